This design comes from an exercise in tuning for small area on the open sky130 flow, not from production work. The RTL was checked by simulation tests, not by an equivalence proof against the original design. The runs stand in the order in which they began. Some may have run side by side, so a run need not build on the results above it, and the first need not be the original design. Not every run is shown, and edits may drop behaviour that the tests do not exercise. Power is estimated from default activity; no workload was simulated.

[design/flow/config.mk]
export PLATFORM = sky130hd
export DESIGN_NAME = pd
export DESIGN_NICKNAME = pd
export VERILOG_FILES = /design/flow/design.v
export SDC_FILE = /design/flow/constraint.sdc
export NUM_CORES = 4
export LEC_CHECK = 0
export CAP_MARGIN = 20
export CORE_MARGIN = 2
export CORE_UTILIZATION = 30
export PLACE_DENSITY = 0.5
export SLEW_MARGIN = 20
[design/flow/constraint.sdc]
create_clock -name core_clock -period 8.0 [get_ports {clock}]
set_input_delay 1.6000 -clock core_clock [delete_from_list [all_inputs] [get_ports {clock}]]
set_output_delay 1.6000 -clock core_clock [all_outputs]
set_load 0.01 [all_outputs]
[design/flow/design.v]
module alu(
    input  wire clock,
    input  wire reset,
    input wire [3:0] ALUSel,
    input wire [31:0] A,
    input wire [31:0] B,
    output reg [31:0] ALU_res
); 
always @( * ) begin
    case(ALUSel)
        4'b0000:  ALU_res = $signed(A) + $signed(B);   
        4'b1000:  ALU_res = $signed(A) - $signed(B);  
        4'b0001:  ALU_res = $unsigned(A) << $unsigned(B[4:0]);  
        4'b0010:  ALU_res = $signed(A) < $signed(B) ? 1:0 ;  
        4'b0011:  ALU_res = $unsigned(A) < $unsigned(B) ? 1:0 ; 
        4'b0100:  ALU_res = $unsigned(A) ^ $unsigned(B);  
        4'b0101:  ALU_res = $unsigned(A) >> $unsigned(B[4:0]); 
        4'b1101:  ALU_res = $signed(A) >>> $unsigned(B[4:0]);  
        4'b0110:  ALU_res = $unsigned(A) | $unsigned(B);  
        4'b0111:  ALU_res = $unsigned(A) & $unsigned(B);  
        default:  ALU_res = A + B;
    endcase
end
endmodule
module cu(
    input  wire clock,
    input  wire reset,
    input wire [6:0] OPC,
    input wire [2:0] func3,
    input wire [6:0] func7,
    input wire BrEQ,  
    input wire BrLT,  
    output reg PCSel,  
    output reg RegWEn,  
    output reg [1:0] BrUn,  
    output reg BSel,  
    output reg ASel,  
    output reg MemRW,  
    output reg [1:0]WBSel,  
    output reg [3:0]ALUSel
); 
always @( * ) begin
    BrUn[0] = func3[1];
    ALUSel[3] = (func7 == 0)? 0 : 1;
    case(OPC)
        7'b0110011: begin    
            PCSel = 0;  
            RegWEn = 1;  
            BSel = 0;  
            ASel = 0;  
            MemRW = 0;  
            WBSel = 2'b01;  
            ALUSel[2:0] = func3;  
            BrUn[1] = 0;
        end 
        7'b0010011: begin  
            PCSel = 0;  
            RegWEn = 1;  
            BSel = 1;  
            ASel = 0;  
            MemRW = 0;  
            WBSel = 2'b01;  
            ALUSel[2:0] = func3;  
            BrUn[1] = 0;
        end 
        7'b1100111: begin  
            PCSel = 1;  
            RegWEn = 1;  
            BSel = 1;  
            ASel = 0;  
            MemRW = 0;  
            WBSel = 2'b10;  
            ALUSel[2:0] = 3'b000;  
            BrUn[1] = 0;
        end 
        7'b0100011: begin
            PCSel = 0;  
            RegWEn = 0;  
            BSel = 1;  
            ASel = 0;  
            MemRW = 1;  
            WBSel = 2'b01;  
            ALUSel[2:0] = 3'b000;  
            BrUn[1] = 0;
        end
        7'b1100011: begin
            PCSel = 0;
            RegWEn = 0;  
            BSel = 1;  
            ASel = 1;  
            MemRW = 0;  
            WBSel = 2'b01;  
            ALUSel[2:0] = 3'b000;  
            BrUn[1] = 1'b1;
        end 
        7'b0110111: begin
            PCSel = 0;  
            RegWEn = 1;  
            BSel = 1;  
            ASel = 0;  
            MemRW = 0;  
            WBSel = 2'b01;  
            ALUSel[2:0] = 3'b000;  
            BrUn[1] = 0;
        end 
        7'b0010111: begin
            PCSel = 0;  
            RegWEn = 1;  
            BSel = 1;  
            ASel = 1;  
            MemRW = 0;  
            WBSel = 2'b01;  
            ALUSel[2:0] = 3'b000;  
            BrUn[1] = 0;
        end 
        7'b1101111: begin
            PCSel = 0;  
            RegWEn = 1;  
            BSel = 1;  
            ASel = 1;  
            MemRW = 0;  
            WBSel = 2'b10;  
            ALUSel[2:0] = 3'b000;  
            BrUn[1] = 0;
        end 
        7'b0000011: begin 
            PCSel = 0;  
            RegWEn = 1;  
            BSel = 1;  
            ASel = 0;  
            MemRW = 0;  
            WBSel = 2'b00;  
            ALUSel[2:0] = 3'b000;  
            BrUn[1] = 0;
        end
        7'b1110011: begin
            PCSel = 0;  
            RegWEn = 0;  
            BSel = 0;  
            ASel = 0;  
            MemRW = 0;  
            WBSel = 2'b01;  
            ALUSel[2:0] = 3'b000;  
            BrUn[1] = 0;
        end 
        default: begin
            PCSel = 0;  
            RegWEn = 0;  
            BSel = 0;  
            ASel = 0;  
            MemRW = 0;  
            WBSel = 2'b01;  
            ALUSel[2:0] = 3'b000;  
            BrUn[1] = 0;
        end
    endcase
end
endmodule
module decode_memory(
    input  wire clock,
    input  wire reset,
    input  wire [31:0] inst,
    output reg [6:0] OPC,
    output reg [4:0] RD,
    output reg [4:0] RS1,
    output reg [4:0] RS2,
    output reg [2:0] func3,
    output reg [6:0] func7,
    output reg [31:0] IMM,
    output reg [4:0] SHAMT
);
wire[19:0] imm_20;
wire[11:0] imm_12;
assign imm_20 = {20{inst[31]}};
assign imm_12 = {12{inst[31]}};
always @( * ) begin
    OPC = inst[6:0];
    case(OPC)
        7'b0110011: begin    
            RD = inst[11:7];
            RS1 = inst[19:15];
            RS2 = inst[24:20];
            func3 = inst[14:12];
            func7 = inst[31:25];
            IMM = 0;
            SHAMT = 0;
        end 
        7'b0010011: begin  
            RD = inst[11:7];
            RS1 = inst[19:15];
            RS2 = 0;
            func3 = inst[14:12];
            func7 = 0;
            IMM[11:0] = inst[31:20];
            IMM[31:12] = imm_20;
            SHAMT = 0 ;
            if(func3 == 3'b001||func3 == 3'b101)begin  
                SHAMT = inst[24:20];
            end
        end 
        7'b1100111: begin  
            RD = inst[11:7];
            RS1 = inst[19:15];
            RS2 = 0;
            func3 = inst[14:12];
            func7 = 0;
            IMM[11:0] = inst[31:20];
            IMM[31:12] = imm_20;
            SHAMT = 0;
        end 
        7'b0100011: begin
            RD = 0;
            RS1 = inst[19:15];
            RS2 = inst[24:20];
            func3 = inst[14:12];
            func7 = 0;
            IMM[4:0] = inst[11:7];
            IMM[11:5] = inst[31:25];
            IMM[31:12] = imm_20;
            SHAMT = 0;
        end
        7'b1100011: begin
            RD = 0;
            RS1 = inst[19:15];
            RS2 = inst[24:20];
            func3 = inst[14:12];
            func7 = 0;
            IMM[0] = 0;
            IMM[4:1] = inst[11:8];
            IMM[10:5] = inst[30:25];
            IMM[11] = inst[7];
            IMM[31:12] = imm_20;
            SHAMT = 0;
        end 
        7'b0110111: begin
            RD = inst[11:7];
            RS1 = 0;
            RS2 = 0;
            func3 = 0;
            func7 = 0;
            IMM[31:12] = inst[31:12];
            IMM[11:0] = {12{1'b0}};
            SHAMT = 0;
        end 
        7'b0010111: begin
            RD = inst[11:7];
            RS1 = 0;
            RS2 = 0;
            func3 = 0;
            func7 = 0;
            IMM[31:12] = inst[31:12];
            IMM[11:0] = {12{1'b0}};
            SHAMT = 0;
        end 
        7'b1101111: begin
            RD = inst[11:7];
            RS1 = 0;
            RS2 = 0;
            func3 = 0;
            func7 = 0;
            IMM[0]= 0; 
            IMM[10:1] = inst[30:21];
            IMM[11] = inst[20];
            IMM[19:12] = inst[19:12];
            IMM[31:20] = imm_12;
            SHAMT = 0;
        end 
        7'b0000011: begin
            RD = inst[11:7];
            RS1 = inst[19:15];
            RS2 = 0;
            func3 = inst[14:12];
            func7 = 0;
            IMM[11:0] = inst[31:20];
            IMM[31:12] = imm_20;
            SHAMT = 0;
        end 
        7'b1110011: begin
            RD = 0;
            RS1 = 0;
            RS2 = 0;
            func3 = 0;
            func7 = 0;
            IMM = 0;
            SHAMT = 0;
        end 
        default: begin
            RD = 0;
            RS1 = 0;
            RS2 = 0;
            func3 = 0;
            func7 = 0;
            IMM = 0;
            SHAMT = 0;
        end
    endcase
end
endmodule
module register_file(
  input  wire clock,
  input wire reset,
  input  wire write_enable,
  input  wire [4:0] addr_rs1,
  input  wire [4:0] addr_rs2,
  input  wire [4:0] addr_rd,
  input  wire [31:0] data_rd,
  output  wire [31:0] data_rs1,
  output  wire [31:0] data_rs2
);
reg [31:0] register[0:31]; 
integer i;  
assign data_rs1 = register[addr_rs1];
assign data_rs2 = register[addr_rs2];
  always @(posedge clock or posedge reset) begin
    if(reset) begin
      for(i=0; i< 32; i=i+1) begin
        register[i] = 0;
      end
      register[2] = 32'h01000000 + 32'd1048576;  
    end
    else if (write_enable && addr_rd != 5'b00000) 
      register[addr_rd] <= data_rd;
  end
endmodule
module pipeline_regs(
    input  wire clock,
    input  wire reset,
    input  wire nop,
    input  wire PCSel_f, 
    input  wire PCSel,  
    input  wire [1:0] BrUn,
    input  wire RegWEn,  
    input  wire BSel,  
    input  wire ASel,  
    input  wire MemRW,  
    input  wire [1:0]WBSel,  
    input  wire [3:0]ALUSel,
    input  wire [31:0]IMM,
    input  wire [2:0] func3,
    input  wire [31:0] pcDi,
    input  wire [31:0] instDi,
    input  wire [31:0] rs1Xi,
    input  wire [31:0] rs2Xi,
    input  wire [4:0]  addr_Xi,
    input  wire [31:0] aluMi,
    input  wire [31:0] rs2Mi,
    input  wire [31:0] dmemWi,
    output reg BSelX,  
    output reg ASelX,  
    output reg MemRWM,  
    output reg PCSelX,  
    output reg [1:0]BrUnX,
    output reg PCSelM,  
    output reg RegWEnW,  
    output reg [1:0]WBSelW,  
    output reg [3:0]ALUSelX,
    output reg [2:0] func3_Xo,
    output reg [2:0]func3_Mo,
    output reg [31:0] pcDo,
    output reg [31:0] instDo,
    output reg [31:0] pcXo,
    output reg [31:0] rs1Xo,
    output reg [31:0] rs2Xo,
    output reg [31:0] immXo,
    output reg [31:0] pcMo,
    output reg [31:0] aluMo,
    output reg [31:0] rs2Mo,
    output reg [31:0] dmemWo,
    output reg [4:0]  addr_Wo,
    output reg [31:0] pcWo
);
    reg [4:0]  addr_Xo;
    reg [4:0]  addr_Mo;
    reg RegWEnX;  
    reg MemRWX;  
    reg RegWEnM;  
    reg [1:0]WBSelM;  
  always @(posedge clock or posedge reset) begin
    if(reset) begin   
        BSelX <= 0;
        ASelX <= 0;
        MemRWM <= 0;
        RegWEnW <= 0;
        WBSelW <= 0;
        ALUSelX <= 0;
        func3_Xo <= 0;
        PCSelX <= 0;
        BrUnX <= 0;
        RegWEnX <= 0;
        MemRWX <= 0;
        PCSelM <= 0;
        RegWEnM <= 0;
        WBSelM <= 0;
        func3_Mo <= 0;
        instDo <= 0;
        pcXo <= 0;
        rs1Xo <= 0;
        rs2Xo <= 0;
        immXo <= 0;
        pcMo <= 0;
        aluMo <= 0;
        rs2Mo <= 0;
        dmemWo <= 0;
        addr_Wo <= 0;
        pcDo <= 0;
        addr_Xo <= 0;
        addr_Mo <= 0;
        pcWo <= 0;
    end
    else if (nop) begin
        RegWEnW  <= RegWEnM;
        WBSelW  <= WBSelM;
        pcWo <= pcMo;
        MemRWM  <= MemRWX;
        PCSelM  <= PCSelX;
        RegWEnM  <= RegWEnX;
        WBSelM  <= WBSel;
        func3_Mo  <= func3_Xo;     
        BSelX  <= 0;
        ASelX  <= 0;
        ALUSelX  <= 0;
        PCSelX  <= 0;
        BrUnX <= 0;
        RegWEnX  <= 0;
        MemRWX  <= 0;
        dmemWo  <= dmemWi;
        addr_Wo  <= addr_Mo;
        pcMo  <= pcXo;
        aluMo  <= aluMi;
        rs2Mo  <= rs2Mi;
        pcXo  <= 0;
        rs1Xo  <= 0;
        rs2Xo  <= 0;
        immXo  <= 0;
        addr_Mo  <= addr_Xo;
        addr_Xo  <= 0;
        func3_Xo  <= 0;
    end
    else if (PCSel_f) begin
        RegWEnW  <= RegWEnM;
        WBSelW  <= WBSelM;
        pcWo <= pcMo;
        MemRWM  <= MemRWX;
        PCSelM  <= PCSelX;
        RegWEnM  <= RegWEnX;
        WBSelM  <= WBSel;
        func3_Mo  <= func3_Xo;     
        BSelX  <= 0;
        ASelX  <= 0;
        ALUSelX  <= 0;
        PCSelX  <= 0;
        BrUnX <= 0;
        RegWEnX  <= 0;;
        MemRWX  <= 0;
        dmemWo  <= dmemWi;
        addr_Wo  <= addr_Mo;
        pcMo  <= pcXo;
        aluMo  <= aluMi;
        rs2Mo  <= rs2Mi;
        pcXo  <= 0;
        rs1Xo  <= 0;
        rs2Xo  <= 0;
        immXo  <= 0;
        instDo  <= 0;
        pcDo  <= 0; 
        addr_Mo  <= addr_Xo;
        addr_Xo  <= 0;
        func3_Xo  <= 0;
    end
    else begin
        RegWEnW  <= RegWEnM;
        WBSelW  <= WBSelM;
        pcWo <= pcMo;
        MemRWM  <= MemRWX;
        PCSelM  <= PCSelX;
        RegWEnM  <= RegWEnX;
        WBSelM  <= WBSel;
        func3_Mo  <= func3_Xo;     
        BSelX  <= BSel;
        ASelX  <= ASel;
        ALUSelX  <= ALUSel;
        PCSelX  <= PCSel;
        BrUnX <= BrUn;
        RegWEnX  <= RegWEn;
        MemRWX  <= MemRW;
        dmemWo  <= dmemWi;
        addr_Wo  <= addr_Mo;
        pcMo  <= pcXo;
        aluMo  <= aluMi;
        rs2Mo  <= rs2Mi;
        pcXo  <= pcDo;
        rs1Xo  <= rs1Xi;
        rs2Xo  <= rs2Xi;
        immXo  <= IMM;
        instDo  <= instDi;
        pcDo  <= pcDi; 
        addr_Mo  <= addr_Xo;
        addr_Xo  <= addr_Xi;
        func3_Xo  <= func3;
    end
 end
endmodule
module f_cu(
    input  wire clock,
    input  wire reset,
    input wire [4:0] addrD,
    input wire [4:0] addrA,
    input wire [4:0] addrB,
    input wire [6:0] OPC,
    input wire [4:0] addrA1,
    input wire [4:0] addrB1,
    input wire [6:0] OPC1,
    output reg f_W_a,  
    output reg f_W_b,  
    output reg f_dataW,  
    output reg f_ALU_a, 
    output reg f_ALU_b, 
    output reg nop, 
    output reg nop_reg
); 
reg [4:0] addrD_reg;
reg [4:0] addrB_reg;
reg [4:0] addrD2_reg;
reg[6:0] OPC_reg;
reg [6:0] OPC2_reg;
reg W_En_m;  
reg W_En_w;
always @( posedge clock or posedge reset) begin
    if(reset)begin
        W_En_m <= 0;
        W_En_w <= 0;
        f_W_a <= 0;
        f_W_b <= 0;
        f_dataW <= 0;
        f_ALU_a <= 0;
        f_ALU_b <= 0;
        nop <= 0;
        addrD_reg <=0;
        addrB_reg <= 0;
        addrD2_reg <= 0;
        OPC_reg <= 0;
        OPC2_reg <= 0;
        nop_reg <= 0;
    end
    else begin
    W_En_m <= (OPC == 7'b0110011 ||OPC == 7'b0010011 || OPC == 7'b0010111 ||OPC == 7'b0110111 ||  OPC == 7'b1101111 || OPC == 7'b1100111 ||OPC == 7'b0000011 ) ? 1 :0 ;
    W_En_w <= (OPC_reg == 7'b0110011 ||OPC_reg == 7'b0010011 || OPC_reg == 7'b0010111 ||OPC_reg == 7'b0110111 ||  OPC_reg == 7'b1101111 || OPC_reg == 7'b1100111 ||OPC_reg == 7'b0000011 ) ? 1 :0 ;
    if(nop)begin
        f_W_a <= (addrA == addrD2_reg && addrA != {5{1'b0}} && W_En_w)? 1:0;
        f_W_b <= (addrB == addrD2_reg && addrB != {5{1'b0}} && W_En_w)? 1:0;
        OPC2_reg <= OPC_reg;
        addrD2_reg <= addrD_reg;
        addrB_reg  <= 0;
        addrD_reg  <= 0;
        OPC_reg <= 0;
        nop <= 0;
        nop_reg <= 1'b1;
    end
    else if (OPC1 == 7'b1101111)begin
        f_dataW <= (addrB_reg == addrD2_reg && addrB_reg != {5{1'b0}} && W_En_w) ? 1:0 ;
        f_W_a <= (addrA == addrD2_reg && addrA != {5{1'b0}} && W_En_w)? 1:0;
        f_W_b <= (addrB == addrD2_reg && addrB != {5{1'b0}} && W_En_w)? 1:0;
        f_ALU_a <= (addrA == addrD_reg && addrA != {5{1'b0}} && W_En_m)? 1:0;
        f_ALU_b <= (addrB == addrD_reg && addrB != {5{1'b0}} && W_En_m)? 1:0;
        nop <= 1;
        OPC2_reg <= OPC_reg;
        addrD2_reg <= addrD_reg;
        addrB_reg  <= addrB;
        addrD_reg  <= addrD;
        OPC_reg <= OPC;
        nop_reg <= 0;
    end
    else begin 
        f_dataW <= (addrB_reg == addrD2_reg && addrB_reg != {5{1'b0}} && W_En_w) ? 1:0 ;
        f_W_a <= (addrA == addrD2_reg && addrA != {5{1'b0}} && W_En_w)? 1:0;
        f_W_b <= (addrB == addrD2_reg && addrB != {5{1'b0}} && W_En_w)? 1:0;
        f_ALU_a <= (addrA == addrD_reg && addrA != {5{1'b0}} && W_En_m)? 1:0;
        f_ALU_b <= (addrB == addrD_reg && addrB != {5{1'b0}} && W_En_m)? 1:0;
        nop <= (OPC == 7'b0000011 && (addrA1 == addrD && addrA1 != {5{1'b0}} || (addrB1 == addrD && addrB1 != {5{1'b0}}  && OPC1 != 7'b0100011 ))) ? 1:0;
        OPC2_reg <= OPC_reg;
        addrD2_reg <= addrD_reg;
        addrB_reg  <= addrB;
        addrD_reg  <= addrD;
        OPC_reg <= OPC;
        nop_reg <= 0;
    end
end  
end
endmodule
module pd(
  input clock,
  input reset,
  output [31:0] imem_addr,
  input  [31:0] imem_rdata,
  output [31:0] dmem_addr,
  output [31:0] dmem_wdata,
  output        dmem_we,
  output [3:0]  dmem_be,
  input  [31:0] dmem_rdata,
  output        wb_en,
  output [4:0]  wb_rd,
  output [31:0] wb_data
);
reg [31:0] PC;  
wire [31:0]rsA;
wire [31:0]rsB;
  wire [31:0] imemory_data_out;
  assign imem_addr = PC;
  assign imemory_data_out = imem_rdata;
  wire [6:0] d_OPC;
  wire [4:0] d_RD;
  wire [4:0] d_RS1;
  wire [4:0] d_RS2;
  wire [2:0] d_func3;
  wire [6:0] d_func7;
  wire [31:0] d_IMM;
  wire [4:0] d_SHAMT;   
  wire [31:0] instDo;
  decode_memory decode_memory_0 (
    .clock(clock),
    .reset(reset),
    .inst(instDo),
    .OPC(d_OPC),
    .RD(d_RD),
    .RS1(d_RS1),
    .RS2(d_RS2),
    .func3(d_func3),
    .func7(d_func7),
    .IMM(d_IMM),
    .SHAMT(d_SHAMT)
  );
  wire c_RegWEn;  
  wire [31:0] r_data_rd;
  wire [31:0] r_data_rs1;
  wire [31:0] r_data_rs2;  
  wire p_RegWEn;
  wire [4:0] addr_Wo;
  wire [31:0] dmemWo;
  register_file register_file_0 (
    .clock(clock),
    .reset(reset),
    .write_enable(p_RegWEn),
    .addr_rs1(d_RS1),
    .addr_rs2(d_RS2),
    .addr_rd(addr_Wo),
    .data_rd(dmemWo),
    .data_rs1(r_data_rs1),
    .data_rs2(r_data_rs2)
  );
  wire[3:0] c_ALUSel;
  wire [31:0] alu_ALU_res;
  wire [31:0] alu_A;
  wire [31:0] alu_B;
  wire[3:0] p_ALUSel;
  alu alu_0 (
    .clock(clock),
    .reset(reset),
    .ALUSel(p_ALUSel),
    .A(alu_A),
    .B(alu_B),
    .ALU_res(alu_ALU_res)
  );
  wire c_MemRW ;  
  wire [31:0] dmemory_dataR;  
  wire [1:0] dmemory_asize;
  assign dmemory_asize = d_func3[1:0]; 
  wire [31:0] aluMo;
  wire [31:0]dataW;
  wire p_MemRW;
  wire [2:0]func3_Mo;
  wire [7:0] pad0;
  wire [7:0] padsign;
  assign pad0 = {8{1'b0}};
  assign padsign = (func3_Mo[1:0] == 2'b01) ? {8{dmem_rdata[7]}} : {8{dmem_rdata[15]}};
  assign dmemory_dataR[7:0]   = dmem_rdata[7:0];
  assign dmemory_dataR[15:8]  = (func3_Mo[1:0] != 2'b00) ? dmem_rdata[15:8]  : (func3_Mo[2] ? pad0 : padsign);
  assign dmemory_dataR[23:16] = (func3_Mo[1:0] == 2'b10) ? dmem_rdata[23:16] : (func3_Mo[2] ? pad0 : padsign);
  assign dmemory_dataR[31:24] = (func3_Mo[1:0] == 2'b10) ? dmem_rdata[31:24] : (func3_Mo[2] ? pad0 : padsign);
  assign dmem_addr  = aluMo;
  assign dmem_wdata = dataW;
  assign dmem_we    = p_MemRW;
  assign dmem_be    = {func3_Mo[1:0] == 2'b10, func3_Mo[1:0] == 2'b10, func3_Mo[1:0] != 2'b00, 1'b1};
  assign wb_en   = p_RegWEn;
  assign wb_rd   = addr_Wo;
  assign wb_data = dmemWo;
    wire c_PCSel ;  
    wire[1:0] c_BrUn; 
    wire c_BSel ;  
    wire c_ASel ;  
    wire[1:0] c_WBSel;  
    wire BrEQ;  
    wire BrLT;  
  cu cu_0 (
    .clock(clock),
    .reset(reset),
    .OPC(d_OPC),
    .func3(d_func3),
    .func7(d_func7),
    .BrEQ(BrEQ),
    .BrLT(BrLT),
    .PCSel(c_PCSel),  
    .RegWEn(c_RegWEn),
    .BrUn(c_BrUn),
    .BSel(c_BSel),
    .ASel(c_ASel),
    .MemRW(c_MemRW),
    .WBSel(c_WBSel),
    .ALUSel(c_ALUSel)
  );
    wire PCSel_f;  
    wire PCSelX ;  
    wire p_PCSel ;  
    wire [1:0]p_BrUn;  
    wire p_BSel ;  
    wire p_ASel ;  
    wire[1:0] p_WBSel;  
    wire [31:0] Imm;
    wire [31:0]rs1Xi;
    wire [31:0]rs2Xi;
    wire [2:0]func3_Xo;
    wire [31:0] pcDo;
    wire [31:0] pcWo;
    wire [31:0] pcXo;
    wire [31:0] rs1Xo;
    wire [31:0] rs2Xo;
    wire [31:0] immXo;
    wire [4:0] shamtXo;
    wire [31:0] pcMo;
    wire [31:0] rs2Mo;
    wire [31:0] instMo;
    wire nop;
  pipeline_regs pipeline_regs_0 (
    .clock(clock),
    .reset(reset),
    .nop(nop),
    .PCSel_f(PCSel_f),  
    .PCSel(c_PCSel),  
    .BrUn(c_BrUn),
    .RegWEn(c_RegWEn),
    .BSel(c_BSel),
    .ASel(c_ASel),
    .MemRW(c_MemRW),
    .WBSel(c_WBSel),
    .ALUSel(c_ALUSel),
    .IMM(Imm),
    .func3(d_func3),
    .pcDi(PC),
    .instDi(imemory_data_out),
    .rs1Xi(rs1Xi),
    .rs2Xi(rs2Xi),
    .addr_Xi(d_RD),
    .aluMi(alu_ALU_res),
    .rs2Mi(rsB),
    .dmemWi(r_data_rd),
    .BSelX(p_BSel),
    .ASelX(p_ASel),
    .MemRWM(p_MemRW),
    .PCSelX(PCSelX),  
    .BrUnX(p_BrUn),
    .PCSelM(p_PCSel),
    .RegWEnW(p_RegWEn),
    .WBSelW(p_WBSel),
    .ALUSelX(p_ALUSel),
    .func3_Xo(func3_Xo),
    .func3_Mo(func3_Mo),
    .pcDo(pcDo),
    .instDo(instDo),
    .pcXo(pcXo),
    .rs1Xo(rs1Xo),
    .rs2Xo(rs2Xo),
    .immXo(immXo),
    .pcMo(pcMo),
    .aluMo(aluMo),
    .rs2Mo(rs2Mo),
    .dmemWo(dmemWo),
    .addr_Wo(addr_Wo),
    .pcWo(pcWo)
  );
  wire [6:0] d1_OPC;
  wire [4:0] d1_RD;
  wire [4:0] d1_RS1;
  wire [4:0] d1_RS2;
  wire [2:0] d1_func3;
  wire [6:0] d1_func7;
  wire [31:0] d1_IMM;
  wire [4:0] d1_SHAMT;   
  decode_memory decode_memory_1 (
    .clock(clock),
    .reset(reset),
    .inst(imemory_data_out),
    .OPC(d1_OPC),
    .RD(d1_RD),
    .RS1(d1_RS1),
    .RS2(d1_RS2),
    .func3(d1_func3),
    .func7(d1_func7),
    .IMM(d1_IMM),
    .SHAMT(d1_SHAMT)
  );
  wire f_ALU_a;
  wire f_ALU_b;
  wire f_W_a;
  wire f_W_b;
  wire f_dataW;
  wire nop_reg;
  f_cu f_cu_0 (
    .clock(clock),
    .reset(reset),
    .addrD(d_RD),
    .addrA(d_RS1),
    .addrB(d_RS2),
    .OPC(d_OPC),
    .addrA1(d1_RS1),
    .addrB1(d1_RS2),
    .OPC1(d1_OPC),
    .f_W_a(f_W_a),
    .f_W_b(f_W_b),
    .f_dataW(f_dataW),
    .f_ALU_a(f_ALU_a),
    .f_ALU_b(f_ALU_b),
    .nop(nop),
    .nop_reg(nop_reg)
  );
assign rsA = f_ALU_a ? aluMo :  (f_W_a ? dmemWo : rs1Xo);
assign rsB = f_ALU_b ? aluMo : (f_W_b ? dmemWo : rs2Xo);
assign dataW = f_dataW ? dmemWo : rs2Mo;
  wire PCSel_B;  
  wire BrEQU;
  wire BrLTU;
  wire BrEQS;
  wire BrLTS;
  assign BrEQU = ($unsigned(rsA) == $unsigned(rsB)) ? 1 : 0;  
  assign BrLTU = ($unsigned(rsA) < $unsigned(rsB)) ? 1: 0;  
  assign BrEQS = ($signed(rsA) == $signed(rsB)) ? 1 : 0;  
  assign BrLTS = ($signed(rsA) < $signed(rsB)) ? 1: 0;  
  assign BrEQ = p_BrUn[0] ? BrEQU : BrEQS;
  assign BrLT = p_BrUn[0] ? BrLTU : BrLTS;
  assign PCSel_B =  (func3_Xo == 3'b000) ? (BrEQ ? 1 : 0) :  
                    (func3_Xo == 3'b001) ? (BrEQ ? 0 : 1) : 
                    (func3_Xo == 3'b100) ? (BrLT ? 1 : 0) : 
                    (func3_Xo == 3'b101) ? (BrLT ? 0 : 1) : 
                    (func3_Xo == 3'b110) ? (BrLT ? 1 : 0) : 
                    (func3_Xo == 3'b111) ? (BrLT ? 0 : 1) : 
                    0;
  assign PCSel_f = (p_BrUn[1]== 1'b1) ? PCSel_B : PCSelX;  
assign rs1Xi = (addr_Wo == d_RS1 && addr_Wo != {5{1'b0}} && p_RegWEn) ? dmemWo : nop_reg ? (f_W_a ? dmemWo:r_data_rs1): r_data_rs1;
assign rs2Xi = (addr_Wo == d_RS2 && addr_Wo != {5{1'b0}} && p_RegWEn) ? dmemWo : nop_reg ? (f_W_b ? dmemWo:r_data_rs2): r_data_rs2;
wire [31:0] shamt;
assign shamt[31:5] = {27{1'b0}};
assign shamt[4:0] = d_SHAMT;
assign Imm = (c_BSel == 1'b1 && c_ALUSel[1:0] == 2'b01) ? shamt : d_IMM ;
assign alu_A = p_ASel ? pcXo : rsA;
assign alu_B = p_BSel ? immXo : rsB;
wire [31:0]pcMo_4;
assign pcMo_4 = (pcMo == {32{1'b0}}) ? 0 : pcMo + 4;
assign r_data_rd = (p_WBSel == 2'b01) ? aluMo : (p_WBSel== 2'b10 ? pcMo_4 : dmemory_dataR);
wire [31:0]PC_4;
assign PC_4 = (PC == {32{1'b0}}) ? 0 : PC + 4;
wire[31:0] PC_nextvalue;
assign PC_nextvalue =  PCSel_f  ? alu_ALU_res : PC_4;
wire[31:0] JAL_PC;
assign JAL_PC = pcDo + d_IMM;
always @(posedge clock or posedge reset) begin
    if (reset)
      PC <= 32'h01000000;
    else if(d_OPC == 7'b1101111 && PC != JAL_PC)
      PC <= JAL_PC;
    else if (nop == 1'b0)
      PC <= PC_nextvalue;
  end
endmodule
[design/flow/run.sh]
#!/bin/bash
# synth_recipe.tcl (not shown) runs the flow's synth.tcl, then flattens the netlist and writes it again
# the make line also repeats each setting of config.mk as NAME=value (left out here)
make -C /OpenROAD-flow-scripts/flow DESIGN_CONFIG=/design/flow/config.mk WORK_HOME=/design/flow/orfs CLKGATE_MAP_FILE= SYNTH_SCRIPT=/design/flow/synth_recipe.tcl finish
==> results of run 1 <==
==> through the flow <==
| stage | hold WS (ns) | utilization (%) | setup slack [ns] | power [mW] | instance area (µm²) |
|---|---|---|---|---|---|
| global placement | 0.334 | 32.6 | 1.38 | 10.6 | 88500 |
| detailed placement | 0.335 | 32.6 | 1.47 | 10.6 | 88500 |
| CTS | 0.348 | 34.7 | 1.41 | 18.6 | 94200 |
| global route | 0.350 | 34.8 | 0.821 | 19.1 | 94300 |
| finish | 0.346 | 34.8 | 1.28 | 18.6 | 94300 |
| floorplan | 0.331 | - | -13.60 | 9.33 | 81900 |
==> power by group through the flow <==
stage | clock, mW | sequential [mW] | combinational, mW
after global placement | 0 | 8.27 | 2.34
after detailed placement | 0 | 8.27 | 2.32
after CTS | 8.15 | 8.14 | 2.33
final | 8.09 | 8.16 | 2.36
after global routing | 8.45 | 8.16 | 2.49
after floorplan | 0 | 7.92 | 1.40
==> cells by family (layout without fill, tap and decap cells) <==
logic type,after synthesis,after routing,synth area share (%)
muxes,1232,1232,16.8
adders and majority gates,170,170,2.62
DFF,1445,1445,44.2
xor gates and xnor gates,125,125,1.52
and+or+nand+nor,1635,1635,9.89
buffers and inverters,922,960,4.41
AOI/OAI and AO/OA,2267,2267,20.6
other,1,18,0.00458
==> worst min path at each step <==
stage | depth (start not counted) | from | endpoint | slack [ns]
3_5_place_dp | 0 | pipeline_regs_0.addr_Mo[3]$_DFF_PP0_ | pipeline_regs_0.addr_Wo[3]$_DFF_PP0_ | 0.33
2_1_floorplan | 0 | pipeline_regs_0.MemRWX$_DFF_PP0_ | pipeline_regs_0.MemRWM$_DFF_PP0_ | 0.33
3_3_place_gp | 0 | pipeline_regs_0.addr_Xo[2]$_DFF_PP0_ | pipeline_regs_0.addr_Mo[2]$_DFF_PP0_ | 0.33
4_1_cts | 0 | pipeline_regs_0.addr_Xo[4]$_DFF_PP0_ | pipeline_regs_0.addr_Mo[4]$_DFF_PP0_ | 0.35
5_1_grt | 0 | pipeline_regs_0.addr_Xo[4]$_DFF_PP0_ | pipeline_regs_0.addr_Mo[4]$_DFF_PP0_ | 0.35
6_report | 0 | pipeline_regs_0.addr_Xo[4]$_DFF_PP0_ | pipeline_regs_0.addr_Mo[4]$_DFF_PP0_ | 0.35
==> final cells by class <==
type                            instances  area [µm²]  area share [%]
Sequential cell                      1445       36200            38.4
Antenna cell                           17        42.5          0.0451
Tap cell                             3570        4470            4.74
Timing Repair Buffer                  490        4390            4.66
Clock buffer                          231        4760            5.05
Multi-Input combinational cell       5430       42900            45.5
Inverter                              168         639           0.678
Clock inverter                         71         947            1.00
==> per-layer routing <==
| layer | global-route usage (%) | vias to the layer above | part of all wire (%) | routed length (µm) |
|---|---|---|---|---|
| met5 | 0.0693 | - | 0.028 | 126 |
| met4 | 21.7 | 20 | 8.0 | 36200 |
| met3 | 9.12 | 1520 | 11 | 48100 |
| met2 | 48.1 | 5556 | 44 | 199000 |
| met1 | 37.9 | 38200 | 37 | 168000 |
| li1 | - | 29400 | - | - |
==> synth_stat cells (99+ instances only) <==
master       n
a21oi_1    269
a221oi_1   300
a22o_1     282
a22oi_1    475
clkbuf_1   606
dfrtp_1   1442
ha_1       164
inv_1      164
mux2_2    1072
mux2i_1    148
nand2_1    402
nand2b_1    99
nand3_1    139
nand4_1    189
nor2_1     396
o21a_1     105
o21ai_0    214
==> results.toml, run 1 <==
[status]
status = "no timing/DRC/antenna violations"

[die]
fp.dieH_um = 527
boundaryPins = 205
die_area_mm2 = 0.277
die_w_um = 527
core-area_mm2 = 0.271
start_util_pct = 30.2
rows = 191

[timing]
slew_headroom_pct = 9.78
setup_viol = 0
post-route-period-util_pct = 84.0
rsz0062_at_grt = "false"
max_freq_ghz = 0.149
slew_viol_final = 0
fin_skew_ns = 0.0552
tightest_slew_ns = 1.35
fin_crit_ns = 6.72
fin_setup_tns_ns = 0
hold_violations = 0

[placed_design]
gp_congestion = 0.981
dp.cells = 11100
port_buffers = 203
dp_hpwl_mm = 289

[clock_tree]
cts_tree = "built"
htreeDepth = 4
cts_buffer_depth = 3
ctsRootBufferMaster = "clkbuf_16"
post_cts_buffers = 0
cts_sinks = 1445
cts_buffers = 166
clkLatencyLatePin_ns = 0.86
path_clk_slew_ns = 0.06
hold_buffers = 0
cts_resized = 0

[cells_and_area]
top_register = "register_file_0.register"
largest_reg_flops = 1024
fill_cells = 27100
layout_commonest_cell = "dfrtp_1"
fin_cells = 11400
final_layout_size_suffix_gt1_share_pct = 23.3
nNetsFinal = 7934
syn2layout_area_growth_pct = 15.2
layout_common_cells = "dfrtp_1 (1430), mux2_2 (1072), a22oi_1 (474)"

[route]
ant_nets = 0
drt-total-wl_mm = 451
route.vias.total = 74800
vias_per_cell = 6.55
drc = 0
wl_per_cell_um = 39.5
drtIter0Drc = 11300
drtPass1Iterations = 8

[global_routing]
grt_pass1_wl_mm = 611
antenna_found_initial = 29
gr-usage-all-layers_pct = 31.4
grt_max_degree = 152
grt_pass1_vias = 72300
overflow = 0

[worst_setup_path]
reg2reg_from = "pipeline_regs_0.instDo[5]$_DFFE_PP0N_"
slowest_stage = "a21oi_1"
worstSetupPathType = "reg2reg"
arrival_ns = 7.40
critPathLaunchType = "flop"
critPathBufInv = 1
crit_fanout = 25
cpPeakStageDelay_ns = 0.86
startpoint = "pipeline_regs_0.instDo[5]$_DFFE_PP0N_"
regToRegSetupSlack_ns = 1.28
cp.required_ns = 8.68
path_delay_family = "compound AO/OA/AOI/OAI gates"
critical_path_depth = 18
rr_worst_depth = 18
crit_chain = "nor2b_1 -> nand3_1 -> a21oi_1 -> nand2_1 -> nand2_1 -> ha_1 -> and4_1 -> a211o_1 -> o221ai_1 -> o21ai_2 -> a221o_1 -> a21oi_2 -> xor3_1 -> nor2_1 -> a41oi_4 -> buf_4 -> a2111oi_0 -> a21oi_1"
end_kind = "flop"
crit_path_end = "PC[30]$_DFFE_PP0P_"
r2r_end = "PC[30]$_DFFE_PP0P_"

[power_and_ir_drop]
pwr-share-clk_pct = 43.5
p_leak_nw = 42.2
seqPwrFrac_pct = 43.8
p_comb_share_pct = 12.7
p_int_mw = 13.0
vdd_drop_max_uv = 207
switching_power_mw = 5.59
switching_share_pct = 30.0
power.density_mw_per_mm2 = 197

[synthesis]
synth_edf_count = 0
synthDistinctLibCells = 108
synthTopCellsByArea = "dfrtp_1 (44%), mux2_2 (15%), a22oi_1 (4.4%)"
syn_area_per_cell_um2 = 10.5
syn_nets = 8030
yosysTopAreaCellShare_pct = 44.1
yosysWarnings = 8
synth_area_mm2 = 0.0819
postSynthCellCount = 7797
synthArstFlopShare_pct = 100
ys_seq_area_share_pct = 44.2
synth_area_leader_cell = "dfrtp_1"
ys_seq_elements = 1445
synth_ff_type = "dfrtp_1"

[job]
maxCapViolCount = 0

[hold_path]
hold_class = "reg2reg"
==> run 2, diff against run 1 <==
==> design/flow/design.v (replaced) <==
module pd(
  input clock,
  input reset,
  output [31:0] imem_addr,
  input  [31:0] imem_rdata,
  output [31:0] dmem_addr,
  output [31:0] dmem_wdata,
  output        dmem_we,
  output [3:0]  dmem_be,
  input  [31:0] dmem_rdata,
  output        wb_en,
  output [4:0]  wb_rd,
  output [31:0] wb_data
);
  localparam [6:0] OP_R = 7'b0110011, OP_I = 7'b0010011, OP_S = 7'b0100011,
                   OP_B = 7'b1100011, OP_LUI = 7'b0110111, OP_AUIPC = 7'b0010111,
                   OP_JAL = 7'b1101111, OP_JALR = 7'b1100111, OP_LD = 7'b0000011;
  reg [31:0] PC;
  reg [6:0]  instD_op;           
  reg [31:7] instD_hi;           
  reg [31:0] pcD;
  reg [31:0] pcX, rs1X, rs2X, immX;
  reg [4:0]  rdX;
  reg [2:0]  f3X;
  reg [3:0]  aluX;
  reg        aselX, bselX, pcselX, brX, wenX, memX;
  reg [1:0]  wbselX;             
  reg [31:0] aluM, rs2M;         
  reg [4:0]  rdM;
  reg [2:0]  f3M;
  reg        memM, wenM;
  reg [1:0]  wbselM;
  reg [31:0] wdW;
  reg [4:0]  rdW;
  reg        wenW;
  reg        W_En_m, W_En_w, f_W_a, f_W_b, f_dataW, f_ALU_a, f_ALU_b, nop, nop_reg;
  reg [4:0]  addrD_reg, addrB_reg, addrD2_reg;
  wire [31:0] inst = {instD_hi, instD_op};
  wire isR    = instD_op == OP_R;
  wire isI    = instD_op == OP_I;
  wire isS    = instD_op == OP_S;
  wire isB    = instD_op == OP_B;
  wire isLUI  = instD_op == OP_LUI;
  wire isAUI  = instD_op == OP_AUIPC;
  wire isJAL  = instD_op == OP_JAL;
  wire isJALR = instD_op == OP_JALR;
  wire isLD   = instD_op == OP_LD;
  wire isIimm  = isI | isJALR | isLD;
  wire hasRD   = isR | isIimm | isLUI | isAUI | isJAL;    
  wire hasRS1  = isR | isIimm | isS | isB;
  wire hasRS2  = isR | isS | isB;
  wire [4:0] d_RD  = hasRD  ? inst[11:7]  : 5'd0;
  wire [4:0] d_RS1 = hasRS1 ? inst[19:15] : 5'd0;
  wire [4:0] d_RS2 = hasRS2 ? inst[24:20] : 5'd0;
  wire [2:0] d_f3  = hasRS1 ? inst[14:12] : 3'd0;
  reg [31:0] d_IMM;
  always @(*) begin
    d_IMM = 32'd0;
    if (isIimm) d_IMM = {{20{inst[31]}}, inst[31:20]};
    if (isS)    d_IMM = {{20{inst[31]}}, inst[31:25], inst[11:7]};
    if (isB)    d_IMM = {{20{inst[31]}}, inst[7], inst[30:25], inst[11:8], 1'b0};
    if (isLUI | isAUI) d_IMM = {inst[31:12], 12'd0};
    if (isJAL)  d_IMM = {{12{inst[31]}}, inst[19:12], inst[20], inst[30:21], 1'b0};
  end
  wire       c_ASel  = isB | isAUI | isJAL;
  wire       c_BSel  = isIimm | isS | isB | isLUI | isAUI | isJAL;
  wire [1:0] c_WBSel = (isJAL | isJALR) ? 2'b10 : (isLD ? 2'b00 : 2'b01);
  wire [3:0] c_ALUSel = {isR & (inst[31:25] != 7'd0), (isR | isI) ? inst[14:12] : 3'd0};
  wire [6:0] f_op   = imem_rdata[6:0];
  wire f_isS   = f_op == OP_S;
  wire f_isJAL = f_op == OP_JAL;
  wire f_hasRS1 = f_op == OP_R || f_op == OP_I || f_op == OP_JALR || f_op == OP_LD || f_isS || f_op == OP_B;
  wire f_hasRS2 = f_op == OP_R || f_isS || f_op == OP_B;
  wire [4:0] addrA1 = f_hasRS1 ? imem_rdata[19:15] : 5'd0;
  wire [4:0] addrB1 = f_hasRS2 ? imem_rdata[24:20] : 5'd0;
  reg  [31:1] valid;
  reg  [31:0] R [1:31];
  wire        wr_any = wenW & (rdW != 5'd0);
  genvar gi;
  generate
    for (gi = 1; gi < 32; gi = gi + 1) begin : rf
      wire we = wenW & (rdW == gi);
      always @(posedge clock)
        if (we) R[gi] <= wdW;
    end
  endgenerate
  always @(posedge clock or posedge reset)
    if (reset) valid <= 31'd0;
    else if (wr_any) valid[rdW] <= 1'b1;
  reg [31:0] r_data_rs1, r_data_rs2;
  integer k;
  always @(*) begin
    r_data_rs1 = (d_RS1 == 5'd2 && !valid[2]) ? 32'h01100000 : 32'd0;
    r_data_rs2 = (d_RS2 == 5'd2 && !valid[2]) ? 32'h01100000 : 32'd0;
    for (k = 1; k < 32; k = k + 1) begin
      r_data_rs1 = r_data_rs1 | ({32{d_RS1 == k && valid[k]}} & R[k]);
      r_data_rs2 = r_data_rs2 | ({32{d_RS2 == k && valid[k]}} & R[k]);
    end
  end
  wire [31:0] rs1Xi = (rdW == d_RS1 && rdW != 5'd0 && wenW) ? wdW :
                      (nop_reg && f_W_a) ? wdW : r_data_rs1;
  wire [31:0] rs2Xi = (rdW == d_RS2 && rdW != 5'd0 && wenW) ? wdW :
                      (nop_reg && f_W_b) ? wdW : r_data_rs2;
  wire [31:0] rsA = f_ALU_a ? aluM : (f_W_a ? wdW : rs1X);
  wire [31:0] rsB = f_ALU_b ? aluM : (f_W_b ? wdW : rs2X);
  wire [31:0] A = aselX ? pcX : rsA;
  wire [31:0] B = bselX ? immX : rsB;
  wire        op_sub = (aluX == 4'b1000) | (aluX == 4'b0010) | (aluX == 4'b0011);
  wire [32:0] sum = {1'b0, A} + {1'b0, B ^ {32{op_sub}}} + {32'd0, op_sub};
  wire        ltu = ~sum[32];
  wire        lts = (A[31] ^ B[31]) ? A[31] : sum[31];
  wire        sh_left = aluX == 4'b0001;
  wire        sh_fill = (aluX == 4'b1101) & A[31];
  reg  [31:0] sh_in, sh_out, alu_res;
  integer j;
  always @(*) begin
    for (j = 0; j < 32; j = j + 1) sh_in[j] = sh_left ? A[31-j] : A[j];
  end
  wire [63:0] sh_ext = {{32{sh_fill}}, sh_in} >> B[4:0];
  always @(*) begin
    for (j = 0; j < 32; j = j + 1) sh_out[j] = sh_left ? sh_ext[31-j] : sh_ext[j];
  end
  always @(*) begin
    case (aluX)
      4'b0000, 4'b1000: alu_res = sum[31:0];
      4'b0001, 4'b0101, 4'b1101: alu_res = sh_out;
      4'b0010: alu_res = {31'd0, lts};
      4'b0011: alu_res = {31'd0, ltu};
      4'b0100: alu_res = A ^ B;
      4'b0110: alu_res = A | B;
      4'b0111: alu_res = A & B;
      default: alu_res = sum[31:0];
    endcase
  end
  wire br_eq = rsA == rsB;
  wire br_lt = {rsA[31] ^ ~f3X[1], rsA[30:0]} < {rsB[31] ^ ~f3X[1], rsB[30:0]};
  wire PCSel_B = f3X[2] ? (br_lt ^ f3X[0]) : (~f3X[1] & (br_eq ^ f3X[0]));
  wire PCSel_f = brX ? PCSel_B : pcselX;
  wire [7:0] padsign = (f3M[1:0] == 2'b01) ? {8{dmem_rdata[7]}} : {8{dmem_rdata[15]}};
  wire [7:0] padv = f3M[2] ? 8'd0 : padsign;
  wire [31:0] dataR = {(f3M[1:0] == 2'b10) ? dmem_rdata[31:24] : padv,
                       (f3M[1:0] == 2'b10) ? dmem_rdata[23:16] : padv,
                       (f3M[1:0] != 2'b00) ? dmem_rdata[15:8]  : padv,
                       dmem_rdata[7:0]};
  wire [31:0] link = (rs2M == 32'd0) ? 32'd0 : rs2M + 32'd4;
  wire [31:0] r_data_rd = (wbselM == 2'b01) ? aluM : (wbselM == 2'b10 ? link : dataR);
  assign dmem_addr  = aluM;
  assign dmem_wdata = f_dataW ? wdW : rs2M;
  assign dmem_we    = memM;
  assign dmem_be    = {f3M[1:0] == 2'b10, f3M[1:0] == 2'b10, f3M[1:0] != 2'b00, 1'b1};
  assign wb_en   = wenW;
  assign wb_rd   = rdW;
  assign wb_data = wdW;
  assign imem_addr = PC;
  wire [31:0] PC_4   = (PC == 32'd0) ? 32'd0 : PC + 32'd4;
  wire [31:0] JAL_PC = pcD + d_IMM;
  always @(posedge clock or posedge reset)
    if (reset) PC <= 32'h01000000;
    else if (isJAL && PC != JAL_PC) PC <= JAL_PC;
    else if (!nop) PC <= PCSel_f ? alu_res : PC_4;
  wire bubble = nop | PCSel_f;
  always @(posedge clock or posedge reset)
    if (reset) begin
      instD_op <= 7'd0;
      rs1X <= 32'd0; rs2X <= 32'd0;
      rdX <= 5'd0; f3X <= 3'd0; aluX <= 4'd0;
      aselX <= 1'b0; bselX <= 1'b0; pcselX <= 1'b0; brX <= 1'b0; wenX <= 1'b0; memX <= 1'b0;
      wbselX <= 2'd0;
      aluM <= 32'd0; rdM <= 5'd0; f3M <= 3'd0; memM <= 1'b0; wenM <= 1'b0; wbselM <= 2'd0;
      rdW <= 5'd0; wenW <= 1'b0;
    end else begin
      wbselX <= c_WBSel;
      aluM <= alu_res; rdM <= rdX; f3M <= f3X; memM <= memX; wenM <= wenX; wbselM <= wbselX;
      rdW <= rdM; wenW <= wenM;
      if (bubble) begin
        rs1X <= 32'd0; rs2X <= 32'd0;
        rdX <= 5'd0; f3X <= 3'd0; aluX <= 4'd0;
        aselX <= 1'b0; bselX <= 1'b0; pcselX <= 1'b0; brX <= 1'b0; wenX <= 1'b0; memX <= 1'b0;
      end else begin
        rs1X <= rs1Xi; rs2X <= rs2Xi;
        rdX <= d_RD; f3X <= d_f3; aluX <= c_ALUSel;
        aselX <= c_ASel; bselX <= c_BSel; pcselX <= isJALR; brX <= isB; wenX <= hasRD; memX <= isS;
      end
      if (!nop) instD_op <= PCSel_f ? 7'd0 : imem_rdata[6:0];
    end
  always @(posedge clock) begin
    wdW  <= r_data_rd;
    rs2M <= (wbselX == 2'b10) ? pcX : rsB;
    if (bubble) begin
      pcX <= 32'd0; immX <= 32'd0;
    end else begin
      pcX <= pcD; immX <= d_IMM;
    end
    if (!nop) begin
      instD_hi <= PCSel_f ? 25'd0 : imem_rdata[31:7];
      pcD      <= PCSel_f ? 32'd0 : PC;
    end
  end
  wire nop_load = isLD && ((addrA1 == d_RD && addrA1 != 5'd0) ||
                           (addrB1 == d_RD && addrB1 != 5'd0 && !f_isS));
  always @(posedge clock or posedge reset)
    if (reset) begin
      W_En_m <= 1'b0; W_En_w <= 1'b0;
      f_W_a <= 1'b0; f_W_b <= 1'b0; f_dataW <= 1'b0; f_ALU_a <= 1'b0; f_ALU_b <= 1'b0;
      nop <= 1'b0; nop_reg <= 1'b0;
      addrD_reg <= 5'd0; addrB_reg <= 5'd0; addrD2_reg <= 5'd0;
    end else begin
      W_En_m <= hasRD;
      W_En_w <= W_En_m & ~nop_reg;
      f_W_a <= (d_RS1 == addrD2_reg && d_RS1 != 5'd0 && W_En_w);
      f_W_b <= (d_RS2 == addrD2_reg && d_RS2 != 5'd0 && W_En_w);
      addrD2_reg <= addrD_reg;
      nop_reg <= nop;
      if (nop) begin
        addrB_reg <= 5'd0; addrD_reg <= 5'd0;
        nop <= 1'b0;
      end else begin
        f_dataW <= (addrB_reg == addrD2_reg && addrB_reg != 5'd0 && W_En_w);
        f_ALU_a <= (d_RS1 == addrD_reg && d_RS1 != 5'd0 && W_En_m);
        f_ALU_b <= (d_RS2 == addrD_reg && d_RS2 != 5'd0 && W_En_m);
        nop <= f_isJAL | nop_load;
        addrB_reg <= d_RS2; addrD_reg <= d_RD;
      end
    end
endmodule
==> run 2 against run 1 <==
Net effect:
- clock skew barely moved
- register-to-register slack better by 0.14 ns
- still clean on timing, DRC and antenna
- global-route usage fell by 0.35 points
- cell area decreased by 12%
- final cell count fell by 16%
- non-clock buffer count shrank 64
- critical path depth is 2 higher
- first-iteration DRC count increased by 11%
- count of clock-buffer cells in the layout fell by 32
- sequential power grew 4.5%
- maximum frequency grew 2.2%
- clock power shrank 9.4%
==> results.toml, run 2 <==
[timing]
slew_viol_final = 0
timing.final.ws_setup_ns = 1.42
slew_headroom_pct = 9.26
setup_viol = 0
fin_crit_ns = 6.58
fin_setup_tns_ns = 0
fin_skew_ns = 0.0556
post-route-period-util_pct = 82.2
max_freq_ghz = 0.152
tightest_slew_ns = 1.35
whs_ns = 0.347
rsz0062_at_grt = "false"
hold_violations = 0

[die]
fp.dieH_um = 494
core-area_mm2 = 0.238
die_w_um = 494
boundaryPins = 205
rows = 179
start_util_pct = 30.2
die_area_mm2 = 0.244

[placed_design]
gp_congestion = 1.01
place_area_mm2 = 0.0782
dp_hpwl_mm = 247
dp_slack_ns = 1.55
port_buffers = 203

[worst_setup_path]
worstSetupPathType = "reg2reg"
critPathBufInv = 1
cp.required_ns = 8.71
crit_chain = "nand2_1 -> nor2_1 -> nand2_1 -> nor3b_1 -> nor2b_1 -> a22o_1 -> ha_1 -> inv_1 -> fa_1 -> nand2b_1 -> a21oi_1 -> o31ai_1 -> a211oi_1 -> nor2_1 -> mux2i_1 -> a2111oi_1 -> nand4_1 -> or4b_1 -> nand2_8 -> mux2_4"
critPathLaunchType = "flop"
reg2reg_from = "instD_op[0]$_DFFE_PP0N_"
slowest_stage = "or4b_1"
cpPeakStageDelay_ns = 0.71
arrival_ns = 7.29
r2r_end = "PC[3]$_DFFE_PP0P_"
regToRegSetupSlack_ns = 1.42
path_delay_family = "simple AND/OR/NAND/NOR gates"
end_kind = "flop"
crit_fanout = 20
rr_worst_depth = 20

[global_routing]
grt_max_degree = 125
grt_pass1_wl_mm = 522
antenna_found_initial = 22
overflow = 0
grt_pass1_vias = 59800
gr-usage-all-layers_pct = 31.0

[hold_path]
hold-path-cell-count = 0
hold-path-endpoint = "rdM[3]$_DFF_PP0_"
hold_class = "reg2reg"
holdCritStartpoint = "rdX[3]$_DFF_PP0_"

[status]
status = "no timing/DRC/antenna violations"

[route]
vias_per_cell = 6.61
ant_nets = 0
met1_length_mm = 157
route.met3.wl_mm = 56.6
drc = 0
drtPass1Iterations = 10
wl_per_cell_um = 40.6
drt-total-wl_mm = 391
dr_wl_met2_mm = 154
drtIter0Drc = 12500
route.vias.total = 63700
routed.top_layer = "met5"

[job]
maxCapViolCount = 0

[cells_and_area]
layout_commonest_cell = "edfxtp_1"
fin_area_mm2 = 0.0833
layout_common_cells = "edfxtp_1 (1049), a22oi_1 (492), nor2_1 (336)"
final_layout_size_suffix_gt1_share_pct = 10.7
nNetsFinal = 6578
top_register = "R"
final-seq-area_mm2 = 0.0398
largest_reg_flops = 992
multi_input_area_mm2 = 0.0301
fill_cells = 23400
syn2layout_area_growth_pct = 15.9

[clock_tree]
cts_tree = "built"
cts_sinks = 1405
post_cts_buffers = 0
cts_resized = 0
cts_buffers = 161
ctsRootBufferMaster = "clkbuf_16"
path_clk_slew_ns = 0.06
hold_buffers = 0
htreeDepth = 4
cts_buffer_depth = 3
clkLatencyLatePin_ns = 0.87

[synthesis]
yosysTopAreaCellShare_pct = 43.8
synth_mux_area_share_pct = 3.14
ys_seq_area_share_pct = 55.3
syn_area_per_cell_um2 = 11.5
postSynthCellCount = 6260
synthDistinctLibCells = 116
yosysWarnings = 2
synth_common_cells = "edfxtp_1 (1049), a22oi_1 (494), clkbuf_1 (413)"
synth_area_mm2 = 0.0719
synth_top_family_by_area = "compound AO/OA/AOI/OAI gates"
synthArstFlopShare_pct = 16.2
synthTopCellsByArea = "edfxtp_1 (44%), dfrtp_1 (7.9%), a22oi_1 (5.2%)"
syn_nets = 6503
synth_ff_type = "edfxtp_1"
synth_simple_gate_area_share_pct = 11.2
ys_seq_elements = 1405
yosysMostFrequentCell = "edfxtp_1"
synthAdderAreaFrac_pct = 3.13
synth_area_leader_cell = "edfxtp_1"
synth-xor-area-share_pct = 2.29
synth_edf_count = 1049
synth-compound-area-share_pct = 21.2

[power_and_ir_drop]
power.density_mw_per_mm2 = 210
vdd_drop_max_uv = 206
power_mw = 17.5
p_leak_nw = 30.4
[run 2: changes by cell type in the layout (fill, tap and decap cells not counted), moves of 51 or more]
| cell | previous run | this run |
|---|---|---|
| a221oi_1 | 300 | 236 |
| and2_1 | 36 | 89 |
| o21ai_0 | 212 | 151 |
| dfxtp_1 | 0 | 128 |
| edfxtp_1 | 0 | 1049 |
| buf_4 | 271 | 220 |
| dfrtp_1 | 1430 | 220 |
| a22o_1 | 282 | 202 |
| mux2_2 | 1072 | 56 |
| nand2_1 | 393 | 319 |
| a222oi_1 | 7 | 118 |
| nand2b_1 | 98 | 34 |
[run 2: worst reg2reg max path: stages, from the launching register on]
cell and delay [ns]:
dfrtp_1 0.40, nand2_1 0.14, nor2_1 0.24, nand2_1 0.17, nor3b_1 0.56, nor2b_1 0.30
a22o_1 0.20, ha_1 0.21, inv_1 0.07, fa_1 0.39, nand2b_1 0.20, a21oi_1 0.44
o31ai_1 0.22, a211oi_1 0.55, nor2_1 0.19, mux2i_1 0.16, a2111oi_1 0.49, nand4_1 0.24
or4b_1 0.71, nand2_8 0.27, mux2_4 0.33
[run 2: worst max-delay path by stage]
stage / from / to / slack, ns / cells past startpoint
after floorplan: reset / PC[0]$_DFFE_PP0P_ / 0.15 / 1
after global placement: instD_op[1]$_DFFE_PP0N_ / PC[20]$_DFFE_PP0P_ / 1.60 / 20
after detailed placement: instD_op[0]$_DFFE_PP0N_ / PC[20]$_DFFE_PP0P_ / 1.55 / 20
after CTS: instD_op[0]$_DFFE_PP0N_ / PC[20]$_DFFE_PP0P_ / 1.52 / 20
after global routing: instD_op[1]$_DFFE_PP0N_ / PC[3]$_DFFE_PP0P_ / 1.04 / 20
final: instD_op[0]$_DFFE_PP0N_ / PC[3]$_DFFE_PP0P_ / 1.42 / 20
[run 2: cell families after synthesis]
family          count (synthesis)
simple gates                 1585
other cells                     1
mux                           211
fa+ha+maj                     179
xor+xnor                      175
compound gates               2030
flops                        1405
buf+inv                       674
[run 2: routing by layer]
layer / global-route usage (%) / vias up
met1: 43.5 / 32000
li1: - / 25000
met5: 0 / -
met3: 10.4 / 1095
met2: 42.4 / 5591
met4: 15.1 / 14
[run 2: where the power goes]
part	leakage (nW)	switching [mW]	total, mW	internal [mW]
Clock	2.47	3.34	7.33	3.99
Sequential	13.9	0.488	8.53	8.04
Combinational	14.0	1.00	1.63	0.629
Total	30.4	4.83	17.5	12.7
[run 2: area by class of cell]
type	instances	area share (%)
sequential	1405	47.7
multi-input combinational	4181	36.1
clock buffer	199	5.09
tap	3167	4.75
timing repair buffer	426	4.49
clock inverter	93	1.09
inverter	160	0.731
antenna	12	0.0360
[run 2: stage by stage]
stage | std cells | utilization [%]
after global placement | 9338 | 32.8
final | 9643 | 35.0
after detailed placement | 9339 | 32.8
after floorplan | 6260 | -
after CTS | 9631 | 35.0
after global routing | 9632 | 35.0
==> run 3, diff against run 2 <==
--- a/design/flow/design.v
+++ b/design/flow/design.v
@@ -19,7 +19,7 @@
   reg [6:0]  instD_op;           
   reg [31:7] instD_hi;           
   reg [31:0] pcD;
-  reg [31:0] pcX, rs1X, rs2X, immX;
+  reg [31:0] rs1X, rs2X, immX;
   reg [4:0]  rdX;
   reg [2:0]  f3X;
   reg [3:0]  aluX;
@@ -32,7 +32,7 @@
   reg [1:0]  wbselM;
   reg [31:0] wdW;
   reg [4:0]  rdW;
-  reg        wenW;
+  reg        wenW, wenW_nz;    
   reg        W_En_m, W_En_w, f_W_a, f_W_b, f_dataW, f_ALU_a, f_ALU_b, nop, nop_reg;
   reg [4:0]  addrD_reg, addrB_reg, addrD2_reg;
   wire [31:0] inst = {instD_hi, instD_op};
@@ -79,31 +79,34 @@
   genvar gi;
   generate
     for (gi = 1; gi < 32; gi = gi + 1) begin : rf
-      wire we = wenW & (rdW == gi);
+      wire we   = wenW & (rdW == gi);
+      wire hold = ~(wenW_nz & (rdW == gi));
       always @(posedge clock)
-        if (we) R[gi] <= wdW;
+        R[gi] <= ({32{we}} & wdW) | ({32{hold}} & R[gi]);
     end
   endgenerate
   always @(posedge clock or posedge reset)
     if (reset) valid <= 31'd0;
     else if (wr_any) valid[rdW] <= 1'b1;
-  reg [31:0] r_data_rs1, r_data_rs2;
+  wire byp1 = (rdW == d_RS1 && rdW != 5'd0 && wenW) || (nop_reg && f_W_a);
+  wire byp2 = (rdW == d_RS2 && rdW != 5'd0 && wenW) || (nop_reg && f_W_b);
+  wire isJ  = isJAL | isJALR;
+  reg [31:0] rs1Xi, rs2Xi;
   integer k;
   always @(*) begin
-    r_data_rs1 = (d_RS1 == 5'd2 && !valid[2]) ? 32'h01100000 : 32'd0;
-    r_data_rs2 = (d_RS2 == 5'd2 && !valid[2]) ? 32'h01100000 : 32'd0;
+    rs1Xi = ({32{byp1}} & wdW) | ((d_RS1 == 5'd2 && !valid[2] && !byp1) ? 32'h01100000 : 32'd0);
+    rs2Xi = ({32{byp2}} & wdW) | ((d_RS2 == 5'd2 && !valid[2] && !byp2) ? 32'h01100000 : 32'd0) |
+            ({32{isJ}} & pcD);
     for (k = 1; k < 32; k = k + 1) begin
-      r_data_rs1 = r_data_rs1 | ({32{d_RS1 == k && valid[k]}} & R[k]);
-      r_data_rs2 = r_data_rs2 | ({32{d_RS2 == k && valid[k]}} & R[k]);
-    end
-  end
-  wire [31:0] rs1Xi = (rdW == d_RS1 && rdW != 5'd0 && wenW) ? wdW :
-                      (nop_reg && f_W_a) ? wdW : r_data_rs1;
-  wire [31:0] rs2Xi = (rdW == d_RS2 && rdW != 5'd0 && wenW) ? wdW :
-                      (nop_reg && f_W_b) ? wdW : r_data_rs2;
-  wire [31:0] rsA = f_ALU_a ? aluM : (f_W_a ? wdW : rs1X);
-  wire [31:0] rsB = f_ALU_b ? aluM : (f_W_b ? wdW : rs2X);
-  wire [31:0] A = aselX ? pcX : rsA;
+      rs1Xi = rs1Xi | ({32{d_RS1 == k && valid[k] && !byp1}} & R[k]);
+      rs2Xi = rs2Xi | ({32{d_RS2 == k && valid[k] && !byp2}} & R[k]);
+    end
+  end
+  wire fm_a = f_ALU_a, fw_a = ~f_ALU_a & f_W_a, fr_a = ~f_ALU_a & ~f_W_a;
+  wire fm_b = f_ALU_b, fw_b = ~f_ALU_b & f_W_b, fr_b = ~f_ALU_b & ~f_W_b;
+  wire [31:0] rsA = ({32{fm_a}} & aluM) | ({32{fw_a}} & wdW) | ({32{fr_a}} & rs1X);
+  wire [31:0] rsB = ({32{fm_b}} & aluM) | ({32{fw_b}} & wdW) | ({32{fr_b}} & rs2X);
+  wire [31:0] A = aselX ? 32'd0 : rsA;
   wire [31:0] B = bselX ? immX : rsB;
   wire        op_sub = (aluX == 4'b1000) | (aluX == 4'b0010) | (aluX == 4'b0011);
   wire [32:0] sum = {1'b0, A} + {1'b0, B ^ {32{op_sub}}} + {32'd0, op_sub};
@@ -111,14 +114,20 @@
   wire        lts = (A[31] ^ B[31]) ? A[31] : sum[31];
   wire        sh_left = aluX == 4'b0001;
   wire        sh_fill = (aluX == 4'b1101) & A[31];
-  reg  [31:0] sh_in, sh_out, alu_res;
+  wire [4:0]  sh_s = B[4:0];
+  wire [4:0]  sh_r = sh_left ? (5'd0 - sh_s) : sh_s;
+  wire [31:0] sh_lmask = 32'hffffffff << sh_s;    
+  wire [31:0] sh_hmask = 32'hffffffff >> sh_s;    
+  reg  [31:0] sh_rot, sh_out, alu_res;
   integer j;
   always @(*) begin
-    for (j = 0; j < 32; j = j + 1) sh_in[j] = sh_left ? A[31-j] : A[j];
-  end
-  wire [63:0] sh_ext = {{32{sh_fill}}, sh_in} >> B[4:0];
-  always @(*) begin
-    for (j = 0; j < 32; j = j + 1) sh_out[j] = sh_left ? sh_ext[31-j] : sh_ext[j];
+    sh_rot = A;
+    if (sh_r[0]) sh_rot = {sh_rot[0],    sh_rot[31:1]};
+    if (sh_r[1]) sh_rot = {sh_rot[1:0],  sh_rot[31:2]};
+    if (sh_r[2]) sh_rot = {sh_rot[3:0],  sh_rot[31:4]};
+    if (sh_r[3]) sh_rot = {sh_rot[7:0],  sh_rot[31:8]};
+    if (sh_r[4]) sh_rot = {sh_rot[15:0], sh_rot[31:16]};
+    sh_out = sh_left ? (sh_rot & sh_lmask) : ((sh_rot & sh_hmask) | ({32{sh_fill}} & ~sh_hmask));
   end
   always @(*) begin
     case (aluX)
@@ -163,34 +172,37 @@
     if (reset) begin
       instD_op <= 7'd0;
       rs1X <= 32'd0; rs2X <= 32'd0;
-      rdX <= 5'd0; f3X <= 3'd0; aluX <= 4'd0;
+      aluX <= 4'd0;
       aselX <= 1'b0; bselX <= 1'b0; pcselX <= 1'b0; brX <= 1'b0; wenX <= 1'b0; memX <= 1'b0;
-      wbselX <= 2'd0;
-      aluM <= 32'd0; rdM <= 5'd0; f3M <= 3'd0; memM <= 1'b0; wenM <= 1'b0; wbselM <= 2'd0;
-      rdW <= 5'd0; wenW <= 1'b0;
-    end else begin
-      wbselX <= c_WBSel;
-      aluM <= alu_res; rdM <= rdX; f3M <= f3X; memM <= memX; wenM <= wenX; wbselM <= wbselX;
-      rdW <= rdM; wenW <= wenM;
+      aluM <= 32'd0; memM <= 1'b0; wenM <= 1'b0;
+      wenW <= 1'b0; wenW_nz <= 1'b0;
+    end else begin
+      aluM <= alu_res; memM <= memX; wenM <= wenX;
+      wenW <= wenM; wenW_nz <= wenM & (rdM != 5'd0);
       if (bubble) begin
         rs1X <= 32'd0; rs2X <= 32'd0;
-        rdX <= 5'd0; f3X <= 3'd0; aluX <= 4'd0;
+        aluX <= 4'd0;
         aselX <= 1'b0; bselX <= 1'b0; pcselX <= 1'b0; brX <= 1'b0; wenX <= 1'b0; memX <= 1'b0;
       end else begin
         rs1X <= rs1Xi; rs2X <= rs2Xi;
-        rdX <= d_RD; f3X <= d_f3; aluX <= c_ALUSel;
+        aluX <= c_ALUSel;
         aselX <= c_ASel; bselX <= c_BSel; pcselX <= isJALR; brX <= isB; wenX <= hasRD; memX <= isS;
       end
       if (!nop) instD_op <= PCSel_f ? 7'd0 : imem_rdata[6:0];
     end
   always @(posedge clock) begin
+    wbselX <= c_WBSel;
+    rdM <= rdX; f3M <= f3X; wbselM <= wbselX;
+    rdW <= rdM;
+    if (bubble) begin
+      rdX <= 5'd0; f3X <= 3'd0;
+    end else begin
+      rdX <= d_RD; f3X <= d_f3;
+    end
     wdW  <= r_data_rd;
-    rs2M <= (wbselX == 2'b10) ? pcX : rsB;
-    if (bubble) begin
-      pcX <= 32'd0; immX <= 32'd0;
-    end else begin
-      pcX <= pcD; immX <= d_IMM;
-    end
+    rs2M <= (wbselX == 2'b10) ? rs2X : rsB;
+    if (bubble) immX <= 32'd0;
+    else immX <= c_ASel ? JAL_PC : d_IMM;
     if (!nop) begin
       instD_hi <= PCSel_f ? 25'd0 : imem_rdata[31:7];
       pcD      <= PCSel_f ? 32'd0 : PC;
@@ -203,23 +215,27 @@
       W_En_m <= 1'b0; W_En_w <= 1'b0;
       f_W_a <= 1'b0; f_W_b <= 1'b0; f_dataW <= 1'b0; f_ALU_a <= 1'b0; f_ALU_b <= 1'b0;
       nop <= 1'b0; nop_reg <= 1'b0;
-      addrD_reg <= 5'd0; addrB_reg <= 5'd0; addrD2_reg <= 5'd0;
     end else begin
       W_En_m <= hasRD;
       W_En_w <= W_En_m & ~nop_reg;
       f_W_a <= (d_RS1 == addrD2_reg && d_RS1 != 5'd0 && W_En_w);
       f_W_b <= (d_RS2 == addrD2_reg && d_RS2 != 5'd0 && W_En_w);
-      addrD2_reg <= addrD_reg;
       nop_reg <= nop;
       if (nop) begin
-        addrB_reg <= 5'd0; addrD_reg <= 5'd0;
         nop <= 1'b0;
       end else begin
         f_dataW <= (addrB_reg == addrD2_reg && addrB_reg != 5'd0 && W_En_w);
         f_ALU_a <= (d_RS1 == addrD_reg && d_RS1 != 5'd0 && W_En_m);
         f_ALU_b <= (d_RS2 == addrD_reg && d_RS2 != 5'd0 && W_En_m);
         nop <= f_isJAL | nop_load;
-        addrB_reg <= d_RS2; addrD_reg <= d_RD;
       end
     end
+  always @(posedge clock) begin
+    addrD2_reg <= addrD_reg;
+    if (nop) begin
+      addrB_reg <= 5'd0; addrD_reg <= 5'd0;
+    end else begin
+      addrB_reg <= d_RS2; addrD_reg <= d_RD;
+    end
+  end
 endmodule
==> design/flow/flow/run.sh (new file) <==
#!/bin/bash
# The standard layout (standard.sh, standard synthesis unchanged), with two arguments changed:
#  - clock tree synthesis: clkbuf_8 buffers, clusters of up to 12 sinks, no dummy loads
#  - port buffering: every input and output port still gets a buffer, a buf_1
# make's output goes to standard.log; each ORFS step writes its own log under orfs/logs.
set -euo pipefail
export CTS_ARGS="-sink_clustering_enable -repair_clock_nets -dont_use_dummy_load -sink_clustering_size 12 -sink_clustering_max_diameter 50 -buf_list sky130_fd_sc_hd__clkbuf_8"
export BUFFER_PORTS_ARGS="-buffer_cell sky130_fd_sc_hd__buf_1"
bash standard.sh > standard.log 2>&1
==> design/flow/standard.sh (new file) <==
#!/bin/bash
# synth_recipe.tcl (not shown) runs the flow's synth.tcl, then flattens the netlist and writes it again
# the make line also repeats each setting of config.mk as NAME=value (left out here)
make -C /OpenROAD-flow-scripts/flow DESIGN_CONFIG=/design/flow/config.mk WORK_HOME=/design/flow/orfs CLKGATE_MAP_FILE= SYNTH_SCRIPT=/design/flow/synth_recipe.tcl "${@:-finish}"
==> design/flow/config.mk (replaced) <==
export PLATFORM = sky130hd
export DESIGN_NAME = pd
export DESIGN_NICKNAME = pd
export VERILOG_FILES = /design/flow/design.v
export SDC_FILE = /design/flow/constraint.sdc
export NUM_CORES = 4
export LEC_CHECK = 0
export CAP_MARGIN = 10
export CORE_MARGIN = 2
export CORE_UTILIZATION = 30
export PLACE_DENSITY = 0.5
export SLEW_MARGIN = 10
removed: design/flow/run.sh
==> run 3 against run 2 <==
Net effect:
- now fails the layout checks on max-capacitance violations, max-slew violations
- clock skew increased by 0.13 ns
- maximum frequency down 0.60%
- hold slack got worse by 0.024 ns
- first-iteration DRC count rose by 24%
- sequential share of layout area down 10 points
- global-route usage up 4.8 points
- clock power down 35%
- final cell count is 9.2% higher
- synthesized cell count is 20% higher
- setup slack worse by 0.040 ns
- core utilization decreased by 1.9 points
- die area is 1.8% lower
- critical path type unchanged
- highest routed layer unchanged
==> results.toml, run 3 <==
[clock_tree]
htreeDepth = 4
post_cts_buffers = 0
hold_buffers = 0
path_clk_slew_ns = 0.07
cts_buffer_depth = 3
clkLatencyLatePin_ns = 1.06
cts_resized = 0
cts_buffers = 183
cts_tree = "built"
ctsRootBufferMaster = "clkbuf_8"
cts_sinks = 1374

[route]
vias_per_cell = 7.16
ant_nets = 0
drtPass1Iterations = 12
route.vias.total = 75300
drc = 0
wl_per_cell_um = 42.5
drt-total-wl_mm = 448
drtIter0Drc = 15500

[synthesis]
synth-compound-area-share_pct = 33.9
postSynthCellCount = 7498
synth_area_mm2 = 0.0706
synth_ff_type = "dfxtp_1"
synthAdderAreaFrac_pct = 3.23
yosysTopAreaCellShare_pct = 32.0
synthDistinctLibCells = 117
synth-xor-area-share_pct = 2.33
synth_simple_gate_area_share_pct = 11.3
syn_nets = 7744
synth_mux_area_share_pct = 3.05
ys_seq_elements = 1374
synth_area_leader_cell = "dfxtp_1"
yosysWarnings = 2
ys_seq_area_share_pct = 41.1
syn_area_per_cell_um2 = 9.42
synthArstFlopShare_pct = 13.8
synth_common_cells = "a22o_1 (1203), dfxtp_1 (1128), clkbuf_1 (631)"
synthTopCellsByArea = "dfxtp_1 (32%), a22o_1 (15%), dfrtp_1 (6.7%)"
synth_top_family_by_area = "compound AO/OA/AOI/OAI gates"
yosysMostFrequentCell = "a22o_1"
synth_edf_count = 57

[power_and_ir_drop]
power_mw = 13.3
p_int_mw = 9.39
p_leak_nw = 29.4
vdd_drop_max_uv = 136
pwr-share-clk_pct = 35.7
power.density_mw_per_mm2 = 171
seqPwrFrac_pct = 55.6
switching_share_pct = 29.4
p_comb_share_pct = 8.7
switching_power_mw = 3.91

[global_routing]
grt_max_degree = 102
antenna_found_initial = 35
overflow = 0
grt_pass1_vias = 68700
gr-usage-all-layers_pct = 35.9
grt_pass1_wl_mm = 596

[job]
maxCapViolCount = 1

[die]
die_area_mm2 = 0.239
start_util_pct = 30.1
boundaryPins = 205
rows = 178
fp.dieH_um = 489
die_w_um = 489
core-area_mm2 = 0.235

[worst_setup_path]
end_kind = "flop"
startpoint = "bselX$_DFF_PP0_"
path_delay_family = "compound AO/OA/AOI/OAI gates"
arrival_ns = 7.48
crit_path_end = "PC[12]$_DFFE_PP0P_"
rr_worst_depth = 15
cp.required_ns = 8.87
r2r_end = "PC[12]$_DFFE_PP0P_"
crit_fanout = 39
slowest_stage = "o21ai_0"
worstSetupPathType = "reg2reg"
reg2reg_from = "bselX$_DFF_PP0_"
crit_chain = "nor2b_1 -> a211o_1 -> buf_4 -> ha_1 -> inv_1 -> ha_1 -> nand2b_1 -> a21boi_2 -> buf_4 -> mux4_2 -> mux2i_1 -> a21oi_1 -> o21ai_0 -> a222oi_1 -> mux2i_1"
critPathLaunchType = "flop"
regToRegSetupSlack_ns = 1.38
critical_path_depth = 15
cpPeakStageDelay_ns = 1.21
critPathBufInv = 3

[placed_design]
dp_hpwl_mm = 278
place_area_mm2 = 0.0750
dp_slack_ns = 1.68
dp.cells = 10300
gp_congestion = 0.964
port_buffers = 203

[cells_and_area]
top_register = "R"
syn2layout_area_growth_pct = 9.95
final_util_pct = 33.1
nNetsFinal = 7593
layout_common_cells = "a22o_1 (1203), dfxtp_1 (1117), a22oi_1 (403)"
fill_cells = 24000
final_layout_size_suffix_gt1_share_pct = 9.60
fin_cells = 10500
largest_reg_flops = 992
layout_commonest_cell = "a22o_1"
fin_area_mm2 = 0.0776

[timing]
fin_setup_tns_ns = 0
whs_ns = 0.322
setup_viol = 0
fin_skew_ns = 0.186
timing.final.ws_setup_ns = 1.38
slew_viol_final = 3
rsz0062_at_grt = "false"
post-route-period-util_pct = 82.7
tightest_slew_ns = 1.57
slew_headroom_pct = -5.84
hold_violations = 0
fin_crit_ns = 6.62
max_freq_ghz = 0.151

[hold_path]
holdCritStartpoint = "rdX[1]$_SDFF_PN0_"
hold_class = "reg2reg"

[status]
check.faults = "max-capacitance violations, max-slew violations"
status = "finished with violations"
-- run 3: cell count changes in the layout (fill, tap and decap cells not counted), sizes merged, moves of 79 or more --
cell,before,now
edfxtp,1049,57
nand2,320,399
a21oi,264,353
dfxtp,128,1128
clkdlybuf4s50,203,0
a22o,202,1203
a22oi,495,404
buf,223,441
-- run 3: final cells by class --
class | instances | area, µm² | area share, %
tap | 3150 | 3940 | 5.08
sequential | 1374 | 29000 | 37.4
inverter | 132 | 507 | 0.653
clock buffer | 183 | 2520 | 3.24
timing repair buffer | 441 | 2680 | 3.45
multi-input combinational | 5215 | 38900 | 50.1
antenna | 32 | 80.1 | 0.103
-- run 3: kinds of logic after synthesis --
family	Yosys count
XOR/XNOR	180
AND/OR/NAND/NOR	1616
buffers and inverters	909
multiplexers	184
other	1
flip-flops	1374
AO/OA/AOI/OAI	3053
adder cells (fa/ha/maj)	181
-- run 3: how the worst min path moves through the flow --
stage                                end  slack (ns)  cells after the start
after floorplan           rdM[0]$_DFF_P_        0.31                      0
after global placement    rdM[0]$_DFF_P_        0.31                      0
after detailed placement  rdM[1]$_DFF_P_        0.31                      0
after CTS                 rdM[4]$_DFF_P_        0.32                      0
after global routing      rdM[4]$_DFF_P_        0.34                      0
final                     rdM[1]$_DFF_P_        0.32                      0
-- run 3: power by group through the flow --
| stage | registers (mW) | logic, mW | clock network (mW) |
|---|---|---|---|
| floorplan | 7.26 | 0.730 | 0 |
| global placement | 7.52 | 1.13 | 0 |
| detailed placement | 7.52 | 1.12 | 0 |
| global route | 7.39 | 1.23 | 4.94 |
| CTS | 7.37 | 1.13 | 4.69 |
| finish | 7.40 | 1.16 | 4.75 |
-- run 3: metal layers --
layer / share of wire (%) / up-vias / GRT usage, %
li1: - / 28800 / -
met1: 39 / 37100 / 46.8
met2: 38 / 7480 / 47.2
met3: 16 / 1866 / 17.2
met4: 7.5 / 16 / 20.9
met5: 0.035 / - / 0.362

[port drivers added, routing unchanged]
The results above use ideal ports. As a check the final layouts listed here were re-extracted and re-timed, cells and wires unchanged. Step 1: set_driving_cell puts a clkbuf_16 on clock and a buf_2 on each other input, an assumption about the parent block. Step 2, shift: input delay + t, output delay - t, t = (earliest + latest rising clock arrival at the registers) / 2. This alone moves slack from input paths to output paths. Three values: ideal ports, drivers, drivers and shift; two values: the first two.
run	shift t [ns]	slack for setup (ns)	worst hold slack (ns)	worst setup path at the end	pins driven straight from the clock port
run 1	0.932	1.279 / 1.279 / 1.279	0.346 / 0.346 / 0.346	register to register	1
run 2	0.921	1.422 / 1.422 / 1.422	0.347 / 0.347 / 0.347	register to register	1
run 3	1.068	1.382 / 1.382 / 1.382	0.322 / 0.322 / 0.322	register to register	1
